From an optimization exercise on the open Yosys and OpenROAD flow, aimed at small area; shortcuts taken in it are not production practice.
At most, simulation tests tie the RTL to the original design; equivalence was not proved.
Runs are listed by start time; runs that overlapped did not see each other's results, and the first one shown may already differ from the original design.
Not every run is shown, and edits may drop behaviour that the tests do not exercise.
Function not checked in run 4: the RTL went through the layout flow alone.
The clock port is modelled as an ideal driver; clocking choices that lean on that would not hold on a real chip.

<file path="run.sh">
#!/bin/bash
# synth_recipe.tcl (not shown) runs the flow's synth.tcl, then flattens the netlist and writes it again
# the make line also repeats each setting of config.mk as NAME=value (left out here)
make -C /OpenROAD-flow-scripts/flow DESIGN_CONFIG=/design/flow/config.mk WORK_HOME=/design/flow/orfs CLKGATE_MAP_FILE= SYNTH_SCRIPT=/design/flow/synth_recipe.tcl finish
</file>
<file path="config.mk">
export PLATFORM = sky130hd
export DESIGN_NAME = newfinalmodule2_
export DESIGN_NICKNAME = newfinalmodule2_
export VERILOG_FILES = /design/flow/design.v
export SDC_FILE = /design/flow/constraint.sdc
export NUM_CORES = 4
export LEC_CHECK = 0
export CAP_MARGIN = 20
export CORE_MARGIN = 2
export CORE_UTILIZATION = 40
export SLEW_MARGIN = 20
</file>
<file path="constraint.sdc">
create_clock -name core_clock -period 10.0 [get_ports {clk}]
set_input_delay 2.0000 -clock core_clock [delete_from_list [all_inputs] [get_ports {clk}]]
set_output_delay 2.0000 -clock core_clock [all_outputs]
set_load 0.01 [all_outputs]
</file>
<file path="design.v">
`timescale 1ns / 1ps
module SevenSegmentLED_(clk,rst,AN_In,C_In,AN_Out,C_Out);
input clk,rst;
input [55:0] C_In;
input [7:0] AN_In;
output reg [7:0] AN_Out;
output reg [6:0] C_Out;
reg [2:0] LEDCounter;
reg [16:0] clkCounter;
reg slowClk;
parameter TOGGLE = 17'd100;  
wire slow_tick = ~slowClk & (clkCounter != TOGGLE) & (clkCounter > TOGGLE/2);
always @ (posedge clk or posedge rst)
begin
    if(rst)
    begin
        AN_Out <= 0;
        C_Out <= 0;
        LEDCounter <= 0;
    end
    else if(slow_tick)
    begin
        LEDCounter <= LEDCounter + 1;
        AN_Out <= ~((8'd1 << LEDCounter)&AN_In);
        C_Out <= ~C_In[LEDCounter*7+:7];
    end
end
always @ (posedge clk or posedge rst)
begin
    if(rst)
    begin
        clkCounter <= 0;
        slowClk <= 0;
    end
    else
    begin
        if(clkCounter == TOGGLE)
        begin
            slowClk <= 0;
            clkCounter <= 0;
        end
        else if(clkCounter > TOGGLE/2)
        begin
            slowClk <= 1;
            clkCounter <= clkCounter + 1;
        end
        else
        begin
            slowClk <= 0;
            clkCounter <= clkCounter + 1;
        end
    end
end
endmodule
`timescale 1ns / 1ps
module SevenLEDDemo_(clk,rst,squash,p0,p1,AN_Out,C_Out);
input clk,rst;
input squash;
input [1:0] p0;
input [1:0] p1;
output [7:0] AN_Out;
output [6:0] C_Out;
reg [7:0] AN_In;
reg [55:0] C_In;
parameter ONE = 7'b0000110, TWO= 7'b1011011, THREE=7'b1001111,P=7'b1110011, ZERO=7'b0111111;
SevenSegmentLED_ SevenSegmentLED(.clk(clk),.rst(rst),.AN_In(AN_In),.C_In(C_In),.AN_Out(AN_Out),.C_Out(C_Out));
always @ (posedge clk or posedge rst)
begin
    if(rst)
    begin
        AN_In <= 8'h0;
        C_In <= 56'h0;
    end
    else
    begin
        AN_In <= 8'b10011001;
        if (p0==2'b00 && p1==2'b00&& squash==0)
        C_In<= {ZERO,7'd0,ZERO,7'd0,7'd0,ZERO,7'd0,ZERO};
        else if (p0==2'b00 && p1==2'b01&& squash==0)
        C_In<= {ZERO,7'd0,7'd0,7'd0,7'd0,ONE,7'd0,ONE};
        else if (p0==2'b00 && p1==2'b10&& squash==0)
        C_In<= {ZERO,7'd0,ZERO,7'd0,7'd0,TWO,7'd0,TWO};
         else if (p0==2'b00 && p1==2'b11&& squash==0)
        C_In<= {ZERO,7'd0,ZERO,P,TWO,THREE,7'd0,THREE};
         else if (p0==2'b01 && p1==2'b00&& squash==0)
        C_In<= {ONE,7'd0,ONE,7'd0,7'd0,ZERO,7'd0,ZERO};
        else if (p0==2'b01 && p1==2'b01&& squash==0)
        C_In<= {ONE,7'd0,ONE,7'd0,7'd0,ONE,7'd0,ONE};
        else if (p0==2'b01 && p1==2'b10&& squash==0)
        C_In<= {ONE,7'd0,ONE,7'd0,7'd0,TWO,7'd0,TWO};
        else if (p0==2'b01 && p1==2'b11&& squash==0)
        C_In<= {ONE,7'd0,ONE,P,TWO,THREE,7'd0,THREE};
        else if (p0==2'b10 && p1==2'b00&& squash==0)
        C_In<= {TWO,7'd0,TWO,7'd0,7'd0,ZERO,7'd0,ZERO};
        else if (p0==2'b10 && p1==2'b01&& squash==0)
        C_In<= {TWO,7'd0,TWO,7'd0,7'd0,ONE,7'd0,ONE};
        else if (p0==2'b10 && p1==2'b10&& squash==0)
        C_In<= {TWO,7'd0,TWO,7'd0,7'd0,TWO,7'd0,TWO};
        else if (p0==2'b10 && p1==2'b11&& squash==0)
        C_In<= {TWO,7'd0,TWO,P,TWO,THREE,7'd0,THREE};
        else if (p0==2'b11 && p1==2'b00&& squash==0)
        C_In<= {THREE,7'd0,THREE,P,ONE,ZERO,7'd0,ZERO};
        else if (p0==2'b11 && p1==2'b01&& squash==0)
        C_In<= {THREE,7'd0,THREE,P,ONE,ONE,7'd0,ONE};
        else if (p0==2'b11 && p1==2'b10 && squash==0)
        C_In<= {THREE,7'd0,THREE,P,ONE,TWO,7'd0,TWO};
      else
      begin
      AN_In <= 8'b10000000;
      if (squash==1 && p0==2'b00)
        C_In<= {ZERO,7'd0,7'd0,7'd0,7'd0,7'd0,7'd0,7'd0};
        else if (squash==1 && p0==2'b01)
        C_In<= {ONE,7'd0,7'd0,7'd0,7'd0,7'd0,7'd0,7'd0};
         else if (squash==1 && p0==2'b10)
        C_In<= {TWO,7'd0,7'd0,7'd0,7'd0,7'd0,7'd0,7'd0};
         else if (squash==1 && p0==2'b11)
        C_In<= {THREE,7'd0,7'd0,7'd0,7'd0,7'd0,7'd0,7'd0};
        end
      end
     end
endmodule
`timescale 1ns / 1ps
module clk_divider_(
input clk_in,
input rst,
input [25:0] ball_speed,
output reg divided_clk,
output tick  
    );
assign tick = (cnt==ball_speed) & ~divided_clk;
reg[25:0] cnt;
always@(posedge clk_in or posedge rst)
begin
if (rst==1) begin
cnt <= 0;
divided_clk <= 0;
end
else begin
if (cnt==ball_speed) begin
cnt <= 0;
divided_clk <= ~divided_clk;
end
else begin
cnt <= cnt +1;
divided_clk <= divided_clk;
end
end
end
endmodule
`timescale 1ns / 1ps
module lights2_(
    input clock, reset,
    input tick,  
    input squash,
    input [1:0] hits,  
    output reg [4:0] out,  
    output reg [15:0] state,
    output reg [2:0] score0,
    output reg [2:0] score1,
    output reg [25:0] ball_speed
    );
    reg fwd;  
    reg server;  
    reg [1:0] er0;
    reg [1:0] er1;
    reg [2:0] s0, s1;  
    reg [1:0] e0, e1;
    parameter  [25:0] initial_value=26'd400;
    parameter [25:0] change_in_value= 26'd80;
    always@(posedge clock or posedge reset) begin
            if(reset==1'b1) begin
                    state <= 1'b1;
                    fwd <= 1'b0;
                    server <= 1'b0;
                    out <= 1'b0;
                    er0 <= 1'b0;
                    er1 <= 1'b0;
                    score0 <= 1'b0;
                    score1 <= 1'b0;
                    ball_speed <= initial_value;
            end
            else if(tick) begin
            s0 = score0; s1 = score1; e0 = er0; e1 = er1;
            if(e0==2'b11) begin
                    e0 = 2'b00;
                    e1 = 2'b00;
                    if(squash==1'b1) begin
                        state <= 16'b0000000000000001;
                        fwd <= 1'b0;
                        s0 = 1'b0;
                        s1 = 1'b0;
                        ball_speed <= initial_value;
                    end
                    else if(squash==1'b0) begin
                        state <= 16'b1000000000000000;
                        fwd <= 1'b1;
                        s1 = s1 + 1'b1;
                       ball_speed <= initial_value;
                    end
            end
            else if(e1==2'b11) begin
                    e0 = 2'b00;
                    e1 = 2'b00;
                    state <= 16'b0000000000000001;
                    ball_speed <= initial_value;
                    fwd <= 1'b0;
                    s0 = s0 + 1'b1;
            end
            else if(s0==2'b11 & state!=16'b0000000000000000) begin
                    state <= 16'b0000000000000000;
                    e0 = 2'b00;
                    e1 = 2'b00;
                   ball_speed <= initial_value;
            end
            else if(s1==2'b11 & state!=16'b1111111111111111) begin
                    state <= 16'b1111111111111111;
                    e0 = 2'b00;
                    e1 = 2'b00;
                    ball_speed <= initial_value;
            end
            else begin
                    if(state==16'b0000000000000001) begin
                            if(fwd==1'b1) begin
                                if(hits[0]==1'b1) begin 
                                        fwd <= 1'b0;
                                        state <= state * 2'b10;
                                        out[4] <= 1'b1;
                                        if (ball_speed > (change_in_value + change_in_value))
                                        ball_speed <= ball_speed-change_in_value;
                                        if(squash==1'b1)begin
                                            s0 = s0 + 2'b01;
                                        end
                                end
                                else if(hits[0]==1'b0) begin 
                                         s1 = s1 + 1'b1;
                                            if(squash==1'b0)begin
                                                if(server==1'b0)begin
                                                    state <= 16'b0000000000000001;
                                                    fwd <= 1'b0;
                                                    server<=1'b1;
                                                     ball_speed <= initial_value;
                                                     end
                                                    else if (squash==1'b1) begin
                                                    if (state==16'b0000000000000001 && fwd==1'b1 && hits[0]==1'b0)
                                                     s0 =1'b0;
                                                     s1 = 1'b0;
                                                     state <= 16'b0000000000000001;
                                                    fwd <= 1'b0;
                                                    server<=1'b0;
                                                    ball_speed <= initial_value;
                                                end
                                                else if(server==1'b1)begin
                                                    state <= 16'b1000000000000000;
                                                    fwd <= 1'b1;
                                                    server<=1'b1;
                                                     ball_speed <= initial_value;
                                                end
                                            end
                                            else if(squash==1'b1)begin
                                                state <= 16'b0000000000000001;
                                                fwd <= 1'b0;
                                                server<=1'b0;
                                                s0= 1'b0;
                                                s1= 1'b0;
                                                ball_speed <= initial_value;
                                            end
                                end
                                end
                            else if(fwd==1'b0) begin
                                if(hits[0]==1'b1)
                                    state<=state*2'b10;
                            end
                    end
                    else if(state==16'b1000000000000000) begin
                            if(squash==1'b1) begin  
                                    state <= state / 2'b10;
                                    fwd <= 1'b1;
                            end
                            else if(squash==1'b0) begin 
                                if(fwd==1'b0) begin
                                        if(hits[1]==1'b1) begin 
                                            fwd <= 1'b1;
                                            state <= state / 2'b10;
                                            out[4] <= 1'b1;
                                            if (ball_speed > (change_in_value + change_in_value))
                                        ball_speed <= ball_speed-change_in_value;
                                        end
                                        else if(hits[1]==1'b0) begin 
                                            s0 = s0 + 1'b1;
                                            if(server==1'b0)begin
                                                state <= 16'b0000000000000001;
                                                fwd <= 1'b0;
                                                server<=1'b1;
                                                ball_speed <= initial_value;
                                            end
                                            else if(server==1'b1)begin
                                                state <= 16'b1000000000000000;
                                                fwd <= 1'b1;
                                                server<=1'b1;
                                                ball_speed <= initial_value;
                                            end
                                        end
                                        end
                                 else if(fwd==1'b1)begin
                                        if(hits[1]==1'b1)begin
                                            state <= state / 2'b10;
                                            if (ball_speed > (change_in_value + change_in_value))
                                        ball_speed <= ball_speed-change_in_value;
                                        end
                                 end
                            end
                    end
                    else if(state==16'b0000000000000000)begin
                        if(squash==1'b0)begin
                            if(hits[0]==1'b1 | hits[1]==1'b1)begin  
                                    state <= 16'b1000000000000000; 
                                    fwd <= 1'b1;
                                    s0 = 1'b0;
                                    s1 = 1'b0;
                                    ball_speed <= initial_value;
                            end
                        end
                        else if(squash==1'b1)begin
                            if(hits[0]==1'b1 | hits[1]==1'b1)begin  
                                    state <= 16'b0000000000000001; 
                                    fwd <= 1'b0;
                                    s0 = 1'b0;
                                    s1 = 1'b0;
                                    ball_speed <= initial_value;
                            end
                        end
                    end
                    else if(state==16'b1111111111111111) begin
                            if(hits[0]==1'b1 | hits[1]==1'b1)begin  
                                    state <= 16'b0000000000000001; 
                                    fwd <= 1'b0;
                                    s0 = 1'b0;
                                    s1 = 1'b0;
                                    ball_speed <= initial_value;
                            end
                    end
                    else begin
                           if(fwd==1'b0)
                         state <= state * 2'b10;
                      else if(fwd==1'b1)
                         state <= state / 2'b10;
                  if(hits[0] == 1'b1)
                              e0 = e0 + 1'b1;
                      if(hits[1] == 1'b1)
                              e1 = e1 + 1'b1;
                    end
            end
            score0 <= s0; score1 <= s1; er0 <= e0; er1 <= e1;
            end
    end
endmodule
`timescale 1ns / 1ps
module newfinalmodule2_(clk, squash, reset, hits, lights_tolight, AN_Out, C_Out);
    input clk, squash, reset;
    input [1:0] hits;
    output [15:0] lights_tolight;
    output [7:0] AN_Out;
    output [6:0] C_Out;
    wire [7:0] scoredisp0, scoredisp1;
    wire [25:0] ball_speed;
    wire [27:0] clkspeed;
    wire clktolights, lights_tick;
    wire [4:0] out;
    lights2_ LIGHTS(.clock(clk), .tick(lights_tick), .squash(squash), .reset(reset), .hits(hits), .out(out), .state(lights_tolight), .score0(scoredisp0) , .score1(scoredisp1), .ball_speed(ball_speed));
    clk_divider_ MAINCLK(.clk_in(clk), .rst(reset), .ball_speed(ball_speed), .divided_clk(clktolights), .tick(lights_tick));
    SevenLEDDemo_ DISPLAY(.clk(clk), .rst(reset) ,.squash(squash), .p0(scoredisp0) , .p1(scoredisp1) , .AN_Out(AN_Out) , .C_Out(C_Out));
endmodule
</file>
==> results.yml, run 1 <==
setup_path:
  slowest_stage: "clkdlybuf4s50_1"
  worstSetupPathType: "in -> reg"
  cp_max_fo: 18
  critPathMaxStageDelay_ns: 0.73
  path_buf_inv: 2
  r2r_end: "LIGHTS.state[1]$_DFFE_PP0P_"
  worstSetupEndpointType: "flop"
  crit_start: "hits[0]"
  endpoint: "LIGHTS.ball_speed[24]$_DFFE_PP0P_"
  setup.worst_path.start_class: "input port"
  path_delay_family: "simple AND/OR/NAND/NOR gates"
  cp_num_cells: 9
  crit_path_cell_trace: "clkdlybuf4s50_1 > or2_2 > a41oi_1 > a211oi_4 > nor3_2 > buf_4 > or4_4 > or4_1 > a21oi_1"
  required_ns: 10.34
  ff2ff_path_depth: 10
  rrSetupSlack_ns: 6.47
  r2r_start: "MAINCLK.cnt[0]$_DFF_PP0_"
  cp.arrival_ns: 4.77
synthesis:
  yosys_warnings: 8
  ys_async_sr_fraction_pct: 100
  syn-instance-count: 873
  syn_area_um2: 7940
  ys_ff_latch: 133
  synth_cell_types: 73
  synth_flop_cell: "dfrtp_1"
  synth_nets: 901
  yosysSeqAreaShare_pct: 42.0
  synth_edf_count: 0
  synth_area_per_cell_um2: 9.09
placed_design:
  place_ws_ns: 5.19
  port_buffers: 35
  detailed_place_hpwl_um: 12700
  gp_congestion: 0.931
clock_tree:
  cts_setup_buffers: 0
  numCtsBuffers: 17
  cts_resized: 0
  cts_root_buf: "clkbuf_16"
  holdBufCountCts: 0
  htreeDepth: 4
  cts_sinks: 133
  cts_tree: "done"
  clock_latency_ns: 0.42
  clk_pin_slew_ns: 0.07
  clock_path_buffers: 2
timing:
  maxSlewHeadroom_pct: 36.7
  worst_slack_ns: 5.57
  period_needed_ns: 4.43
  fin_setup_tns_ns: 0
  rsz0062_at_grt: "no"
  slew_viol_final: 0
  fin_skew_ns: 0.0147
  max_freq_ghz: 0.226
  tightest_slew_ns: 0.946
  finalSetupViolCount: 0
  finalHoldViolations: 0
  post-route-period-util_pct: 44.3
layout:
  post-route-util_pct: 46.7
  final_common_cell: "dfrtp_1"
  antenna_cells: 0
  syn2layout_area_growth_pct: 14.6
  mostFrequentLayoutCells: "dfrtp_1 (129), nor2_1 (92), nand2_1 (66)"
  layout-drive-gt1-share_pct: 8.99
  fin_nets: 916
floorplanning:
  initial_core_util_pct: 40.8
  die_w_um: 145
  dieHeight_um: 145
  die-area_um2: 21000
  core_um2: 19500
  ios: 36
  rows: 51
hold_path:
  hp-start: "DISPLAY.AN_In[7]$_DFF_PP0_"
  hp-class: "reg -> reg"
global_route:
  antenna_found_initial: 0
  gr-total-overflow: 0
  grt_usage_pct: 18.6
  grt_pass1_vias: 5998
  grt_max_degree: 87
  grt_first_pass_wirelength_um: 31200
detailed_routing:
  num_vias: 6454
  avgViaCountPerCell: 5.54
  drc: 0
  wirelength_um: 18600
  final_antenna_net_count: 0
  dr.first_iter.drc_count: 656
  avgRoutedWirePerCell_um: 15.9
  drt_first_pass_iters: 5
run_status:
  status: "timing/DRC/antenna clean"
flow_run:
  maxCapViolCount: 0
-- per-layer routing --
metal | global-route usage [%] | wire (µm) | share of wire (%)
met1 | 27.8 | 8890 | 48
met2 | 27.5 | 8500 | 46
met3 | 3.82 | 1010 | 5.4
met4 | 4.50 | 155 | 0.84
met5 | 0 | 0 | 0
-- cell usage after synthesis (4+ instances only) --
library cell | count | area share (%)
nor4_1 | 23 | 1.8
a41oi_1 | 4 | 0.44
xnor2_1 | 53 | 5.8
xor2_1 | 22 | 2.4
nand2_1 | 66 | 3.1
a31oi_1 | 9 | 0.71
and3_1 | 13 | 1.0
o21ai_0 | 40 | 2.5
nand2b_1 | 8 | 0.63
o41ai_1 | 4 | 0.44
nor2b_1 | 12 | 0.95
a21o_1 | 18 | 1.7
and4_1 | 5 | 0.55
or3_1 | 11 | 0.87
mux2i_1 | 11 | 1.4
ha_1 | 23 | 3.6
o21bai_1 | 5 | 0.47
or2_2 | 7 | 0.55
o31ai_1 | 5 | 0.47
dfstp_2 | 4 | 1.3
nand4_1 | 16 | 1.3
inv_1 | 36 | 1.7
nor3_1 | 17 | 1.1
dfrtp_1 | 129 | 41
a211oi_1 | 9 | 0.85
and2_1 | 6 | 0.47
o22ai_1 | 4 | 0.32
mux2_2 | 14 | 2.0
a22o_1 | 11 | 1.2
or4_1 | 6 | 0.57
nand3_1 | 30 | 1.9
a21oi_1 | 44 | 2.8
clkbuf_1 | 44 | 2.1
o221ai_1 | 4 | 0.44
o21ai_1 | 8 | 0.50
o2111ai_1 | 4 | 0.44
nor2_1 | 92 | 4.4
-- area by class of cell --
class / count / area, µm²
multi-input combinational: 655 / 4280
clock inverter: 15 / 166
sequential: 133 / 3330
tap: 265 / 332
clock buffer: 17 / 425
inverter: 37 / 144
fill: 1861 / 10400
timing repair buffer: 44 / 418
-- cell families after synthesis --
kind of cell    share of synthesized area (%)
simple gates                             21.5
compound gates                           16.5
flops                                    42.0
buf+inv                                  4.16
xor+xnor                                 8.28
mux                                      3.80
fa+ha+maj                                3.75
other cells                            0.0472
-- worst min path at each step --
stage	slack (ns)	to	depth (start not counted)
detailed placement	0.42	DISPLAY.SevenSegmentLED.AN_Out[7]$_DFFE_PP0P_	1
global route	0.46	DISPLAY.SevenSegmentLED.AN_Out[7]$_DFFE_PP0P_	1
floorplan	0.41	DISPLAY.SevenSegmentLED.AN_Out[7]$_DFFE_PP0P_	1
global placement	0.42	DISPLAY.SevenSegmentLED.AN_Out[7]$_DFFE_PP0P_	1
CTS	0.43	DISPLAY.SevenSegmentLED.AN_Out[7]$_DFFE_PP0P_	1
finish	0.43	DISPLAY.SevenSegmentLED.AN_Out[7]$_DFFE_PP0P_	1
-- sequential cells by signal, summed over array words and instances (netlist names) --
name / flops
MAINCLK.cnt: 26
LIGHTS.ball_speed: 22
DISPLAY.C_In: 21
DISPLAY.SevenSegmentLED.clkCounter: 17
LIGHTS.state: 16
DISPLAY.SevenSegmentLED.C_Out: 7
DISPLAY.SevenSegmentLED.AN_Out: 5
DISPLAY.SevenSegmentLED.LEDCounter: 3
LIGHTS.score0: 3
LIGHTS.score1: 3
DISPLAY.AN_In: 2
LIGHTS.er0: 2
LIGHTS.er1: 2
DISPLAY.SevenSegmentLED.slowClk: 1
LIGHTS.fwd: 1
LIGHTS.server: 1
MAINCLK.divided_clk: 1
-- metrics by stage --
step / instance area [µm²] / hold slack (ns) / cells
detailed placement: 8510 / 0.424 / 1134
global placement: 8510 / 0.419 / 1134
floorplan: 7940 / 0.412 / 873
finish: 9100 / 0.431 / 1166
global route: 9100 / 0.464 / 1166
CTS: 9100 / 0.434 / 1166
Power of run 1 is not shown: the default activity estimate is doubtful for this run.
==> run 2: changes to the inputs <==
==> design.v (replaced) <==
`timescale 1ns / 1ps
module SevenSegmentLED_(clk,rst,code_in,pos,AN_Out,C_Out);
input clk,rst;
input [2:0] code_in;
output [2:0] pos;
output [7:0] AN_Out;
output reg [6:0] C_Out;
reg [6:0] clkCounter;
reg [2:0] last;             
reg [2:0] code;
wire slow_tick = &clkCounter[4:0];
assign pos = last + 3'd1;
always @ (posedge clk or posedge rst)
begin
    if (rst) begin
        clkCounter <= 7'b0110101;
        last <= 3'd7;
        code <= 3'd0;
    end else begin
        clkCounter <= {clkCounter[5:0], (clkCounter[6] ^ clkCounter[2]) & ~slow_tick};
        if (slow_tick) begin
            last <= pos;
            code <= code_in;
        end
    end
end
wire on = (code != 3'd0);
wire lit = on & (code != 3'd1);
assign AN_Out = {~(lit & (last == 3'd7)), {2{on}}, ~(lit & (last == 3'd4)),
                 ~(lit & (last == 3'd3)), {2{on}}, ~(lit & (last == 3'd0))} & {8{on}};
always @*
    case (code)
    3'd0: C_Out = 7'b0000000;
    3'd3: C_Out = 7'b1000000;
    3'd4: C_Out = 7'b1111001;
    3'd5: C_Out = 7'b0100100;
    3'd6: C_Out = 7'b0110000;
    3'd7: C_Out = 7'b0001100;
    default: C_Out = 7'b1111111;
    endcase
endmodule
`timescale 1ns / 1ps
module SevenLEDDemo_(clk,rst,squash,p0,p1,AN_Out,C_Out);
input clk,rst;
input squash;
input [1:0] p0;
input [1:0] p1;
output [7:0] AN_Out;
output [6:0] C_Out;
wire [2:0] pos;             
wire [1:0] d0 = {p0[1], p0[1] ^ p0[0]};
wire [1:0] d1 = {p1[1], p1[1] ^ p1[0]};
reg [2:0] code;
SevenSegmentLED_ SevenSegmentLED(.clk(clk),.rst(rst),.code_in(code),.pos(pos),.AN_Out(AN_Out),.C_Out(C_Out));
always @ (posedge clk)
begin
    if (squash)
        code <= (pos == 3'd7) ? 3'd3 + d0 : 3'd1;
    else
        case (pos)
        3'd0, 3'd2: code <= 3'd3 + d1;
        3'd3:       code <= (d1 == 2'd3) ? 3'd5 : (d0 == 2'd3) ? 3'd4 : 3'd2;
        3'd4:       code <= (d1 == 2'd3 || d0 == 2'd3) ? 3'd7 : 3'd2;
        3'd5:       code <= (d0 == 2'd0 && d1 == 2'd1) ? 3'd1 : 3'd3 + d0;
        3'd7:       code <= 3'd3 + d0;
        default:    code <= 3'd1;
        endcase
end
endmodule
`timescale 1ns / 1ps
module clk_divider_(
    input clk_in,
    input rst,
    input [1:0] bs_next,    
    output tick             
    );
reg [9:0] s;
assign tick = (s[9:3] == 7'b1110000) & (s[1:0] == 2'b00);
always @(posedge clk_in or posedge rst)
    if (rst)
        s <= 10'b0010100011;
    else if (tick)
        case (bs_next)
            2'b00: s <= 10'b1110101011;
            2'b01: s <= 10'b0110000111;
            2'b11: s <= 10'b1100101111;
            default: s <= 10'b1100001001;
        endcase
    else
        s <= {s[8:0], s[9] ^ s[2]};
endmodule
`timescale 1ns / 1ps
module lights2_(
    input clock, reset,
    input tick,             
    input squash,
    input [1:0] hits,       
    output [15:0] lights,
    output reg [1:0] score0,
    output reg [1:0] score1,
    output [1:0] bs_next
    );
    reg won;
    reg [3:0] k;
    reg fwd;                
    reg server;
    reg [1:0] er0, er1;
    reg [1:0] bs;
    wire h0 = hits[0], h1 = hits[1], h = h0 | h1, sq = squash;
    wire at0    = ~won & (k == 4'd0);
    wire at15   = ~won & (k == 4'd15);
    wire woff   = won & ~k[0];
    wire won_on = won & k[0];
    wire mid    = ~won & (k != 4'd0) & (k != 4'd15);
    wire e0f = er0 == 2'b10;                  
    wire e1f = ~e0f & (er1 == 2'b10);         
    wire w0  = ~e0f & ~e1f & (score0 == 2'b10) & ~woff;
    wire w1  = ~e0f & ~e1f & ~w0 & (score1 == 2'b10) & ~won_on;
    wire normal = ~e0f & ~e1f & ~w0 & ~w1;
    wire A0 = normal & at0, A15 = normal & at15, MID = normal & mid;
    wire WO = normal & woff, WN = normal & won_on;
    wire miss0 = A0 & fwd & ~h0;
    wire miss1 = A15 & ~sq & ~fwd & ~h1;
    wire hit0  = A0 & fwd & h0;
    wire hit1  = A15 & ~sq & h1;
    wire L0  = (e0f & sq) | e1f | (miss0 & (sq | ~server)) | (miss1 & ~server) | (WO & h & sq) | (WN & h);
    wire L15 = (e0f & ~sq) | (miss0 & ~sq & server) | (miss1 & server) | (WO & h & ~sq);
    wire up   = (A0 & h0) | (MID & ~fwd);
    wire down = (A15 & (sq | h1)) | (MID & fwd);
    wire sclr = (e0f & sq) | (miss0 & sq) | ((WO | WN) & h);
    wire inc0 = e1f | (hit0 & sq) | miss1;
    wire inc1 = (e0f & ~sq) | (miss0 & ~sq);
    wire brst = ~normal | miss0 | miss1 | ((WO | WN) & h);
    wire binc = hit0 | hit1;
    assign bs_next = brst ? 2'b00 : binc ? {bs[1] | bs[0], ~bs[1]} : bs;
    function [1:0] jinc(input [1:0] v);
        jinc = {v[0], ~v[1]};
    endfunction
    assign lights = won ? {16{k[0]}} : (16'd1 << k);
    always @(posedge clock or posedge reset) begin
        if (reset) begin
            won <= 1'b0; k <= 4'd0; fwd <= 1'b0; server <= 1'b0;
            er0 <= 2'd0; er1 <= 2'd0; score0 <= 2'd0; score1 <= 2'd0; bs <= 2'd0;
        end else if (tick) begin
            if (L0) begin won <= 1'b0; k <= 4'd0; fwd <= 1'b0; end
            else if (L15) begin won <= 1'b0; k <= 4'd15; fwd <= 1'b1; end
            else if (w0) begin won <= 1'b1; k <= 4'd0; end
            else if (w1) begin won <= 1'b1; k <= 4'd15; end
            else if (up) begin k <= k + 4'd1; fwd <= 1'b0; end
            else if (down) begin k <= k - 4'd1; fwd <= 1'b1; end
            if (~normal) begin er0 <= 2'b00; er1 <= 2'b00; end
            else if (MID) begin
                if (h0) er0 <= jinc(er0);
                if (h1) er1 <= jinc(er1);
            end
            if (sclr) begin score0 <= 2'b00; score1 <= 2'b00; end
            else begin
                if (inc0) score0 <= jinc(score0);
                if (inc1) score1 <= jinc(score1);
            end
            if (miss0 & sq) server <= 1'b0;
            else if (miss0 | miss1) server <= 1'b1;
            bs <= bs_next;
        end
    end
endmodule
`timescale 1ns / 1ps
module newfinalmodule2_(clk, squash, reset, hits, lights_tolight, AN_Out, C_Out);
    input clk, squash, reset;
    input [1:0] hits;
    output [15:0] lights_tolight;
    output [7:0] AN_Out;
    output [6:0] C_Out;
    wire tick;
    wire [1:0] bs_next;
    wire [1:0] score0, score1;
    lights2_ LIGHTS(.clock(clk), .reset(reset), .tick(tick), .squash(squash), .hits(hits),
                    .lights(lights_tolight), .score0(score0), .score1(score1), .bs_next(bs_next));
    clk_divider_ MAINCLK(.clk_in(clk), .rst(reset), .bs_next(bs_next), .tick(tick));
    SevenLEDDemo_ DISPLAY(.clk(clk), .rst(reset), .squash(squash), .p0(score0), .p1(score1),
                          .AN_Out(AN_Out), .C_Out(C_Out));
endmodule
==> results.yml, run 2 <==
run_status:
  status: "timing/DRC/antenna clean"
timing:
  slew_viol_final: 0
  fin_worst_hold_slack_ns: 0.382
  fin_setup_tns_ns: 0
  finalHoldViolations: 0
  finalSetupViolCount: 0
  rsz0062_at_grt: "no"
  period_needed_ns: 4.43
  fin_skew_ns: 0.00548
  tightest_slew_ns: 0.683
  maxSlewHeadroom_pct: 54.5
  max_freq_ghz: 0.226
  post-route-period-util_pct: 44.3
synthesis:
  yosysTopAreaCellShare_pct: 24.3
  yosysMostFrequentCell: "nand2_1"
  synth_nets: 368
  syn_area_um2: 2990
  synthTopCellsByCount: "nand2_1 (38), nor2_1 (32), dfrtp_1 (29)"
  ys_async_sr_fraction_pct: 93.0
  synthTopCellsByArea: "dfrtp_1 (24%), dfstp_2 (9.7%), ha_1 (9.2%)"
  synth_edf_count: 0
  syn-instance-count: 340
  synth_cell_types: 62
  yosysSeqAreaShare_pct: 35.9
  synth_area_per_cell_um2: 8.80
  synth_flop_cell: "dfrtp_1"
  yosysTopAreaCell: "dfrtp_1"
  yosys_warnings: 4
  ys_ff_latch: 43
layout:
  post-route-util_pct: 47.3
  mostFrequentLayoutCells: "nand2_1 (38), clkdlybuf4s50_1 (35), nor2_1 (32)"
  final_common_cell: "nand2_1"
  largest_reg_flops: 10
  syn2layout_area_growth_pct: 14.7
  largest-register: "MAINCLK.s"
  layout-drive-gt1-share_pct: 9.97
  reg_top3: "MAINCLK.s x10, DISPLAY.SevenSegmentLED.clkCounter x7, LIGHTS.k x4"
  fin_nets: 388
  antenna_cells: 0
hold_path:
  hp-class: "reg -> reg"
  min_to: "DISPLAY.SevenSegmentLED.clkCounter[2]$_DFF_PP1_"
  hp-start: "DISPLAY.SevenSegmentLED.clkCounter[1]$_DFF_PP0_"
  holdPathStages: 0
global_route:
  use_met1_pct: 20.8
  use_met2_pct: 27.1
  grt_usage_pct: 15.7
  grt_max_degree: 41
  antenna_found_initial: 0
  gr-total-overflow: 0
  grt_first_pass_wirelength_um: 10800
  grt_pass1_vias: 2323
  use_met3_pct: 2.50
  busiest_layer: "met2"
clock_tree:
  cts_root_buf: "clkbuf_8"
  clock_latency_ns: 0.30
  cts_sinks: 43
  cts_tree: "done"
  clock_path_buffers: 2
  cts_resized: 0
  cts_setup_buffers: 0
  numCtsBuffers: 5
  htreeDepth: 2
  holdBufCountCts: 0
  clk_pin_slew_ns: 0.09
placed_design:
  port_buffers: 35
  detailed_place_hpwl_um: 4770
  gp_congestion: 0.898
detailed_routing:
  wirelength_um: 6360
  dr.first_iter.drc_count: 79
  num_vias: 2506
  avgViaCountPerCell: 5.45
  final_antenna_net_count: 0
  avgRoutedWirePerCell_um: 13.8
  drt_first_pass_iters: 5
  drc: 0
floorplanning:
  die-area_um2: 8190
  dieHeight_um: 90.5
  die_w_um: 90.5
  rows: 31
  ios: 36
  core_um2: 7250
  initial_core_util_pct: 41.2
flow_run:
  maxCapViolCount: 0
setup_path:
  worstSetupPathType: "in -> reg"
  cp.arrival_ns: 4.65
  r2r_start: "LIGHTS.k[0]$_DFFE_PP0P_"
  cp_max_fo: 13
  r2r_end: "LIGHTS.k[3]$_DFFE_PP0P_"
  ff2ff_path_depth: 11
  required_ns: 10.22
  rrSetupSlack_ns: 6.76
  setup.worst_path.start_class: "input port"
  worstSetupEndpointType: "flop"
run 2: cell count changes after synthesis, moves of 18 or more:
cell | before | now
dfrtp_1 | 129 | 29
nor2_1 | 92 | 32
xnor2_1 | 53 | 9
clkbuf_1 | 44 | 13
nand2_1 | 66 | 38
nand3_1 | 30 | 4
a21oi_1 | 44 | 21
nor4_1 | 23 | 3
xor2_1 | 22 | 2
inv_1 | 36 | 18
run 2: critical path: stages:
cell,delay (ns)
clkdlybuf4s50_1,0.63
nor3b_1,0.25
a31oi_1,0.19
o221ai_1,0.14
a21oi_1,0.43
nand3_1,0.21
or2_2,0.38
ha_1,0.27
o21bai_1,0.15
run 2: cells by family (layout without fill, tap and decap cells):
family	after synthesis	count (layout)	synth area share [%]
adder cells (fa/ha/maj)	23	23	9.87
multiplexers	6	6	2.59
XOR/XNOR	11	11	3.22
flip-flops	43	43	35.9
buffers and inverters	42	63	6.86
AO/OA/AOI/OAI	98	98	21.7
AND/OR/NAND/NOR	117	117	19.9
run 2: metal layers:
| metal | part of all wire (%) | vias up |
|---|---|---|
| li1 | - | 1238 |
| met1 | 48 | 1191 |
| met2 | 47 | 65 |
| met3 | 4.0 | 12 |
| met4 | 0.94 | 0 |
| met5 | 0 | - |
run 2: how the worst max path moves through the flow:
stage,slack [ns],from,end
after floorplan,6.32,hits[0],LIGHTS.k[3]$_DFFE_PP0P_
after global placement,5.39,squash,MAINCLK.s[5]$_DFF_PP1_
after detailed placement,5.32,squash,MAINCLK.s[5]$_DFF_PP1_
after CTS,5.60,squash,MAINCLK.s[5]$_DFF_PP1_
after global routing,5.39,squash,MAINCLK.s[7]$_DFF_PP1_
final,5.57,squash,MAINCLK.s[5]$_DFF_PP1_
run 2: layout make-up:
class	instances	area (µm²)
well taps	99	124
flip-flops and latches	43	1070
multi-input cells	255	1710
clock buffers	5	68.8
clock inverters	3	23.8
inverters	19	71.3
fillers	720	3820
repair buffers	36	358
run 2: stage by stage:
step                instance area [µm²]  instances  worst slack (ns)
floorplan                          2990        340              6.32
global placement                   3340        452              5.39
detailed placement                 3340        452              5.32
CTS                                3430        460              5.60
global route                       3430        460              5.39
finish                             3430        460              5.57
Power of run 2 is not shown: the default activity estimate is doubtful for this run.
==> run 3: changes to the inputs <==
==> flow/run.sh (new file) <==
#!/bin/bash
# Layout flow: the standard synthesis, then OpenROAD's area-oriented
# re-synthesis of the combinational logic (registers untouched), then the
# standard layout with port buffers of the smallest buffer cell.
set -euo pipefail
RES=orfs/results/${FLOW_PLATFORM}/newfinalmodule2_/base
bash standard.sh synth > synth_standard.log 2>&1
openroad -no_init -exit flow/restructure.tcl > restructure.log 2>&1
bash standard.sh "BUFFER_PORTS_ARGS=-buffer_cell sky130_fd_sc_hd__buf_1" finish > layout.log 2>&1
==> flow/restructure.tcl (new file) <==
# Re-synthesise the combinational logic of the standard synthesis for area.
set res orfs/results/$::env(FLOW_PLATFORM)/newfinalmodule2_/base
set lib $::env(FLOW_HOME)/platforms/sky130hd/lib/sky130_fd_sc_hd__tt_025C_1v80.lib
read_liberty $lib
read_db $res/1_synth.odb
read_sdc $res/1_synth.sdc
report_design_area
file mkdir rmp_work
restructure -target area -liberty_file $lib \
    -tielo_port sky130_fd_sc_hd__conb_1/LO -tiehi_port sky130_fd_sc_hd__conb_1/HI \
    -work_dir rmp_work -abc_logfile rmp_work/abc.log
report_design_area
write_db $res/1_synth.odb
==> standard.sh (new file) <==
#!/bin/bash
# synth_recipe.tcl (not shown) runs the flow's synth.tcl, then flattens the netlist and writes it again
# the make line also repeats each setting of config.mk as NAME=value (left out here)
make -C /OpenROAD-flow-scripts/flow DESIGN_CONFIG=/design/flow/config.mk WORK_HOME=/design/flow/orfs CLKGATE_MAP_FILE= SYNTH_SCRIPT=/design/flow/synth_recipe.tcl "${@:-finish}"
removed: run.sh
==> results.yml, run 3 <==
detailed_routing:
  final_antenna_net_count: 0
  drc: 0
  dr.first_iter.drc_count: 149
  drt_first_pass_iters: 4
  avgRoutedWirePerCell_um: 13.5
  wirelength_um: 5470
  num_vias: 2248
  avgViaCountPerCell: 5.56
floorplanning:
  core_um2: 5850
  initial_core_util_pct: 40.7
  ios: 36
  die-area_um2: 6590
  die_w_um: 81.2
  rows: 28
  dieHeight_um: 81.2
layout:
  largest-register: "MAINCLK.s"
  antenna_cells: 0
  mostFrequentLayoutCells: "nor2_1 (52), clkinv_1 (45), buf_1 (35)"
  final_common_cell: "nor2_1"
  fin_nets: 333
  reg_top3: "MAINCLK.s x10, DISPLAY.SevenSegmentLED.clkCounter x7, LIGHTS.k x4"
  post-route-util_pct: 46.5
  layout-drive-gt1-share_pct: 6.69
  num-fill-cells: 579
  largest_reg_flops: 10
  syn2layout_area_growth_pct: 14.1
flow_run:
  maxCapViolCount: 0
placed_design:
  detailed_place_hpwl_um: 4040
  place_ws_ns: 6.08
  port_buffers: 35
  gp_congestion: 0.928
setup_path:
  worstSetupEndpointType: "output port"
  cp.arrival_ns: 2.13
  required_ns: 8.00
  setup.worst_path.start_class: "flop"
  r2r_start: "LIGHTS.k[0]$_DFFE_PP0P_"
  r2r_end: "LIGHTS.k[2]$_DFFE_PP0P_"
  ff2ff_path_depth: 8
  rrSetupSlack_ns: 6.41
  worstSetupPathType: "reg -> out"
  cp_max_fo: 18
clock_tree:
  cts_sinks: 43
  htreeDepth: 2
  clock_path_buffers: 2
  numCtsBuffers: 5
  cts_resized: 0
  clk_pin_slew_ns: 0.09
  cts_root_buf: "clkbuf_8"
  holdBufCountCts: 0
  clock_latency_ns: 0.30
  cts_tree: "done"
  cts_setup_buffers: 0
synthesis:
  synth_area_per_cell_um2: 8.21
  yosys_warnings: 4
  syn-instance-count: 290
  synth_nets: 295
  syn_area_um2: 2380
timing:
  worst_slack_ns: 5.87
  finalHoldViolations: 0
  fin_setup_tns_ns: 0
  maxSlewHeadroom_pct: 44.6
  finalSetupViolCount: 0
  slew_viol_final: 0
  max_freq_ghz: 0.242
  fin_skew_ns: 0.00465
  tightest_slew_ns: 0.826
  period_needed_ns: 4.13
  rsz0062_at_grt: "no"
  post-route-period-util_pct: 41.3
hold_path:
  hp-start: "DISPLAY.SevenSegmentLED.clkCounter[4]$_DFF_PP1_"
  min_to: "DISPLAY.SevenSegmentLED.clkCounter[5]$_DFF_PP1_"
  holdPathStages: 0
  hp-class: "reg -> reg"
global_route:
  grt_first_pass_wirelength_um: 9140
  grt_max_degree: 41
  grt_usage_pct: 18.0
  grt_pass1_vias: 1964
  gr-total-overflow: 0
  antenna_found_initial: 0
run_status:
  status: "timing/DRC/antenna clean"
-- run 3: changes by cell type in the layout (fill, tap and decap cells not counted), moves of 5 or more --
cell             previous run  this run
nand2_1                    38        10
o21ai_0                    25        20
ha_1                       22         0
clkdlybuf4s50_1            35         0
nor2_1                     32        52
inv_1                      18         0
buf_1                       0        35
o32ai_1                     0         9
a21oi_1                    21        11
o22ai_1                     1        18
xnor2_1                     9         1
clkinv_1                    1        45
-- run 3: worst max-delay path, stage by stage, from the launching register on --
cell and delay (ns):
dfrtp_1 0.69, clkinv_1 0.36, o22ai_1 0.25, clkinv_1 0.23
nor2_1 0.15, buf_1 0.16
-- run 3: cell type report --
cell class	count	area, µm²	share of cell area (%)
Tap cell	75	93.8	3.45
Timing Repair Buffer	37	146	5.38
Multi-Input combinational cell	196	1120	41.3
Clock buffer	5	68.8	2.53
Sequential cell	43	1070	39.5
Inverter	45	169	6.21
Clock inverter	3	43.8	1.61
-- run 3: worst max-delay path by stage --
stage,startpoint,endpoint,cells past startpoint
after floorplan,hits[0],LIGHTS.k[2]$_DFFE_PP0P_,9
after global placement,hits[1],LIGHTS.k[3]$_DFFE_PP0P_,8
after detailed placement,hits[1],LIGHTS.k[3]$_DFFE_PP0P_,8
after CTS,LIGHTS.won$_DFFE_PP0P_,lights_tolight[14],5
after global routing,LIGHTS.k[0]$_DFFE_PP0P_,lights_tolight[10],5
final,LIGHTS.won$_DFFE_PP0P_,lights_tolight[10],5
-- run 3: stage by stage --
stage / area [µm²] / std cells / hold WS, ns
after floorplan: 2380 / 290 / 0.354
after global placement: 2610 / 396 / 0.358
after detailed placement: 2610 / 396 / 0.358
after CTS: 2720 / 404 / 0.370
after global routing: 2720 / 404 / 0.381
final: 2720 / 404 / 0.369
-- run 3: layer usage --
metal / vias to the layer above / GRT usage (%) / wire length (µm)
met5: - / 0 / 0
met2: 69 / 28.1 / 2560
met4: 0 / 7.46 / 57
li1: 1129 / - / -
met3: 6 / 3.44 / 283
met1: 1044 / 24.6 / 2560
Power of run 3 is not shown: the default activity estimate is doubtful for this run.
==> run 4: changes to the inputs <==
--- a/design.v
+++ b/design.v
@@ -1,43 +1,51 @@
 `timescale 1ns / 1ps
-module SevenSegmentLED_(clk,rst,code_in,pos,AN_Out,C_Out);
+module SevenSegmentLED_(clk,rst,code_in,last,AN_Out,C_Out);
 input clk,rst;
 input [2:0] code_in;
-output [2:0] pos;
-output [7:0] AN_Out;
+output reg [2:0] last;      
+output reg [7:0] AN_Out;
 output reg [6:0] C_Out;
 reg [6:0] clkCounter;
-reg [2:0] last;             
 reg [2:0] code;
 wire slow_tick = &clkCounter[4:0];
-assign pos = last + 3'd1;
 always @ (posedge clk or posedge rst)
 begin
     if (rst) begin
         clkCounter <= 7'b0110101;
         last <= 3'd7;
-        code <= 3'd0;
+        code <= 3'b000;
     end else begin
         clkCounter <= {clkCounter[5:0], (clkCounter[6] ^ clkCounter[2]) & ~slow_tick};
         if (slow_tick) begin
-            last <= pos;
+            last <= last + 3'd1;
             code <= code_in;
         end
     end
 end
-wire on = (code != 3'd0);
-wire lit = on & (code != 3'd1);
-assign AN_Out = {~(lit & (last == 3'd7)), {2{on}}, ~(lit & (last == 3'd4)),
-                 ~(lit & (last == 3'd3)), {2{on}}, ~(lit & (last == 3'd0))} & {8{on}};
 always @*
+begin
     case (code)
-    3'd0: C_Out = 7'b0000000;
-    3'd3: C_Out = 7'b1000000;
-    3'd4: C_Out = 7'b1111001;
-    3'd5: C_Out = 7'b0100100;
-    3'd6: C_Out = 7'b0110000;
-    3'd7: C_Out = 7'b0001100;
+    3'b000: C_Out = 7'b0000000;
+    3'b011: C_Out = 7'b0001100;
+    3'b100: C_Out = 7'b1000000;
+    3'b101: C_Out = 7'b1111001;
+    3'b111: C_Out = 7'b0100100;
+    3'b110: C_Out = 7'b0110000;
     default: C_Out = 7'b1111111;
     endcase
+    if (code == 3'b000)
+        AN_Out = 8'h00;
+    else if (code == 3'b001)
+        AN_Out = 8'hff;
+    else
+        case (last)
+        3'd0: AN_Out = 8'hfe;
+        3'd3: AN_Out = 8'hf7;
+        3'd4: AN_Out = 8'hef;
+        3'd7: AN_Out = 8'h7f;
+        default: AN_Out = 8'hff;
+        endcase
+end
 endmodule
 `timescale 1ns / 1ps
 module SevenLEDDemo_(clk,rst,squash,p0,p1,AN_Out,C_Out);
@@ -47,23 +55,22 @@
 input [1:0] p1;
 output [7:0] AN_Out;
 output [6:0] C_Out;
-wire [2:0] pos;             
-wire [1:0] d0 = {p0[1], p0[1] ^ p0[0]};
-wire [1:0] d1 = {p1[1], p1[1] ^ p1[0]};
-reg [2:0] code;
-SevenSegmentLED_ SevenSegmentLED(.clk(clk),.rst(rst),.code_in(code),.pos(pos),.AN_Out(AN_Out),.C_Out(C_Out));
+wire [2:0] last;            
+reg [2:0] code;             
+SevenSegmentLED_ SevenSegmentLED(.clk(clk),.rst(rst),.code_in(code),.last(last),.AN_Out(AN_Out),.C_Out(C_Out));
+wire p0_3 = (p0 == 2'b10), p1_3 = (p1 == 2'b10);
 always @ (posedge clk)
 begin
     if (squash)
-        code <= (pos == 3'd7) ? 3'd3 + d0 : 3'd1;
+        code <= (last == 3'd6) ? {1'b1, p0} : 3'b001;
     else
-        case (pos)
-        3'd0, 3'd2: code <= 3'd3 + d1;
-        3'd3:       code <= (d1 == 2'd3) ? 3'd5 : (d0 == 2'd3) ? 3'd4 : 3'd2;
-        3'd4:       code <= (d1 == 2'd3 || d0 == 2'd3) ? 3'd7 : 3'd2;
-        3'd5:       code <= (d0 == 2'd0 && d1 == 2'd1) ? 3'd1 : 3'd3 + d0;
-        3'd7:       code <= 3'd3 + d0;
-        default:    code <= 3'd1;
+        case (last)
+        3'd7, 3'd1: code <= {1'b1, p1};
+        3'd2:       code <= p1_3 ? 3'b111 : p0_3 ? 3'b101 : 3'b010;
+        3'd3:       code <= (p0_3 | p1_3) ? 3'b011 : 3'b010;
+        3'd4:       code <= (p0 == 2'b00 && p1 == 2'b01) ? 3'b001 : {1'b1, p0};
+        3'd6:       code <= {1'b1, p0};
+        default:    code <= 3'b001;
         endcase
 end
 endmodule
==> flow/run.sh (replaced) <==
#!/bin/bash
# Layout flow: the standard synthesis, then an area-oriented re-mapping of its
# combinational logic with Yosys/ABC (the registers keep their cells and
# names), then the standard layout with port buffers of the smallest buffer.
# Each tool writes its full output to a log file of its own in this folder.
set -euo pipefail
RES=orfs/results/${FLOW_PLATFORM}/newfinalmodule2_/base
LIB=${FLOW_HOME}/platforms/sky130hd/lib/sky130_fd_sc_hd__tt_025C_1v80.lib
export TMPDIR=$PWD/tmp
mkdir -p $TMPDIR

bash standard.sh synth > 1_synth_standard.log 2>&1

# re-map the combinational logic
cp $RES/1_2_yosys.v 1_2_yosys_standard.v
python3 flow/remap.py $LIB 1_2_yosys_standard.v remap_in.v > remap_convert.log 2>&1
cat > remap.ys <<EOT
read_liberty -lib $LIB
read_verilog remap_in.v
hierarchy -top $FLOW_TOP
proc; opt -purge
techmap; opt -purge
abc -liberty $LIB $(cat flow/dont_use.txt) -script $PWD/flow/area.abc
opt_clean -purge
hilomap -singleton -hicell sky130_fd_sc_hd__conb_1 HI -locell sky130_fd_sc_hd__conb_1 LO
splitnets
insbuf -buf sky130_fd_sc_hd__buf_1 A X
opt_clean -purge
stat -liberty $LIB
check -assert
write_verilog -noattr -noexpr -nohex -nodec remap_out.v
EOT
yosys -s remap.ys > remap_yosys.log 2>&1
cp remap_out.v $RES/1_2_yosys.v
rm -f $RES/1_synth.odb $RES/1_synth.sdc
bash standard.sh synth > 1_synth_odb.log 2>&1

bash standard.sh "BUFFER_PORTS_ARGS=-buffer_cell sky130_fd_sc_hd__buf_1" finish > 2_layout.log 2>&1
==> flow/area.abc (new file) <==
strash
&get -n
&deepsyn -T 60
&put
dch -f
amap
topo
==> flow/dont_use.txt (new file) <==
-dont_use sky130_fd_sc_hd__lpflow_bleeder_1 -dont_use sky130_fd_sc_hd__lpflow_clkbufkapwr_1 -dont_use sky130_fd_sc_hd__lpflow_clkbufkapwr_16 -dont_use sky130_fd_sc_hd__lpflow_clkbufkapwr_2 -dont_use sky130_fd_sc_hd__lpflow_clkbufkapwr_4 -dont_use sky130_fd_sc_hd__lpflow_clkbufkapwr_8 -dont_use sky130_fd_sc_hd__lpflow_clkinvkapwr_1 -dont_use sky130_fd_sc_hd__lpflow_clkinvkapwr_16 -dont_use sky130_fd_sc_hd__lpflow_clkinvkapwr_2 -dont_use sky130_fd_sc_hd__lpflow_clkinvkapwr_4 -dont_use sky130_fd_sc_hd__lpflow_clkinvkapwr_8 -dont_use sky130_fd_sc_hd__lpflow_decapkapwr_12 -dont_use sky130_fd_sc_hd__lpflow_decapkapwr_3 -dont_use sky130_fd_sc_hd__lpflow_decapkapwr_4 -dont_use sky130_fd_sc_hd__lpflow_decapkapwr_6 -dont_use sky130_fd_sc_hd__lpflow_decapkapwr_8 -dont_use sky130_fd_sc_hd__lpflow_inputiso0n_1 -dont_use sky130_fd_sc_hd__lpflow_inputiso0p_1 -dont_use sky130_fd_sc_hd__lpflow_inputiso1n_1 -dont_use sky130_fd_sc_hd__lpflow_inputiso1p_1 -dont_use sky130_fd_sc_hd__lpflow_inputisolatch_1 -dont_use sky130_fd_sc_hd__lpflow_isobufsrc_1 -dont_use sky130_fd_sc_hd__lpflow_isobufsrc_16 -dont_use sky130_fd_sc_hd__lpflow_isobufsrc_2 -dont_use sky130_fd_sc_hd__lpflow_isobufsrc_4 -dont_use sky130_fd_sc_hd__lpflow_isobufsrc_8 -dont_use sky130_fd_sc_hd__lpflow_isobufsrckapwr_16 -dont_use sky130_fd_sc_hd__lpflow_lsbuf_lh_hl_isowell_tap_1 -dont_use sky130_fd_sc_hd__lpflow_lsbuf_lh_hl_isowell_tap_2 -dont_use sky130_fd_sc_hd__lpflow_lsbuf_lh_hl_isowell_tap_4 -dont_use sky130_fd_sc_hd__lpflow_lsbuf_lh_isowell_4 -dont_use sky130_fd_sc_hd__lpflow_lsbuf_lh_isowell_tap_1 -dont_use sky130_fd_sc_hd__lpflow_lsbuf_lh_isowell_tap_2 -dont_use sky130_fd_sc_hd__lpflow_lsbuf_lh_isowell_tap_4 -dont_use sky130_fd_sc_hd__probe_p_8 -dont_use sky130_fd_sc_hd__probec_p_8 
==> flow/remap.py (new file) <==
#!/usr/bin/env python3
"""Turn the combinational standard cells of a gate netlist back into assign
statements (from the cells' liberty functions) so that Yosys/ABC can map the
logic again. Sequential cells are left as they are, with their names.
usage: remap.py LIBERTY IN.v OUT.v"""
import re, sys

def liberty_cells(path):
    text = open(path).read()
    cells = {}
    for m in re.finditer(r'\n\s*cell\s*\(\s*"?([\w]+)"?\s*\)\s*\{', text):
        name = m.group(1)
        i = m.end(); depth = 1
        while depth:
            c = text[i]
            if c == '{': depth += 1
            elif c == '}': depth -= 1
            i += 1
        body = text[m.end():i]
        seq = re.search(r'\n\s*(ff|latch|ff_bank|statetable)\s*\(', body) is not None
        outs = {}
        for pm in re.finditer(r'\n\s*pin\s*\(\s*"?(\w+)"?\s*\)\s*\{', body):
            j = pm.end(); d = 1
            while d:
                c = body[j]
                if c == '{': d += 1
                elif c == '}': d -= 1
                j += 1
            pb = body[pm.end():j]
            if re.search(r'direction\s*:\s*"?output', pb):
                fm = re.search(r'\n\s*function\s*:\s*"([^"]*)"', pb)
                outs[pm.group(1)] = fm.group(1) if fm else None
        cells[name] = (seq, outs)
    return cells

def main():
    lib, src, dst = sys.argv[1:4]
    cells = liberty_cells(lib)
    text = open(src).read()
    inst_re = re.compile(r'^(\s*)(sky130_\w+)\s+(\\\S+\s|\S+)\s*\((.*?)\);', re.S | re.M)
    conn_re = re.compile(r'\.(\w+)\s*\(\s*(.*?)\s*\)\s*(?:,|$)', re.S)
    out = []; pos = 0; n = 0
    for m in inst_re.finditer(text):
        cell = m.group(2)
        seq, outs = cells[cell]
        if seq or not outs or any(f is None for f in outs.values()):
            continue
        conns = {}
        for cm in conn_re.finditer(m.group(4).strip()):
            e = cm.group(2)
            if e.startswith('\\') and not e.endswith(' '):
                e = e + ' '
            conns[cm.group(1)] = e
        lines = []
        for pin, f in outs.items():
            if pin not in conns or conns[pin].strip() == '':
                continue
            expr = re.sub(r'\b([A-Za-z_]\w*)\b', lambda t: '(' + conns[t.group(1)] + ')', f)
            expr = expr.replace('!', '~').replace('+', '|')
            lines.append('%sassign %s = %s;' % (m.group(1), conns[pin], expr))
        out.append(text[pos:m.start()]); out.append('\n'.join(lines)); pos = m.end(); n += 1
    out.append(text[pos:])
    open(dst, 'w').write(''.join(out))
    print('converted %d cells' % n)

main()
removed: flow/restructure.tcl
==> results.yml, run 4 <==
placed_design:
  port_buffers: 35
  gp_congestion: 0.880
  dp_cells: 368
  detailed_place_hpwl_um: 3560
  place_ws_ns: 5.42
clock_tree:
  htreeDepth: 2
  numCtsBuffers: 5
  cts_sinks: 43
  cts_setup_buffers: 0
  cts_root_buf: "clkbuf_8"
  clock_latency_ns: 0.30
  holdBufCountCts: 0
  cts_resized: 0
  clk_pin_slew_ns: 0.08
  clock_path_buffers: 2
  cts_tree: "done"
setup_path:
  r2r_end: "LIGHTS.k[1]$_DFFE_PP0P_"
  rrSetupSlack_ns: 5.95
  worstSetupPathType: "in -> reg"
  slowest_stage: "nor3b_1"
  required_ns: 10.21
  path_buf_inv: 3
  path_delay_family: "simple AND/OR/NAND/NOR gates"
  cp_max_fo: 4
  ff2ff_path_depth: 19
  setup.worst_path.start_class: "input port"
  critPathMaxStageDelay_ns: 0.28
  crit_path_cell_trace: "buf_1 > nor3b_1 > nor2_1 > o21ai_0 > clkinv_1 > nor2_1 > nor3_1 > o21a_1 > nand3_1 > clkinv_1 > nor2_1 > o21ai_0 > nor2_1 > a21oi_1 > o21ai_0 > a21oi_1 > o32ai_1"
  worstSetupEndpointType: "flop"
  r2r_start: "MAINCLK.s[9]$_DFF_PP0_"
  cp_common_cell: "nor2_1"
  cp.arrival_ns: 4.57
  cp_num_cells: 17
detailed_routing:
  drt_first_pass_iters: 5
  final_antenna_net_count: 0
  dr.first_iter.drc_count: 130
  avgRoutedWirePerCell_um: 12.4
  avgViaCountPerCell: 5.23
  drc: 0
  wirelength_um: 4650
  num_vias: 1967
timing:
  finalSetupViolCount: 0
  max_freq_ghz: 0.229
  fin_skew_ns: 0.00696
  rsz0062_at_grt: "no"
  slew_viol_final: 0
  worst_slack_ns: 5.63
  period_needed_ns: 4.37
  fin_setup_tns_ns: 0
  tightest_slew_ns: 0.484
  post-route-period-util_pct: 43.7
  maxSlewHeadroom_pct: 67.7
  finalHoldViolations: 0
synthesis:
  syn_area_um2: 2140
  synth_nets: 271
  synth_area_per_cell_um2: 8.06
  syn-instance-count: 266
  yosys_warnings: 4
flow_run:
  maxCapViolCount: 0
floorplanning:
  dieHeight_um: 77.2
  rows: 26
  die-area_um2: 5960
  core_um2: 5140
  initial_core_util_pct: 41.7
  ios: 36
  die_w_um: 77.2
layout:
  stdcell_count: 376
  final_common_cell: "clkinv_1"
  largest_reg_flops: 10
  syn2layout_area_growth_pct: 15.5
  largest-register: "MAINCLK.s"
  layout-drive-gt1-share_pct: 6.54
  fin_nets: 310
  reg_top3: "MAINCLK.s x10, DISPLAY.SevenSegmentLED.clkCounter x7, LIGHTS.k x4"
  antenna_cells: 0
  mostFrequentLayoutCells: "clkinv_1 (48), nor2_1 (43), buf_1 (35)"
run_status:
  status: "timing/DRC/antenna clean"
global_route:
  antenna_found_initial: 0
  gr-total-overflow: 0
  busiest_layer: "met2"
  grt_pass1_vias: 1771
  use_met1_pct: 23.9
  use_met2_pct: 26.1
  use_met3_pct: 4.00
  grt_max_degree: 41
  grt_usage_pct: 17.1
  grt_first_pass_wirelength_um: 8200
hold_path:
  min_to: "DISPLAY.SevenSegmentLED.clkCounter[5]$_DFF_PP1_"
  hp-class: "reg -> reg"
  holdPathStages: 0
  hp-start: "DISPLAY.SevenSegmentLED.clkCounter[4]$_DFF_PP1_"
[run 4: how the worst max path moves through the flow]
| stage | start | to |
|---|---|---|
| after floorplan | hits[0] | LIGHTS.k[1]$_DFFE_PP0P_ |
| after global placement | hits[0] | LIGHTS.k[1]$_DFFE_PP0P_ |
| after detailed placement | hits[0] | LIGHTS.k[1]$_DFFE_PP0P_ |
| after CTS | hits[0] | LIGHTS.k[1]$_DFFE_PP0P_ |
| after global routing | hits[0] | LIGHTS.k[1]$_DFFE_PP0P_ |
| final | hits[0] | LIGHTS.k[1]$_DFFE_PP0P_ |
[run 4: final cells by class]
| class | count | area [µm²] |
|---|---|---|
| timing repair buffer | 36 | 139 |
| fill | 533 | 2660 |
| tap | 70 | 87.6 |
| multi-input combinational | 171 | 875 |
| inverter | 48 | 180 |
| sequential | 43 | 1070 |
| clock buffer | 6 | 82.6 |
| clock inverter | 2 | 38.8 |
[run 4: routing by layer]
metal,wire [µm],vias to the layer above
met2,2060,62
met4,68,0
met3,298,9
li1,-,983
met5,0,-
met1,2220,913
[run 4: metrics by stage]
step	utilization (%)	hold WS [ns]	cell area, µm²
3_5_place_dp	45.8	0.360	2360
3_3_place_gp	45.8	0.358	2360
6_report	48.2	0.370	2480
4_1_cts	48.2	0.372	2480
5_1_grt	48.2	0.381	2480
2_1_floorplan	-	0.354	2140
Power of run 4 is not shown: the default activity estimate is doubtful for this run.
==> run 5: changes to the inputs <==
--- a/design.v
+++ b/design.v
@@ -114,30 +114,34 @@
     reg [1:0] er0, er1;
     reg [1:0] bs;
     wire h0 = hits[0], h1 = hits[1], h = h0 | h1, sq = squash;
-    wire at0    = ~won & (k == 4'd0);
-    wire at15   = ~won & (k == 4'd15);
-    wire woff   = won & ~k[0];
-    wire won_on = won & k[0];
-    wire mid    = ~won & (k != 4'd0) & (k != 4'd15);
-    wire e0f = er0 == 2'b10;                  
-    wire e1f = ~e0f & (er1 == 2'b10);         
-    wire w0  = ~e0f & ~e1f & (score0 == 2'b10) & ~woff;
-    wire w1  = ~e0f & ~e1f & ~w0 & (score1 == 2'b10) & ~won_on;
-    wire normal = ~e0f & ~e1f & ~w0 & ~w1;
-    wire A0 = normal & at0, A15 = normal & at15, MID = normal & mid;
-    wire WO = normal & woff, WN = normal & won_on;
-    wire miss0 = A0 & fwd & ~h0;
-    wire miss1 = A15 & ~sq & ~fwd & ~h1;
-    wire hit0  = A0 & fwd & h0;
-    wire hit1  = A15 & ~sq & h1;
-    wire L0  = (e0f & sq) | e1f | (miss0 & (sq | ~server)) | (miss1 & ~server) | (WO & h & sq) | (WN & h);
-    wire L15 = (e0f & ~sq) | (miss0 & ~sq & server) | (miss1 & server) | (WO & h & ~sq);
-    wire up   = (A0 & h0) | (MID & ~fwd);
-    wire down = (A15 & (sq | h1)) | (MID & fwd);
-    wire sclr = (e0f & sq) | (miss0 & sq) | ((WO | WN) & h);
-    wire inc0 = e1f | (hit0 & sq) | miss1;
-    wire inc1 = (e0f & ~sq) | (miss0 & ~sq);
-    wire brst = ~normal | miss0 | miss1 | ((WO | WN) & h);
+    wire e0 = er0 == 2'b10;           
+    wire e1 = er1 == 2'b10;           
+    wire x  = e0 | e1;
+    wire s0 = score0 == 2'b10;
+    wire s1 = score1 == 2'b10;
+    wire kz = k == 4'd0;
+    wire kf = k == 4'd15;
+    wire play    = ~won & ~x & ~s0 & ~s1;     
+    wire win0    = ~won & ~x & s0;
+    wire win1    = ~won & ~x & s1;
+    wire hit0    = play & kz & fwd & h0;
+    wire miss0   = play & kz & fwd & ~h0;
+    wire serve0  = play & kz & ~fwd & h0;
+    wire leave15 = play & kf & (sq | h1);
+    wire hit1    = play & kf & ~sq & h1;
+    wire miss1   = play & kf & ~sq & ~fwd & ~h1;
+    wire mid     = play & ~kz & ~kf;
+    wire restart = won & h;
+    wire to0  = (e0 & sq) | (~e0 & e1) | (miss0 & sq) | ((miss0 | miss1) & ~server) |
+                (restart & (k[0] | sq));
+    wire to15 = (e0 & ~sq) | ((miss0 | miss1) & ~sq & server) | (restart & ~k[0] & ~sq);
+    wire up   = serve0 | hit0 | (mid & ~fwd);
+    wire down = leave15 | (mid & fwd);
+    wire clr_e  = x | win0 | win1;
+    wire clr_s  = (e0 & sq) | (miss0 & sq) | restart;
+    wire inc_s0 = (~e0 & e1) | (hit0 & sq) | miss1;
+    wire inc_s1 = (e0 & ~sq) | (miss0 & ~sq);
+    wire brst = clr_e | miss0 | miss1 | restart;
     wire binc = hit0 | hit1;
     assign bs_next = brst ? 2'b00 : binc ? {bs[1] | bs[0], ~bs[1]} : bs;
     function [1:0] jinc(input [1:0] v);
@@ -149,21 +153,21 @@
             won <= 1'b0; k <= 4'd0; fwd <= 1'b0; server <= 1'b0;
             er0 <= 2'd0; er1 <= 2'd0; score0 <= 2'd0; score1 <= 2'd0; bs <= 2'd0;
         end else if (tick) begin
-            if (L0) begin won <= 1'b0; k <= 4'd0; fwd <= 1'b0; end
-            else if (L15) begin won <= 1'b0; k <= 4'd15; fwd <= 1'b1; end
-            else if (w0) begin won <= 1'b1; k <= 4'd0; end
-            else if (w1) begin won <= 1'b1; k <= 4'd15; end
+            if (to0) begin won <= 1'b0; k <= 4'd0; fwd <= 1'b0; end
+            else if (to15) begin won <= 1'b0; k <= 4'd15; fwd <= 1'b1; end
+            else if (win0) begin won <= 1'b1; k[0] <= 1'b0; end
+            else if (win1) begin won <= 1'b1; k[0] <= 1'b1; end
             else if (up) begin k <= k + 4'd1; fwd <= 1'b0; end
             else if (down) begin k <= k - 4'd1; fwd <= 1'b1; end
-            if (~normal) begin er0 <= 2'b00; er1 <= 2'b00; end
-            else if (MID) begin
+            if (clr_e) begin er0 <= 2'b00; er1 <= 2'b00; end
+            else if (mid) begin
                 if (h0) er0 <= jinc(er0);
                 if (h1) er1 <= jinc(er1);
             end
-            if (sclr) begin score0 <= 2'b00; score1 <= 2'b00; end
+            if (clr_s) begin score0 <= 2'b00; score1 <= 2'b00; end
             else begin
-                if (inc0) score0 <= jinc(score0);
-                if (inc1) score1 <= jinc(score1);
+                if (inc_s0) score0 <= jinc(score0);
+                if (inc_s1) score1 <= jinc(score1);
             end
             if (miss0 & sq) server <= 1'b0;
             else if (miss0 | miss1) server <= 1'b1;
--- a/flow/run.sh
+++ b/flow/run.sh
@@ -35,4 +35,6 @@
 rm -f $RES/1_synth.odb $RES/1_synth.sdc
 bash standard.sh synth > 1_synth_odb.log 2>&1
 
-bash standard.sh "BUFFER_PORTS_ARGS=-buffer_cell sky130_fd_sc_hd__buf_1" finish > 2_layout.log 2>&1
+bash standard.sh "BUFFER_PORTS_ARGS=-buffer_cell sky130_fd_sc_hd__buf_1" \
+    "CTS_ARGS=-sink_clustering_enable -repair_clock_nets -dont_use_dummy_load -buf_list sky130_fd_sc_hd__clkbuf_8 -root_buf sky130_fd_sc_hd__clkbuf_8" \
+    finish > 2_layout.log 2>&1
==> results.yml, run 5 <==
run_status:
  status: "timing/DRC/antenna clean"
detailed_routing:
  drt_first_pass_iters: 5
  topRoutingLayerUsed: "met4"
  wl_met3_um: 199
  dr_wl_met2_um: 1990
  drc: 0
  avgViaCountPerCell: 5.02
  final_antenna_net_count: 0
  avgRoutedWirePerCell_um: 11.9
  num_vias: 1848
  wirelength_um: 4360
  dr.first_iter.drc_count: 100
  wl_met1_um: 2160
timing:
  fin_setup_tns_ns: 0
  finalSetupViolCount: 0
  finalHoldViolations: 0
  post-route-period-util_pct: 40.6
  period_needed_ns: 4.06
  tightest_slew_ns: 0.516
  max_freq_ghz: 0.246
  rsz0062_at_grt: "no"
  maxSlewHeadroom_pct: 65.6
  slew_viol_final: 0
  fin_skew_ns: 0.0259
floorplanning:
  initial_core_util_pct: 41.2
  dieHeight_um: 76.3
  ios: 36
  core_um2: 5070
  die_w_um: 76.3
  rows: 26
  die-area_um2: 5820
clock_tree:
  clk_pin_slew_ns: 0.09
  cts_resized: 0
  htreeDepth: 2
  holdBufCountCts: 0
  cts_setup_buffers: 0
  cts_root_buf: "clkbuf_8"
  clock_path_buffers: 2
  cts_tree: "done"
  clock_latency_ns: 0.29
  cts_sinks: 43
  numCtsBuffers: 5
placed_design:
  gp_congestion: 0.930
  placed_area_um2: 2300
  detailed_place_hpwl_um: 3240
  port_buffers: 35
synthesis:
  synth_nets: 266
  syn-instance-count: 261
  synth_area_per_cell_um2: 8.02
  yosys_warnings: 4
  syn_area_um2: 2090
global_route:
  gr-total-overflow: 0
  antenna_found_initial: 0
  grt_usage_pct: 16.3
  grt_pass1_vias: 1789
  grt_first_pass_wirelength_um: 7780
  grt_max_degree: 41
setup_path:
  slowest_stage: "nor3_1"
  worstSetupPathType: "reg -> out"
  ff2ff_path_depth: 13
  cp_max_fo: 6
  cp_common_cell: "clkinv_1"
  required_ns: 8.00
  critPathMaxStageDelay_ns: 0.41
  rrSetupSlack_ns: 6.92
  cp.arrival_ns: 2.06
  crit_path_cell_trace: "clkinv_1 > nor2_1 > clkinv_1 > nor3_1 > clkinv_1 > nand2_1 > buf_1"
  setup.worst_path.start_class: "flop"
  r2r_start: "MAINCLK.s[4]$_DFF_PP0_"
  worstSetupEndpointType: "output port"
  r2r_end: "MAINCLK.s[3]$_DFF_PP0_"
layout:
  largest_reg_flops: 10
  final_cell_area_um2: 2370
  antenna_cells: 0
  reg_top3: "MAINCLK.s x10, DISPLAY.SevenSegmentLED.clkCounter x7, LIGHTS.k x4"
  layout-drive-gt1-share_pct: 5.70
  largest-register: "MAINCLK.s"
  final_common_cell: "nor2_1"
  mostFrequentLayoutCells: "nor2_1 (73), clkinv_1 (43), buf_1 (35)"
  syn2layout_area_growth_pct: 13.4
  fin_nets: 305
hold_path:
  hp-start: "MAINCLK.s[3]$_DFF_PP0_"
  min_to: "MAINCLK.s[4]$_DFF_PP0_"
  holdPathStages: 0
  hp-class: "reg -> reg"
flow_run:
  maxCapViolCount: 0
## run 5: layout make-up
type                    instances  area (µm²)
fillers                       534        2700
flip-flops and latches         43        1070
multi-input cells             171         841
inverters                      43         161
repair buffers                 36         139
well taps                      70        87.6
clock buffers                   5        68.8
## run 5: critical path: cells and delay by family (launching register included)
family / cells / cell delay [ns]
buffers and inverters: 4 / 0.65
DFF: 1 / 0.39
and+or+nand+nor: 3 / 0.75
## run 5: worst max path at each step
stage                                  startpoint                     end  slack (ns)
after CTS                 LIGHTS.k[0]$_DFFE_PP0P_      lights_tolight[15]        5.94
after floorplan           LIGHTS.k[0]$_DFFE_PP0P_      lights_tolight[15]        6.67
after detailed placement                   squash  MAINCLK.s[3]$_DFF_PP0_        6.19
after global placement                     squash  MAINCLK.s[3]$_DFF_PP0_        6.25
final                     LIGHTS.k[0]$_DFFE_PP0P_      lights_tolight[15]        5.94
after global routing      LIGHTS.k[0]$_DFFE_PP0P_      lights_tolight[15]        5.73
## run 5: metal layers
metal / global-route usage [%] / vias up
met5: 0 / -
met4: 3.82 / 0
met3: 3.55 / 2
met2: 25.2 / 47
met1: 23.5 / 847
li1: - / 952
## run 5: stage by stage
stage | std cells | hold slack [ns] | setup slack [ns] | util (%)
2_1_floorplan | 261 | 0.354 | 6.67 | -
3_3_place_gp | 363 | 0.359 | 6.25 | 45.4
3_5_place_dp | 363 | 0.361 | 6.19 | 45.4
4_1_cts | 368 | 0.369 | 5.94 | 46.7
5_1_grt | 368 | 0.378 | 5.73 | 46.7
6_report | 368 | 0.360 | 5.94 | 46.7
Power of run 5 is not shown: the default activity estimate is doubtful for this run.
==> run 6: changes to the inputs <==
==> flow/run.sh (replaced) <==
#!/bin/bash
# Layout flow: the standard synthesis, then an area-oriented re-mapping of its
# combinational logic with Yosys/ABC (the registers keep their cells and
# names; the smallest of several ABC runs is kept), then the standard layout
# with port buffers of the smallest buffer, a clock tree of clkbuf_4 cells
# without dummy loads, and clkbuf_8 in place of the tree buffers whose
# flip-flops would otherwise see too slow a clock edge.
# Each tool writes its full output to a log file of its own in this folder.
set -euo pipefail
RES=orfs/results/${FLOW_PLATFORM}/newfinalmodule2_/base
LIB=${FLOW_HOME}/platforms/sky130hd/lib/sky130_fd_sc_hd__tt_025C_1v80.lib
export TMPDIR=$PWD/tmp
mkdir -p $TMPDIR
LAYOUT_ARGS=("BUFFER_PORTS_ARGS=-buffer_cell sky130_fd_sc_hd__buf_1"
  "CTS_ARGS=-sink_clustering_enable -repair_clock_nets -dont_use_dummy_load -buf_list sky130_fd_sc_hd__clkbuf_4 -root_buf sky130_fd_sc_hd__clkbuf_4")

bash standard.sh synth > 1_synth_standard.log 2>&1

# re-map the combinational logic
cp $RES/1_2_yosys.v 1_2_yosys_standard.v
python3 flow/remap.py $LIB 1_2_yosys_standard.v remap_in.v > remap_convert.log 2>&1
run_remap() {
  local seed=$1
  sed "s/@SEED@/$seed/" flow/area.abc > remap_$seed.abc
  cat > remap_$seed.ys <<EOT
read_liberty -lib $LIB
read_verilog remap_in.v
hierarchy -top $FLOW_TOP
proc; opt -purge
techmap; opt -purge
abc -liberty $LIB $(cat flow/dont_use.txt) -script $PWD/remap_$seed.abc
opt_clean -purge
hilomap -singleton -hicell sky130_fd_sc_hd__conb_1 HI -locell sky130_fd_sc_hd__conb_1 LO
splitnets
insbuf -buf sky130_fd_sc_hd__buf_1 A X
opt_clean -purge
tee -o remap_$seed.stat stat -liberty $LIB
check -assert
write_verilog -noattr -noexpr -nohex -nodec remap_out_$seed.v
EOT
  yosys -s remap_$seed.ys > remap_yosys_$seed.log 2>&1 || true
}
for round in "1 2 3 4" "5 6 7 8"; do
  for s in $round; do run_remap $s & done
  wait
done
best=""; best_area=""
for s in 1 2 3 4 5 6 7 8; do
  [[ -f remap_out_$s.v ]] || continue
  a=$(sed -n "s/.*Chip area for module .*: //p" remap_$s.stat | tail -1)
  echo "seed $s area $a" >> remap_choice.log
  if [[ -z "$best" ]] || awk "BEGIN{exit !($a < $best_area)}"; then best=$s; best_area=$a; fi
done
echo "kept seed $best area $best_area" >> remap_choice.log
cp remap_out_$best.v $RES/1_2_yosys.v
rm -f $RES/1_synth.odb $RES/1_synth.sdc
bash standard.sh synth > 1_synth_odb.log 2>&1

bash standard.sh "${LAYOUT_ARGS[@]}" cts > 2_layout_to_cts.log 2>&1
openroad -no_init -exit flow/clock_buffers.tcl > 3_clock_buffers.log 2>&1
bash standard.sh "${LAYOUT_ARGS[@]}" finish > 4_layout_finish.log 2>&1
==> flow/area.abc (replaced) <==
strash
&get -n
&deepsyn -T 60 -S @SEED@
&put
dch -f
amap
topo
==> flow/clock_buffers.tcl (new file) <==
# Swap clock tree buffers (clkbuf_4) for clkbuf_8 where the flip-flop clock
# pins they drive would see a slow edge, then legalise the placement.
set res orfs/results/$::env(FLOW_PLATFORM)/newfinalmodule2_/base
set platform $::env(FLOW_HOME)/platforms/$::env(FLOW_PLATFORM)
read_liberty $platform/lib/sky130_fd_sc_hd__tt_025C_1v80.lib
read_db $res/4_cts.odb
read_sdc $res/4_cts.sdc
source $platform/setRC.tcl
set_propagated_clock [all_clocks]
set block [ord::get_db_block]
for {set pass 0} {$pass < 8} {incr pass} {
  estimate_parasitics -placement
  set worst_slew 0
  set worst_buf ""
  foreach inst [$block getInsts] {
    if {[[$inst getMaster] getName] ne "sky130_fd_sc_hd__clkbuf_4"} continue
    if {![string match "clkbuf_*" [$inst getName]]} continue
    set net [[[$inst findITerm X] getNet] getName]
    foreach pin [get_pins -of_objects [get_nets $net]] {
      if {[get_property $pin direction] ne "input"} continue
      set s [get_property $pin slew_max]
      if {$s > $worst_slew} { set worst_slew $s; set worst_buf [$inst getName] }
    }
  }
  puts "pass $pass: worst slew [format %.4f $worst_slew] ns behind $worst_buf"
  if {$worst_slew <= 0.115 || $worst_buf eq ""} break
  puts "resizing $worst_buf to sky130_fd_sc_hd__clkbuf_8"
  replace_cell $worst_buf sky130_fd_sc_hd__clkbuf_8
}
detailed_placement
check_placement -verbose
write_db $res/4_cts.odb
==> results.yml, run 6 <==
floorplanning:
  die-area_um2: 5820
  ios: 36
  dieHeight_um: 76.3
  core_um2: 5070
  initial_core_util_pct: 41.2
  die_w_um: 76.3
  rows: 26
timing:
  period_needed_ns: 4.25
  fin_skew_ns: 0.0289
  fin_setup_tns_ns: 0
  slew_viol_final: 0
  finalSetupViolCount: 0
  maxSlewHeadroom_pct: 43.4
  finalHoldViolations: 0
  post-route-period-util_pct: 42.5
  max_freq_ghz: 0.235
  rsz0062_at_grt: "no"
  tightest_slew_ns: 0.842
setup_path:
  cp_common_cell: "nor2_1"
  slowest_stage: "or4_1"
  worstSetupEndpointType: "flop"
  path_buf_inv: 1
  crit_path_cell_trace: "or4_1 > or4_1 > nor2_1 > or3_1 > nor2_1 > nand2_1 > nor2_1 > nor2_1 > clkinv_1 > or3_1 > a211oi_1 > nor2b_1 > and2_0 > a21oi_1"
  cp_max_fo: 9
  path_delay_family: "simple AND/OR/NAND/NOR gates"
  cp.arrival_ns: 4.45
  worstSetupPathType: "reg -> reg"
  critPathMaxStageDelay_ns: 0.63
  setup.worst_path.start_class: "flop"
  required_ns: 10.20
layout:
  mostFrequentLayoutCells: "nor2_1 (74), clkinv_1 (38), buf_1 (35)"
  post-route-util_pct: 46.4
  num-fill-cells: 510
  syn2layout_area_growth_pct: 12.5
  layout-drive-gt1-share_pct: 5.76
  reg_top3: "MAINCLK.s x10, DISPLAY.SevenSegmentLED.clkCounter x7, LIGHTS.k x4"
  fin_nets: 302
  final_common_cell: "nor2_1"
  antenna_cells: 0
  final_cell_area_um2: 2350
  largest-register: "MAINCLK.s"
  largest_reg_flops: 10
detailed_routing:
  avgViaCountPerCell: 5.13
  wirelength_um: 4530
  avgRoutedWirePerCell_um: 12.4
  wl_met3_um: 248
  wl_met1_um: 2200
  drc: 0
  final_antenna_net_count: 0
  dr_wl_met2_um: 2020
  drt_first_pass_iters: 4
  num_vias: 1871
  dr.first_iter.drc_count: 105
  topRoutingLayerUsed: "met4"
synthesis:
  syn_area_um2: 2090
  yosys_warnings: 4
  syn-instance-count: 258
  synth_area_per_cell_um2: 8.10
  synth_nets: 263
clock_tree:
  clock_latency_ns: 0.34
  cts_root_buf: "clkbuf_4"
  clock_path_buffers: 2
  holdBufCountCts: 0
  htreeDepth: 2
  cts_resized: 0
  cts_tree: "done"
  cts_setup_buffers: 0
  clk_pin_slew_ns: 0.09
  numCtsBuffers: 5
  cts_sinks: 43
placed_design:
  port_buffers: 35
  placed_area_um2: 2300
  gp_congestion: 0.875
  detailed_place_hpwl_um: 3390
flow_run:
  maxCapViolCount: 0
global_route:
  grt_pass1_vias: 1738
  grt_max_degree: 41
  gr-total-overflow: 0
  grt_first_pass_wirelength_um: 8000
  grt_usage_pct: 16.9
  antenna_found_initial: 0
hold_path:
  hp-class: "reg -> reg"
run_status:
  status: "timing/DRC/antenna clean"
==> run 6: worst paths after layout <==
| check | startpoint | to | slack (ns) | cells after the start |
|---|---|---|---|---|
| setup reg to reg | MAINCLK.s[1]$_DFF_PP1_ | MAINCLK.s[3]$_DFF_PP0_ | 5.75 | 14 |
| min in group asynchronous | reset | DISPLAY.SevenSegmentLED.code[2]$_DFFE_PP0P_ | 1.73 | 3 |
| hold reg to reg | DISPLAY.SevenSegmentLED.clkCounter[4]$_DFF_PP1_ | DISPLAY.SevenSegmentLED.clkCounter[5]$_DFF_PP1_ | 0.37 | 0 |
| hold / removal | DISPLAY.SevenSegmentLED.clkCounter[4]$_DFF_PP1_ | DISPLAY.SevenSegmentLED.clkCounter[5]$_DFF_PP1_ | 0.37 | 0 |
| setup / recovery | MAINCLK.s[1]$_DFF_PP1_ | MAINCLK.s[3]$_DFF_PP0_ | 5.75 | 14 |
| max in group asynchronous | reset | MAINCLK.s[0]$_DFF_PP1_ | 7.89 | 3 |
==> run 6: through the flow <==
step / worst slack [ns] / hold WS, ns / cells
floorplan: 6.19 / 0.354 / 258
finish: 5.75 / 0.374 / 365
detailed placement: 5.76 / 0.359 / 360
global placement: 5.84 / 0.360 / 360
CTS: 5.72 / 0.379 / 365
global route: 5.40 / 0.380 / 365
==> run 6: worst reg2reg max path, cell delays in order (launching register included) <==
cell	delay, ns
dfstp_2	0.39
or4_1	0.50
or4_1	0.63
nor2_1	0.45
or3_1	0.31
nor2_1	0.09
nand2_1	0.09
nor2_1	0.06
nor2_1	0.21
clkinv_1	0.24
or3_1	0.38
a211oi_1	0.22
nor2b_1	0.23
and2_0	0.26
a21oi_1	0.06
==> run 6: routing by layer <==
metal	up-vias	global-route usage, %
met2	68	25.8
li1	948	-
met1	849	23.7
met5	-	0
met3	6	2.84
met4	0	7.45
==> run 6: cell type report <==
type                            instances  area, µm²  area share [%]
Inverter                               38        143            6.06
Tap cell                               70       87.6            3.72
Timing Repair Buffer                   36        139            5.90
Clock buffer                            5       50.0            2.13
Sequential cell                        43       1070            45.7
Multi-Input combinational cell        173        858            36.5
Power of run 6 is not shown: the default activity estimate is doubtful for this run.
==> run 7: changes to the inputs <==
--- a/design.v
+++ b/design.v
@@ -2,22 +2,24 @@
 module SevenSegmentLED_(clk,rst,code_in,last,AN_Out,C_Out);
 input clk,rst;
 input [2:0] code_in;
-output reg [2:0] last;      
+output [2:0] last;          
 output reg [7:0] AN_Out;
 output reg [6:0] C_Out;
 reg [6:0] clkCounter;
 reg [2:0] code;
+reg [2:0] nlast;            
+assign last = ~nlast;
 wire slow_tick = &clkCounter[4:0];
 always @ (posedge clk or posedge rst)
 begin
     if (rst) begin
         clkCounter <= 7'b0110101;
-        last <= 3'd7;
+        nlast <= 3'd0;
         code <= 3'b000;
     end else begin
         clkCounter <= {clkCounter[5:0], (clkCounter[6] ^ clkCounter[2]) & ~slow_tick};
         if (slow_tick) begin
-            last <= last + 3'd1;
+            nlast <= nlast - 3'd1;
             code <= code_in;
         end
     end
@@ -26,16 +28,16 @@
 begin
     case (code)
     3'b000: C_Out = 7'b0000000;
-    3'b011: C_Out = 7'b0001100;
     3'b100: C_Out = 7'b1000000;
     3'b101: C_Out = 7'b1111001;
-    3'b111: C_Out = 7'b0100100;
-    3'b110: C_Out = 7'b0110000;
+    3'b001: C_Out = 7'b0100100;
+    3'b010: C_Out = 7'b0110000;
+    3'b011: C_Out = 7'b0001100;
     default: C_Out = 7'b1111111;
     endcase
     if (code == 3'b000)
         AN_Out = 8'h00;
-    else if (code == 3'b001)
+    else if (code == 3'b110)
         AN_Out = 8'hff;
     else
         case (last)
@@ -59,18 +61,20 @@
 reg [2:0] code;             
 SevenSegmentLED_ SevenSegmentLED(.clk(clk),.rst(rst),.code_in(code),.last(last),.AN_Out(AN_Out),.C_Out(C_Out));
 wire p0_3 = (p0 == 2'b10), p1_3 = (p1 == 2'b10);
+wire [2:0] dig0 = {~p0[1], p0[1] & ~p0[0], p0[0]};
+wire [2:0] dig1 = {~p1[1], p1[1] & ~p1[0], p1[0]};
 always @ (posedge clk)
 begin
     if (squash)
-        code <= (last == 3'd6) ? {1'b1, p0} : 3'b001;
+        code <= (last == 3'd6) ? dig0 : 3'b110;
     else
         case (last)
-        3'd7, 3'd1: code <= {1'b1, p1};
-        3'd2:       code <= p1_3 ? 3'b111 : p0_3 ? 3'b101 : 3'b010;
-        3'd3:       code <= (p0_3 | p1_3) ? 3'b011 : 3'b010;
-        3'd4:       code <= (p0 == 2'b00 && p1 == 2'b01) ? 3'b001 : {1'b1, p0};
-        3'd6:       code <= {1'b1, p0};
-        default:    code <= 3'b001;
+        3'd7, 3'd1: code <= dig1;
+        3'd2:       code <= p1_3 ? 3'b001 : p0_3 ? 3'b101 : 3'b111;
+        3'd3:       code <= (p0_3 | p1_3) ? 3'b011 : 3'b111;
+        3'd4:       code <= (p0 == 2'b00 && p1 == 2'b01) ? 3'b110 : dig0;
+        3'd6:       code <= dig0;
+        default:    code <= 3'b110;
         endcase
 end
 endmodule
--- a/flow/run.sh
+++ b/flow/run.sh
@@ -40,12 +40,12 @@
 EOT
   yosys -s remap_$seed.ys > remap_yosys_$seed.log 2>&1 || true
 }
-for round in "1 2 3 4" "5 6 7 8"; do
+for round in "1 2 3 4" "5 6 7 8" "9 10 11 12"; do
   for s in $round; do run_remap $s & done
   wait
 done
 best=""; best_area=""
-for s in 1 2 3 4 5 6 7 8; do
+for s in 1 2 3 4 5 6 7 8 9 10 11 12; do
   [[ -f remap_out_$s.v ]] || continue
   a=$(sed -n "s/.*Chip area for module .*: //p" remap_$s.stat | tail -1)
   echo "seed $s area $a" >> remap_choice.log
==> results.yml, run 7 <==
run_status:
  status: "timing/DRC/antenna clean"
timing:
  maxSlewHeadroom_pct: 58.3
  rsz0062_at_grt: "no"
  finalSetupViolCount: 0
  finalHoldViolations: 0
  fin_setup_tns_ns: 0
  slew_viol_final: 0
  post-route-period-util_pct: 38.4
  max_freq_ghz: 0.261
  period_needed_ns: 3.84
  fin_skew_ns: 0.0265
  tightest_slew_ns: 0.623
clock_tree:
  cts_resized: 0
  cts_setup_buffers: 0
  clock_path_buffers: 2
  clock_latency_ns: 0.34
  clk_pin_slew_ns: 0.08
  htreeDepth: 2
  cts_sinks: 43
  holdBufCountCts: 0
  cts_root_buf: "clkbuf_4"
  cts_tree: "done"
  numCtsBuffers: 5
setup_path:
  setup.worst_path.start_class: "input port"
  cp.arrival_ns: 4.03
  slowest_stage: "nor2_1"
  required_ns: 10.19
  worstSetupPathType: "in -> reg"
  path_delay_family: "simple AND/OR/NAND/NOR gates"
  cp_max_fo: 10
  worstSetupEndpointType: "flop"
  crit_path_cell_trace: "buf_1 > clkinv_1 > a21oi_1 > a311oi_1 > nor2_1 > clkinv_1 > nor2_1 > clkinv_1 > o221ai_1 > nor2_1"
  path_buf_inv: 4
  r2r_start: "MAINCLK.s[1]$_DFF_PP1_"
  crit_start: "hits[1]"
  critPathMaxStageDelay_ns: 0.50
global_route:
  grt_pass1_vias: 1546
  grt_first_pass_wirelength_um: 7110
  antenna_found_initial: 0
  grt_max_degree: 41
  grt_usage_pct: 16.5
  gr-total-overflow: 0
layout:
  largest-register: "MAINCLK.s"
  reg_top3: "MAINCLK.s x10, DISPLAY.SevenSegmentLED.clkCounter x7, LIGHTS.k x4"
  antenna_cells: 0
  fin_nets: 295
  syn2layout_area_growth_pct: 12.8
  stdcell_count: 358
  largest_reg_flops: 10
  mostFrequentLayoutCells: "nor2_1 (71), clkinv_1 (37), buf_1 (35)"
  final_common_cell: "nor2_1"
  layout-drive-gt1-share_pct: 4.86
floorplanning:
  dieHeight_um: 75.5
  die_w_um: 75.5
  rows: 26
  ios: 36
  initial_core_util_pct: 40.8
  core_um2: 5010
  die-area_um2: 5700
detailed_routing:
  final_antenna_net_count: 0
  drt_first_pass_iters: 4
  drc: 0
  wirelength_um: 4280
  num_vias: 1821
  avgRoutedWirePerCell_um: 12.0
  avgViaCountPerCell: 5.09
  dr.first_iter.drc_count: 80
placed_design:
  detailed_place_hpwl_um: 3160
  port_buffers: 35
  gp_congestion: 0.916
  dp_cells: 353
hold_path:
  hp-start: "DISPLAY.SevenSegmentLED.clkCounter[4]$_DFF_PP1_"
  hp-class: "reg -> reg"
synthesis:
  syn_area_um2: 2050
  synth_area_per_cell_um2: 8.15
  syn-instance-count: 251
  synth_nets: 256
  yosys_warnings: 4
flow_run:
  maxCapViolCount: 0
-- run 7: per-stage QoR --
| step | setup slack, ns | util [%] | area [µm²] | hold WS [ns] |
|---|---|---|---|---|
| 4_1_cts | 6.22 | 45.8 | 2290 | 0.379 |
| 6_report | 6.16 | 46.1 | 2310 | 0.371 |
| 3_5_place_dp | 5.84 | 45.1 | 2260 | 0.360 |
| 5_1_grt | 5.80 | 46.1 | 2310 | 0.377 |
| 3_3_place_gp | 5.89 | 45.1 | 2260 | 0.357 |
| 2_1_floorplan | 6.29 | - | 2050 | 0.354 |
-- run 7: final timing paths --
check                                                                   to  slack, ns  cells past startpoint
setup / recovery                                   LIGHTS.k[2]$_DFFE_PP0P_       6.16                     10
hold / removal             DISPLAY.SevenSegmentLED.clkCounter[5]$_DFF_PP1_       0.37                      0
setup reg to reg                                   LIGHTS.k[2]$_DFFE_PP0P_       6.89                     13
hold reg to reg            DISPLAY.SevenSegmentLED.clkCounter[5]$_DFF_PP1_       0.37                      0
max in group asynchronous  DISPLAY.SevenSegmentLED.clkCounter[0]$_DFF_PP1_       7.89                      3
min in group asynchronous                           MAINCLK.s[2]$_DFF_PP0_       1.73                      3
-- run 7: final cells by class --
cell class	instances	area [µm²]
Fill cell	520	2700
Tap cell	70	87.6
Timing Repair Buffer	36	139
Inverter	37	139
Clock buffer	5	50.0
Multi-Input combinational cell	167	821
Sequential cell	43	1070
-- run 7: per-layer routing --
metal  part of all wire [%]  global-route usage (%)  up-vias  wire length (µm)
li1                       -                       -      918                 -
met1                     49                    23.5      843              2080
met2                     44                    24.5       50              1890
met3                    5.7                    4.76       10               246
met4                    1.6                    5.07        0                68
met5                      0                       0        -                 0
Power of run 7 is not shown: the default activity estimate is doubtful for this run.
==> run 8: changes to the inputs <==
--- a/flow/run.sh
+++ b/flow/run.sh
@@ -20,38 +20,48 @@
 cp $RES/1_2_yosys.v 1_2_yosys_standard.v
 python3 flow/remap.py $LIB 1_2_yosys_standard.v remap_in.v > remap_convert.log 2>&1
 run_remap() {
-  local seed=$1
-  sed "s/@SEED@/$seed/" flow/area.abc > remap_$seed.abc
-  cat > remap_$seed.ys <<EOT
+  local tag=$1 seed=$2 input=$3
+  sed "s/@SEED@/$seed/" flow/area.abc > remap_$tag.abc
+  cat > remap_$tag.ys <<EOT
 read_liberty -lib $LIB
-read_verilog remap_in.v
+read_verilog $input
 hierarchy -top $FLOW_TOP
 proc; opt -purge
 techmap; opt -purge
-abc -liberty $LIB $(cat flow/dont_use.txt) -script $PWD/remap_$seed.abc
+abc -liberty $LIB $(cat flow/dont_use.txt) -script $PWD/remap_$tag.abc
 opt_clean -purge
 hilomap -singleton -hicell sky130_fd_sc_hd__conb_1 HI -locell sky130_fd_sc_hd__conb_1 LO
 splitnets
 insbuf -buf sky130_fd_sc_hd__buf_1 A X
 opt_clean -purge
-tee -o remap_$seed.stat stat -liberty $LIB
+tee -o remap_$tag.stat stat -liberty $LIB
 check -assert
-write_verilog -noattr -noexpr -nohex -nodec remap_out_$seed.v
+write_verilog -noattr -noexpr -nohex -nodec remap_out_$tag.v
 EOT
-  yosys -s remap_$seed.ys > remap_yosys_$seed.log 2>&1 || true
+  yosys -s remap_$tag.ys > remap_yosys_$tag.log 2>&1 || true
 }
+best=""; best_area=""
+pick() {
+  local tag=$1
+  [[ -f remap_out_$tag.v ]] || return 0
+  local a=$(sed -n "s/.*Chip area for module .*: //p" remap_$tag.stat | tail -1)
+  echo "$tag area $a" >> remap_choice.log
+  if [[ -z "$best" ]] || awk "BEGIN{exit !($a < $best_area)}"; then best=$tag; best_area=$a; fi
+}
+# pass 1: from the standard synthesis, 12 seeds, 4 at a time
 for round in "1 2 3 4" "5 6 7 8" "9 10 11 12"; do
-  for s in $round; do run_remap $s & done
+  for s in $round; do run_remap p1s$s $s remap_in.v & done
   wait
 done
-best=""; best_area=""
-for s in 1 2 3 4 5 6 7 8 9 10 11 12; do
-  [[ -f remap_out_$s.v ]] || continue
-  a=$(sed -n "s/.*Chip area for module .*: //p" remap_$s.stat | tail -1)
-  echo "seed $s area $a" >> remap_choice.log
-  if [[ -z "$best" ]] || awk "BEGIN{exit !($a < $best_area)}"; then best=$s; best_area=$a; fi
+for s in 1 2 3 4 5 6 7 8 9 10 11 12; do pick p1s$s; done
+# pass 2: from the best of pass 1, 8 seeds
+python3 flow/remap.py $LIB remap_out_$best.v remap_in2.v > remap_convert2.log 2>&1
+for round in "1 2 3 4" "5 6 7 8"; do
+  for s in $round; do run_remap p2s$s $s remap_in2.v & done
+  wait
 done
-echo "kept seed $best area $best_area" >> remap_choice.log
+for s in 1 2 3 4 5 6 7 8; do pick p2s$s; done
+echo "kept $best area $best_area" >> remap_choice.log
 cp remap_out_$best.v $RES/1_2_yosys.v
 rm -f $RES/1_synth.odb $RES/1_synth.sdc
 bash standard.sh synth > 1_synth_odb.log 2>&1
==> results.yml, run 8 <==
timing:
  slew_viol_final: 0
  finalSetupViolCount: 0
  finalHoldViolations: 0
  rsz0062_at_grt: "no"
  max_freq_ghz: 0.263
  tightest_slew_ns: 0.672
  maxSlewHeadroom_pct: 54.1
  fin_setup_tns_ns: 0
  post-route-period-util_pct: 38.1
  fin_skew_ns: 0.0162
  period_needed_ns: 3.81
detailed_routing:
  avgViaCountPerCell: 5.17
  drc: 0
  avgRoutedWirePerCell_um: 12.1
  final_antenna_net_count: 0
  dr.first_iter.drc_count: 170
  num_vias: 1798
  drt_first_pass_iters: 4
  wirelength_um: 4220
synthesis:
  syn-instance-count: 243
  yosys_warnings: 4
  synth_nets: 248
  syn_area_um2: 2030
  synth_area_per_cell_um2: 8.37
floorplanning:
  dieHeight_um: 75.3
  ios: 36
  rows: 25
  die-area_um2: 5670
  core_um2: 4820
  initial_core_util_pct: 42.2
  die_w_um: 75.3
clock_tree:
  cts_setup_buffers: 0
  clock_latency_ns: 0.34
  numCtsBuffers: 5
  cts_root_buf: "clkbuf_4"
  clk_pin_slew_ns: 0.10
  cts_resized: 0
  htreeDepth: 2
  cts_sinks: 43
  holdBufCountCts: 0
  clock_path_buffers: 2
  cts_tree: "done"
global_route:
  grt_pass1_vias: 1601
  grt_first_pass_wirelength_um: 7150
  grt_usage_pct: 16.5
  gr-total-overflow: 0
  grt_max_degree: 41
  antenna_found_initial: 0
layout:
  multiInputGateArea_um2: 827
  largest-register: "MAINCLK.s"
  antenna_cells: 0
  largest_reg_flops: 10
  layout-drive-gt1-share_pct: 5.34
  regArea_um2: 1070
  fin_nets: 288
  final_common_cell: "nor2_1"
  reg_top3: "MAINCLK.s x10, DISPLAY.SevenSegmentLED.clkCounter x7, LIGHTS.k x4"
  num-fill-cells: 506
  mostFrequentLayoutCells: "nor2_1 (60), buf_1 (35), dfrtp_1 (32), clkinv_1 (32), nand2_1 (16)"
  syn2layout_area_growth_pct: 12.7
setup_path:
  path_buf_inv: 2
  cp.arrival_ns: 1.81
  worstSetupPathType: "reg -> out"
  path_delay_family: "flip-flops"
  cp_common_cell: "nor2_1"
  critPathMaxStageDelay_ns: 0.51
  crit_path_cell_trace: "clkinv_1 > nor2_1 > a31oi_1 > nor2_1 > buf_1"
  required_ns: 8.00
  worstSetupEndpointType: "output port"
  cp_max_fo: 8
  slowest_stage: "dfrtp_1"
  setup.worst_path.start_class: "flop"
hold_path:
  hp-class: "reg -> reg"
placed_design:
  gp_congestion: 0.908
  detailed_place_hpwl_um: 3220
  port_buffers: 35
flow_run:
  maxCapViolCount: 0
run_status:
  status: "timing/DRC/antenna clean"
-- run 8: worst paths after layout --
path | slack [ns] | endpoint | cells past startpoint | from
setup / recovery | 6.19 | lights_tolight[6] | 5 | LIGHTS.won$_DFFE_PP0P_
hold / removal | 0.37 | DISPLAY.SevenSegmentLED.clkCounter[5]$_DFF_PP1_ | 0 | DISPLAY.SevenSegmentLED.clkCounter[4]$_DFF_PP1_
setup reg to reg | 6.50 | LIGHTS.k[3]$_DFFE_PP0P_ | 12 | MAINCLK.s[8]$_DFF_PP0_
hold reg to reg | 0.37 | DISPLAY.SevenSegmentLED.clkCounter[5]$_DFF_PP1_ | 0 | DISPLAY.SevenSegmentLED.clkCounter[4]$_DFF_PP1_
max in group asynchronous | 7.90 | DISPLAY.SevenSegmentLED.clkCounter[2]$_DFF_PP1_ | 3 | reset
min in group asynchronous | 1.73 | MAINCLK.s[8]$_DFF_PP0_ | 3 | reset
-- run 8: cell type report --
class	count	share of cell area, %
Multi-Input combinational cell	164	36.1
Inverter	32	5.24
Tap cell	67	3.66
Sequential cell	43	46.7
Clock buffer	5	1.91
Timing Repair Buffer	37	6.39
-- run 8: per-layer routing --
metal | share of wire, % | vias up | GRT usage, %
met4 | 1.8 | 0 | 7.21
met1 | 51 | 838 | 24.0
met3 | 3.3 | 9 | 3.17
met2 | 44 | 42 | 24.1
met5 | 0 | - | 0
li1 | - | 909 | -
-- run 8: stage by stage --
stage          area [µm²]  utilization (%)  hold WS, ns  instances  setup WS [ns]
6_report             2290             47.6        0.370        348           6.19
5_1_grt              2290             47.6        0.383        348           6.00
4_1_cts              2290             47.5        0.374        348           6.21
3_5_place_dp         2250             46.7        0.357        343           6.21
3_3_place_gp         2250             46.7        0.355        343           6.30
2_1_floorplan        2030                -        0.354        243           6.37
-- run 8: worst reg2reg max path, stage by stage (launching register included) --
cell and delay [ns]:
dfrtp_1 0.34, clkinv_1 0.08, nor4_1 0.28, nand2_1 0.09, nor3_1 0.33, clkinv_1 0.29, nor2_1 0.31, nand3_1 0.14
a2111oi_0 0.56, o21ai_0 0.31, or2_0 0.31, a211oi_1 0.24, nor2_1 0.08
Power of run 8 is not shown: the default activity estimate is doubtful for this run.
==> run 9: changes to the inputs <==
--- a/flow/run.sh
+++ b/flow/run.sh
@@ -61,6 +61,12 @@
   wait
 done
 for s in 1 2 3 4 5 6 7 8; do pick p2s$s; done
+python3 flow/remap.py $LIB remap_out_$best.v remap_in3.v > remap_convert3.log 2>&1
+for round in "1 2 3 4" "5 6 7 8"; do
+  for s in $round; do run_remap p3s$s $s remap_in3.v & done
+  wait
+done
+for s in 1 2 3 4 5 6 7 8; do pick p3s$s; done
 echo "kept $best area $best_area" >> remap_choice.log
 cp remap_out_$best.v $RES/1_2_yosys.v
 rm -f $RES/1_synth.odb $RES/1_synth.sdc
==> results.yml, run 9 <==
run_status:
  status: "timing/DRC/antenna clean"
setup_path:
  cp_common_cell: "clkinv_1"
  r2r_end: "LIGHTS.k[3]$_DFFE_PP0P_"
  setup.worst_path.start_class: "flop"
  crit_path_cell_trace: "or4_1 > nor3_1 > nor4bb_1 > clkinv_1 > or2_0 > nor3_1 > clkinv_1 > o22ai_1 > clkinv_1 > nor2_1 > clkinv_1 > o221ai_1 > nor2_1"
  cp.arrival_ns: 4.50
  slowest_stage: "or4_1"
  cp_max_fo: 9
  rrSetupSlack_ns: 5.67
  worstSetupPathType: "reg -> reg"
  required_ns: 10.17
  r2r_start: "MAINCLK.s[4]$_DFF_PP0_"
  ff2ff_path_depth: 13
  critPathMaxStageDelay_ns: 0.52
  path_buf_inv: 4
  path_delay_family: "simple AND/OR/NAND/NOR gates"
  worstSetupEndpointType: "flop"
timing:
  worst_slack_ns: 5.67
  fin_setup_tns_ns: 0
  tightest_slew_ns: 0.949
  post-route-period-util_pct: 43.3
  period_needed_ns: 4.33
  max_freq_ghz: 0.231
  finalHoldViolations: 0
  slew_viol_final: 0
  rsz0062_at_grt: "no"
  finalSetupViolCount: 0
  maxSlewHeadroom_pct: 35.1
  fin_skew_ns: 0.0267
synthesis:
  syn_area_um2: 2020
  synth_nets: 247
  yosys_warnings: 4
  synth_area_per_cell_um2: 8.36
  syn-instance-count: 242
clock_tree:
  cts_sinks: 43
  clock_path_buffers: 2
  cts_root_buf: "clkbuf_4"
  cts_resized: 0
  clk_pin_slew_ns: 0.10
  cts_tree: "done"
  cts_setup_buffers: 0
  numCtsBuffers: 5
  holdBufCountCts: 0
  clock_latency_ns: 0.33
  htreeDepth: 2
floorplanning:
  die_w_um: 75.1
  die-area_um2: 5640
  rows: 25
  dieHeight_um: 75.1
  initial_core_util_pct: 42.2
  ios: 36
  core_um2: 4790
layout:
  fin_nets: 286
  antenna_cells: 0
  largest_reg_flops: 10
  reg_top3: "MAINCLK.s x10, DISPLAY.SevenSegmentLED.clkCounter x7, LIGHTS.k x4"
  syn2layout_area_growth_pct: 12.7
  final_common_cell: "nor2_1"
  largest-register: "MAINCLK.s"
  stdcell_count: 346
  layout-drive-gt1-share_pct: 5.02
  mostFrequentLayoutCells: "nor2_1 (63), buf_1 (35), dfrtp_1 (32), clkinv_1 (32), o21ai_0 (17)"
global_route:
  grt_max_degree: 41
  antenna_found_initial: 0
  grt_pass1_vias: 1513
  grt_usage_pct: 15.5
  gr-total-overflow: 0
  grt_first_pass_wirelength_um: 6710
placed_design:
  port_buffers: 35
  detailed_place_hpwl_um: 3080
  place_ws_ns: 5.61
  dp_cells: 341
  gp_congestion: 0.914
detailed_routing:
  final_antenna_net_count: 0
  dr.first_iter.drc_count: 121
  avgRoutedWirePerCell_um: 11.8
  wirelength_um: 4070
  drt_first_pass_iters: 4
  num_vias: 1776
  drc: 0
  avgViaCountPerCell: 5.13
hold_path:
  min_to: "DISPLAY.SevenSegmentLED.clkCounter[5]$_DFF_PP1_"
  hp-class: "reg -> reg"
  hp-start: "DISPLAY.SevenSegmentLED.clkCounter[4]$_DFF_PP1_"
  holdPathStages: 0
flow_run:
  maxCapViolCount: 0
## run 9: cell count changes in the layout (fill, tap and decap cells not counted), moves of 2 or more
cell and change:
nand2_1 -2, nor2_1 +3, o21ai_0 +3, or3_1 -2, a22oi_1 -2, nor3_1 +3
o32a_1 +2, a32oi_1 -2, o21a_1 -4
## run 9: final cells by class
cell class                      count  area, µm²
Sequential cell                    43       1070
Clock buffer                        5       50.0
Inverter                           32        120
Tap cell                           67       83.8
Fill cell                         464       2510
Multi-Input combinational cell    163        816
Timing Repair Buffer               36        139
## run 9: worst register-to-register path, stage by stage, from the launching register on
cell,delay [ns]
dfrtp_1,0.39
or4_1,0.52
nor3_1,0.17
nor4bb_1,0.38
clkinv_1,0.34
or2_0,0.34
nor3_1,0.24
clkinv_1,0.14
o22ai_1,0.45
clkinv_1,0.34
nor2_1,0.27
clkinv_1,0.09
o221ai_1,0.37
nor2_1,0.12
## run 9: how the worst max path moves through the flow
stage	endpoint	slack (ns)	from	cells past startpoint
floorplan	MAINCLK.s[3]$_DFF_PP0_	6.29	hits[0]	10
global placement	LIGHTS.k[3]$_DFFE_PP0P_	5.77	MAINCLK.s[4]$_DFF_PP0_	13
detailed placement	MAINCLK.s[3]$_DFF_PP0_	5.61	hits[1]	11
CTS	LIGHTS.k[1]$_DFFE_PP0P_	5.78	MAINCLK.s[4]$_DFF_PP0_	13
global route	LIGHTS.k[3]$_DFFE_PP0P_	5.12	MAINCLK.s[4]$_DFF_PP0_	13
finish	LIGHTS.k[3]$_DFFE_PP0P_	5.67	MAINCLK.s[4]$_DFF_PP0_	13
## run 9: stage by stage
step	area [µm²]	hold WS, ns	utilization, %
final	2280	0.368	47.6
after floorplan	2020	0.354	-
after detailed placement	2230	0.357	46.6
after global routing	2280	0.377	47.6
after CTS	2270	0.356	47.4
after global placement	2230	0.357	46.6
## run 9: layer usage
| layer | part of all wire (%) | vias up | GRT usage (%) |
|---|---|---|---|
| met5 | 0 | - | 0 |
| met4 | 1.1 | 0 | 5.16 |
| met3 | 4.8 | 4 | 3.75 |
| met2 | 44 | 48 | 23.5 |
| met1 | 50 | 819 | 21.8 |
| li1 | - | 905 | - |
Power of run 9 is not shown: the default activity estimate is doubtful for this run.
==> run 10: changes to the inputs <==
--- a/flow/run.sh
+++ b/flow/run.sh
@@ -67,6 +67,12 @@
   wait
 done
 for s in 1 2 3 4 5 6 7 8; do pick p3s$s; done
+python3 flow/remap.py $LIB remap_out_$best.v remap_in4.v > remap_convert4.log 2>&1
+for round in "1 2 3 4" "5 6 7 8"; do
+  for s in $round; do run_remap p4s$s $s remap_in4.v & done
+  wait
+done
+for s in 1 2 3 4 5 6 7 8; do pick p4s$s; done
 echo "kept $best area $best_area" >> remap_choice.log
 cp remap_out_$best.v $RES/1_2_yosys.v
 rm -f $RES/1_synth.odb $RES/1_synth.sdc
==> results.yml, run 10 <==
layout:
  num-fill-cells: 464
  syn2layout_area_growth_pct: 12.7
  largest-register: "MAINCLK.s"
  antenna_cells: 0
  reg_top3: "MAINCLK.s x10, DISPLAY.SevenSegmentLED.clkCounter x7, LIGHTS.k x4"
  final_common_cell: "nor2_1"
  mostFrequentLayoutCells: "nor2_1 (63), buf_1 (35), dfrtp_1 (32), clkinv_1 (32), o21ai_0 (17)"
  largest_reg_flops: 10
  fin_nets: 286
  layout-drive-gt1-share_pct: 5.02
  post-route-util_pct: 47.6
  final_cell_area_um2: 2280
clock_tree:
  numCtsBuffers: 5
  cts_tree: "done"
  clock_path_buffers: 2
  htreeDepth: 2
  clk_pin_slew_ns: 0.10
  cts_resized: 0
  cts_setup_buffers: 0
  cts_sinks: 43
  cts_root_buf: "clkbuf_4"
  clock_latency_ns: 0.33
  holdBufCountCts: 0
timing:
  max_freq_ghz: 0.231
  period_needed_ns: 4.33
  rsz0062_at_grt: "no"
  slew_viol_final: 0
  tightest_slew_ns: 0.949
  worst_slack_ns: 5.67
  finalSetupViolCount: 0
  maxSlewHeadroom_pct: 35.1
  finalHoldViolations: 0
  post-route-period-util_pct: 43.3
  fin_skew_ns: 0.0267
  fin_setup_tns_ns: 0
setup_path:
  cp_max_fo: 9
  critPathMaxStageDelay_ns: 0.52
  path_delay_family: "simple AND/OR/NAND/NOR gates"
  worstSetupPathType: "reg -> reg"
  cp_common_cell: "clkinv_1"
  setup.worst_path.start_class: "flop"
  path_buf_inv: 4
  cp.arrival_ns: 4.50
  crit_path_cell_trace: "or4_1 > nor3_1 > nor4bb_1 > clkinv_1 > or2_0 > nor3_1 > clkinv_1 > o22ai_1 > clkinv_1 > nor2_1 > clkinv_1 > o221ai_1 > nor2_1"
  required_ns: 10.17
  slowest_stage: "or4_1"
  worstSetupEndpointType: "flop"
detailed_routing:
  drc: 0
  avgViaCountPerCell: 5.13
  wirelength_um: 4070
  avgRoutedWirePerCell_um: 11.8
  drt_first_pass_iters: 4
  num_vias: 1776
  final_antenna_net_count: 0
  dr.first_iter.drc_count: 121
floorplanning:
  die-area_um2: 5640
  dieHeight_um: 75.1
  initial_core_util_pct: 42.2
  die_w_um: 75.1
  ios: 36
  core_um2: 4790
  rows: 25
synthesis:
  synth_area_per_cell_um2: 8.36
  synth_nets: 247
  syn-instance-count: 242
  syn_area_um2: 2020
  yosys_warnings: 4
global_route:
  grt_max_degree: 41
  gr-total-overflow: 0
  grt_first_pass_wirelength_um: 6710
  grt_usage_pct: 15.5
  grt_pass1_vias: 1513
  antenna_found_initial: 0
placed_design:
  gp_congestion: 0.914
  port_buffers: 35
  detailed_place_hpwl_um: 3080
  place_ws_ns: 5.61
  placed_area_um2: 2230
run_status:
  status: "timing/DRC/antenna clean"
hold_path:
  hp-class: "reg -> reg"
flow_run:
  maxCapViolCount: 0
[run 10: final timing paths]
| path | startpoint | end | slack (ns) | depth (start not counted) |
|---|---|---|---|---|
| min in group asynchronous | reset | DISPLAY.SevenSegmentLED.clkCounter[3]$_DFF_PP0_ | 1.74 | 3 |
| worst max register to register | MAINCLK.s[4]$_DFF_PP0_ | LIGHTS.k[3]$_DFFE_PP0P_ | 5.67 | 13 |
| worst min-delay path | DISPLAY.SevenSegmentLED.clkCounter[4]$_DFF_PP1_ | DISPLAY.SevenSegmentLED.clkCounter[5]$_DFF_PP1_ | 0.37 | 0 |
| worst max-delay path | MAINCLK.s[4]$_DFF_PP0_ | LIGHTS.k[3]$_DFFE_PP0P_ | 5.67 | 13 |
| worst min register to register | DISPLAY.SevenSegmentLED.clkCounter[4]$_DFF_PP1_ | DISPLAY.SevenSegmentLED.clkCounter[5]$_DFF_PP1_ | 0.37 | 0 |
| max in group asynchronous | reset | MAINCLK.s[0]$_DFF_PP1_ | 7.88 | 3 |
[run 10: cell type report]
cell class / count / area, µm² / area share, %
timing repair buffer: 36 / 139 / 6.09
sequential: 43 / 1070 / 47.0
clock buffer: 5 / 50.0 / 2.20
multi-input combinational: 163 / 816 / 35.8
tap: 67 / 83.8 / 3.68
inverter: 32 / 120 / 5.27
[run 10: stage by stage]
stage / hold slack, ns / cells
floorplan: 0.354 / 242
global placement: 0.357 / 341
detailed placement: 0.357 / 341
CTS: 0.356 / 346
global route: 0.377 / 346
finish: 0.368 / 346
[run 10: routing by layer]
layer / GRT usage, % / vias to the layer above / share of wire [%]
li1: - / 905 / -
met1: 21.8 / 819 / 50
met2: 23.5 / 48 / 44
met3: 3.75 / 4 / 4.8
met4: 5.16 / 0 / 1.1
met5: 0 / - / 0
[run 10: worst reg2reg max path: cells and delay by family, from the launching register on]
family          cells  cell delay [ns]
simple gates        7             2.04
compound gates      2             0.82
flops               1             0.39
buf+inv             4             0.91
Power of run 10 is not shown: the default activity estimate is doubtful for this run.

[re-timing with driven ports]
How much do the figures lean on ideal ports? The routed layouts below were timed once more, with nothing changed but the port constraints. Step 1 (the two cells are an assumption about what drives the block):
set clk [get_ports {clk}]
set_driving_cell -lib_cell sky130_fd_sc_hd__clkbuf_16 $clk
set_driving_cell -lib_cell sky130_fd_sc_hd__buf_2 [delete_from_list [all_inputs] $clk]
Step 2, shift: input delay + t, output delay - t, t = (earliest + latest rising clock arrival at the registers) / 2. This alone moves slack from input paths to output paths. Three values: ideal, step 1, step 2; two values: the first two.
| run | shift t [ns] | setup slack, ns | worst slew at a driven data input, ns | pins driven straight from the clock port |
|---|---|---|---|---|
| run 1 | 0.459 | 5.567 / 5.589 / 5.131 | 0.03 | 1 |
| run 2 | 0.320 | 5.572 / 5.575 / 5.255 | 0.03 | 1 |
| run 3 | 0.319 | 5.870 / 5.845 / 5.991 | 0.03 | 1 |
| run 4 | 0.321 | 5.633 / 5.639 / 5.318 | 0.04 | 1 |
| run 5 | 0.305 | 5.941 / 5.916 / 6.073 | 0.04 | 1 |
| run 6 | 0.355 | 5.747 / 5.747 / 5.736 | 0.03 | 1 |
| run 7 | 0.352 | 6.165 / 6.170 / 5.818 | 0.03 | 1 |
| run 8 | 0.355 | 6.192 / 6.169 / 6.150 | 0.03 | 1 |
| run 9 | 0.341 | 5.674 / 5.674 / 5.649 | 0.03 | 1 |
| run 10 | 0.341 | 5.674 / 5.674 / 5.649 | 0.03 | 1 |
After both steps every run listed still meets setup and hold. The setup slack of run 1, which loses most, moves by +0.022 ns with the drivers and by -0.436 ns with both steps.
